Background: an optimization exercise with open tools, aiming at small area and a short achievable clock period. Do not read the settings as production practice.
Function was checked by simulation only, so behaviour that the tests miss may differ from the original.
The runs stand in the order in which they began. Some may have run side by side, so a run need not build on the results above it, and the first need not be the original design.
Some runs may be left out. An edit can pass the tests and still lose a function that they never use.
No activity file was given, so power comes from the tool's default toggle rates.

<file path="flow/config.mk">
export PLATFORM = sky130hd
export DESIGN_NAME = gpu
export DESIGN_NICKNAME = gpu
export VERILOG_FILES = /design/flow/design.v
export SDC_FILE = /design/flow/constraint.sdc
export NUM_CORES = 4
export LEC_CHECK = 0
export CAP_MARGIN = 20
export CORE_MARGIN = 2
export CORE_UTILIZATION = 40
export SLEW_MARGIN = 20
</file>
<file path="flow/run.sh">
#!/bin/bash
# synth_recipe.tcl (not shown) runs the flow's synth.tcl, then flattens the netlist and writes it again
# the make line also repeats each setting of config.mk as NAME=value (left out here)
make -C /OpenROAD-flow-scripts/flow DESIGN_CONFIG=/design/flow/config.mk WORK_HOME=/design/flow/orfs CLKGATE_MAP_FILE= SYNTH_SCRIPT=/design/flow/synth_recipe.tcl finish
</file>
<file path="flow/design.v">
module gpu (
    input clk,
    input rst,
    input [1:0] shape,
    input [23:0] color,
    input signed [11:0] x0,
    input signed [11:0] y0,
    input signed [11:0] x1,
    input signed [11:0] y1,
    input signed [11:0] x2,
    input signed [11:0] y2,
    input signed [11:0] cx,
    input signed [11:0] cy,
    input [11:0] radius,
    output reg [23:0] pixel,
    output reg [9:0] counterX,
    output reg [9:0] counterY,
    output terminated,
    output reg write_done
);
    reg [19:0] term_counter;
    always @(posedge clk) begin
        if (rst)
            term_counter <= 20'd10000;
        else if (write_done && term_counter > 0)
            term_counter <= term_counter - 1;
    end
    assign terminated = write_done && term_counter == 0;
    reg [9:0] writeX;
    reg [9:0] writeY;
    reg write_state;
    always @(posedge clk) begin
        if (rst) begin
            writeX <= 0;
            writeY <= 0;
            write_state <= 0;
            write_done <= 0;
        end else if (!write_done) begin
            if (write_state) begin
                if (writeX < 99) begin
                    writeX <= writeX + 1;
                end else begin
                    writeX <= 0;
                    if (writeY < 99) begin
                        writeY <= writeY + 1;
                    end else begin
                        writeY <= 0;
                        write_state <= 0;
                        write_done <= 1;
                    end
                end
            end else begin
                write_state <= 1;
            end
        end
    end
    always @(posedge clk) begin
        if (rst) begin
            counterX <= 0;
            counterY <= 0;
        end else if (write_done) begin
            if (counterX == 639) begin
                counterX <= 0;
                if (counterY == 479)
                    counterY <= 0;
                else
                    counterY <= counterY + 1;
            end else begin
                counterX <= counterX + 1;
            end
        end
    end
    wire sample = write_done ? (counterY == 479 && counterX == 540)
                             : (write_state && writeY == 99 && writeX == 0);
    wire swap   = write_done ? (counterY == 479 && counterX == 639)
                             : (write_state && writeY == 99 && writeX == 99);
    reg [1:0] s_shape, a_shape;
    reg [23:0] s_color, a_color;
    reg signed [11:0] s_x0, s_y0, s_x1, s_y1, s_x2, s_y2, s_cx, s_cy;
    reg signed [11:0] a_x0, a_y0, a_x1, a_y1, a_x2, a_y2, a_cx, a_cy;
    reg [11:0] s_radius, a_radius;
    always @(posedge clk) begin
        if (sample) begin
            s_shape <= shape;
            s_color <= color;
            s_x0 <= x0;
            s_y0 <= y0;
            s_x1 <= x1;
            s_y1 <= y1;
            s_x2 <= x2;
            s_y2 <= y2;
            s_cx <= cx;
            s_cy <= cy;
            s_radius <= radius;
        end
        if (swap) begin
            a_shape <= s_shape;
            a_color <= s_color;
            a_x0 <= s_x0;
            a_y0 <= s_y0;
            a_x1 <= s_x1;
            a_y1 <= s_y1;
            a_x2 <= s_x2;
            a_y2 <= s_y2;
            a_cx <= s_cx;
            a_cy <= s_cy;
            a_radius <= s_radius;
        end
    end
    wire signed [13:0] px = {4'b0, counterX};
    wire signed [13:0] py = {4'b0, counterY};
    wire signed [13:0] ex0 = a_x0;
    wire signed [13:0] ey0 = a_y0;
    wire signed [13:0] ex1 = a_x1;
    wire signed [13:0] ey1 = a_y1;
    wire signed [13:0] ex2 = a_x2;
    wire signed [13:0] ey2 = a_y2;
    wire signed [13:0] ecx = a_cx;
    wire signed [13:0] ecy = a_cy;
    wire inside_rect = (px >= ex0) && (px < ex1) && (py >= ey0) && (py < ey1);
    wire signed [13:0] d1x = px - ex0;
    wire signed [13:0] d1y = py - ey0;
    wire signed [13:0] d2x = px - ex1;
    wire signed [13:0] d2y = py - ey1;
    wire signed [13:0] d3x = px - ex2;
    wire signed [13:0] d3y = py - ey2;
    wire signed [13:0] k1x = ex1 - ex0;
    wire signed [13:0] k1y = ey1 - ey0;
    wire signed [13:0] k2x = ex2 - ex1;
    wire signed [13:0] k2y = ey2 - ey1;
    wire signed [13:0] k3x = ex0 - ex2;
    wire signed [13:0] k3y = ey0 - ey2;
    wire signed [28:0] edge1 = -(d1x * k1y) + (d1y * k1x);
    wire signed [28:0] edge2 = -(d2x * k2y) + (d2y * k2x);
    wire signed [28:0] edge3 = -(d3x * k3y) + (d3y * k3x);
    wire inside_triangle = (edge1 >= 0) && (edge2 >= 0) && (edge3 >= 0);
    wire signed [13:0] dcx = px - ecx;
    wire signed [13:0] dcy = py - ecy;
    wire signed [28:0] dist_sq = dcx * dcx + dcy * dcy;
    wire signed [28:0] radius_sq = $signed({1'b0, a_radius}) * $signed({1'b0, a_radius});
    wire inside_circle = dist_sq <= radius_sq;
    reg hit;
    always @(*) begin
        case (a_shape)
            2'd0: hit = inside_rect;
            2'd1: hit = inside_triangle;
            2'd2: hit = inside_circle;
            default: hit = 1'b0;
        endcase
    end
    reg [23:0] pix_r;
    always @(posedge clk) begin
        if (rst) begin
            pix_r <= 0;
            pixel <= 0;
        end else begin
            pix_r <= (write_done && hit) ? a_color : 24'd0;
            pixel <= pix_r;
        end
    end
endmodule
</file>
<file path="flow/constraint.sdc">
create_clock -name core_clock -period 11.0 [get_ports {clk}]
set_input_delay 2.2000 -clock core_clock [delete_from_list [all_inputs] [get_ports {clk}]]
set_output_delay 2.2000 -clock core_clock [all_outputs]
set_load 0.01 [all_outputs]
</file>
==> results.txt, run 1 <==
reg2reg setup slack=0.49 ns; fmax=95.2 MHz; Die Area=0.190 mm^2; I/O Buffers=181; Hold Violations, Final=0; worst min-delay path class=flop to flop; clk root buf=clkbuf_16; status=finished clean; Worst Path Required=11.50 ns; fin nets=10.3k; TritonCTS clock tree=done; Initial Utilization=40.2%; Pre-antenna DRT Iters=6; Core Region=0.185 mm^2; slew margin rel.=28.7%; Placed Cells incl. Taps=10.2k; Iteration-0 DRC Markers=3055; clk_skew=0.0474 ns; r2r endpoint=pix_r[6]; GP Congestion=0.932; endpoint class of the critical path=flop; worst reg2reg path depth=33; cells after synthesis=7554; Post-synth top cells=inv_1, fa_1, ha_1; Period minus WS final=10.51 ns; H-tree Lvls=2; RSZ-0062 raised after global routing=false; share of cells above drive strength 1=4.55%; Post-Route WL=204000 um; crit path DAT=11.01 ns; Finished Layout Cells=10.3k; Slowest cell on crit path=nor4_1; num rows=158; first-pass GRT wire length=322000 um; async set-or-reset flop fraction in the synthesized netlist=0%; largest net degree at the start of global routing=61; CP Max Fanout=19; Worst Hold Launch=s_y2[7]; Yosys warning total=1; IO Count=182; WHS Endpoint=a_y2[7]; final setup violation count=0; CP max stage delay=0.79 ns; max cap viols=0; drt via density=4.96; vias in the first global route=56.1k; die height=435 um; vias=51.1k; synth top area cells=fa_1, ha_1, edfxtp_1; Die W=435 um; cts hold-fix bufs=0; post-route ant nets=0; share of the synthesized area in the top cell type=44.3%; DR WL/cell=19.8 um; WS Path Type=flop to flop; Tcrit/Tclk final=95.5%; Clock Sinks=378; most frequent cell on the critical path=fa_1; detailed-route DRC error count=0; initial antenna violation count=2; Post-Syn Nets=10.0k; buffers and inverters on the worst path=7; Worst Tran Pin Value=1.07 ns; R2R Path Start=a_y0[2]; sequential element share of the synthesized area=13.8%; type of origin of the critical path=flop; count leader, synth=inv_1; CP delay by family, top=adder cells; Cell Area, Synth=0.0744 mm^2; Total GRT Usage=22.1%; Post-synth EDFFs=268; later-pin clock latency in the skew report=0.67 ns; Mean Syn Cell Area=9.85 um^2; clk slew on worst S/H paths=0.07 ns; WHS=0.390 ns; gr ovfl total=0; deepest clock path buffer count=3; largest area contributor in the netlist=fa_1; FF+latch count, synth=378; ys flop type=edfxtp_1; library cells used by synthesis=73; P&R area growth vs syn=10.0%; hold path depth=0; cts bufs inserted=46; max-slew violation count=0; DP HPWL=179000 um; fill count=17.9k
==> timing repair <==
| action | 4_1_cts | 5_1_grt |
|---|---|---|
| pin swaps | 0 | 1 |
| gates resized for setup | 3 | 27 |
| endpoints found under the setup margin | 24 | 24 |
| cloned | 0 | 0 |
| buffers inserted | 0 | 4 |
==> cells in the final DEF, fill, tap and decap left out, types with 34 or more instances in the layout <==
cell             count
inv_1             1937
fa_1              1644
ha_1               685
nor2_1             588
nand2_1            552
edfxtp_1           268
buf_4              182
clkdlybuf4s50_1    180
xnor2_1            166
a21oi_1            151
nor2b_1            131
nand2b_1           129
dfxtp_1            110
o21ai_1             98
and2_1              95
nor3_1              87
xor2_1              82
nand3_1             77
a21boi_1            51
and3_1              46
clkbuf_16           46
a21o_1              43
o21ai_0             34
==> sequential cells by signal (all words and copies together), names as in the netlist, 20 cells and up <==
register / flops
s_color: 24
term_counter: 20
pix_r: 24
a_color: 24
pixel: 24
==> worst reg2reg max path: cells and delay by family, from the launching register on <==
kind                     cells  cell delay [ns]
AO/OA/AOI/OAI               10             2.28
XOR/XNOR                     1             0.39
adder cells (fa/ha/maj)      9             4.32
buffers and inverters        7             0.76
flip-flops                   1             0.60
AND/OR/NAND/NOR              6             2.04
==> final cells by class <==
class	instances	area, um^2	area share [%]
inverter	1966	7390	9.02
clock buffer	53	1200	1.46
antenna	3	7.51	0.00917
timing repair buffer	367	3240	3.96
tap	2480	3100	3.79
clock inverter	32	357	0.436
multi-input combinational	5028	56300	68.8
sequential	378	10200	12.5
==> worst max path at each step <==
stage | end | depth (start not counted) | start
after floorplan | pix_r[0] | 42 | counterX[0]
after global placement | pix_r[10] | 35 | counterX[0]
after detailed placement | pix_r[7] | 36 | counterX[0]
after CTS | pix_r[6] | 40 | counterX[0]
after global routing | pix_r[6] | 41 | counterY[0]
final | pix_r[6] | 33 | a_y0[2]
==> cells by family after synthesis <==
kind of cell / share of synthesized area (%)
multiplexers: 0.138
AO/OA/AOI/OAI: 4.68
AND/OR/NAND/NOR: 11.8
buffers and inverters: 10.8
adder cells (fa/ha/maj): 55.8
XOR/XNOR: 3.02
flip-flops: 13.8
==> layer usage <==
layer | up-vias | track usage (%) | wire (um) | part of all wire [%]
li1 | 23200 | - | - | -
met1 | 26300 | 27.6 | 81700 | 40
met2 | 1262 | 37.9 | 101000 | 49
met3 | 331 | 2.45 | 9450 | 4.6
met4 | 0 | 11.4 | 12500 | 6.1
met5 | - | 0 | 0 | 0
==> through the flow <==
| step | utilization, % | TNS, ns | cell area [um^2] | setup slack [ns] |
|---|---|---|---|---|
| 2_1_floorplan | - | 0 | 74400 | 0.666 |
| 3_3_place_gp | 43.2 | -11.62 | 80100 | -0.489 |
| 3_5_place_dp | 43.3 | -5.13 | 80100 | -0.279 |
| 4_1_cts | 44.1 | 0 | 81700 | 0.0646 |
| 5_1_grt | 44.2 | 0 | 81900 | 0.00422 |
| 6_report | 44.2 | 0 | 81900 | 0.494 |
Power of run 1 is not shown: the default activity estimate is doubtful for this run.
==> inputs of run 2 (changes only) <==
==> flow/design.v (replaced) <==
module gpu_span (
    input clk,
    input sample,
    input start,
    input [9:0] Yn,
    input [1:0] shape,
    input signed [11:0] x0,
    input signed [11:0] y0,
    input signed [11:0] x1,
    input signed [11:0] y1,
    input signed [11:0] x2,
    input signed [11:0] y2,
    input signed [11:0] cx,
    input signed [11:0] cy,
    input [11:0] radius,
    output reg [9:0] lo,
    output reg [9:0] hi
);
    reg [1:0] shp;
    reg [11:0] px0, py0, px1, py1, px2, py2;
    reg [1:0] edg;           
    reg [4:0] stp;           
    reg [24:0] P;            
    reg [13:0] B;            
    reg [12:0] A;            
    reg sb, sa, sd;          
    wire act  = (edg != 2'd3);
    wire e0   = (edg == 2'd0);
    wire s_rect = (shp == 2'd0);
    wire s_tri  = (shp == 2'd1);
    wire s_cir  = (shp == 2'd2);
    wire s_none = (shp == 2'd3);
    wire st_mul  = (stp >= 5'd4) && (stp <= 5'd15);
    wire st_hi   = (stp >= 5'd16) && (stp <= 5'd28);    
    wire t_lb  = act & s_tri & (stp == 5'd0);
    wire t_la  = act & s_tri & (stp == 5'd1);
    wire t_ld  = act & s_tri & (stp == 5'd2);
    wire t_neg = act & s_tri & (stp == 5'd3);
    wire t_mul = act & s_tri & st_mul;
    wire t_div = act & s_tri & st_hi;
    wire t_fin = act & s_tri & (stp == 5'd29);
    wire c_ld  = act & s_cir & e0 & (stp == 5'd0);
    wire c_neg = act & s_cir & e0 & (stp == 5'd1);
    wire c_lbr = act & s_cir & e0 & (stp == 5'd2);
    wire c_lpr = act & s_cir & e0 & (stp == 5'd3);
    wire c_mul = act & s_cir & e0 & st_mul;
    wire c_sq  = act & s_cir & e0 & st_hi & (stp != 5'd28);
    wire c_sq0 = (stp == 5'd16);
    wire c_fl  = act & s_cir & e0 & (stp == 5'd28);
    wire c_fu  = act & s_cir & e0 & (stp == 5'd29);
    wire r_chk = act & s_rect & e0 & (stp == 5'd0);
    wire r_fl  = act & s_rect & e0 & (stp == 5'd1);
    wire r_fu  = act & s_rect & e0 & (stp == 5'd2);
    wire r_chk2= act & s_rect & e0 & (stp == 5'd3);
    wire r_rot = act & s_rect & e0 & ((stp == 5'd2) | (stp == 5'd4) | (stp == 5'd5));
    wire n_emp = act & s_none & e0 & (stp == 5'd0);
    wire rot = t_fin | r_rot;
    wire ld_d = t_ld | c_ld | r_chk | r_chk2;
    wire neg  = t_neg | c_neg;
    wire mul  = t_mul | c_mul;
    reg [14:0] X, Y;
    reg inv, cin;
    wire sat = P[12];                        
    wire tneg = sd ^ sa;                     
    wire tc = sd & (P[24:13] != 12'd0);      
    always @(*) begin
        X = 15'd0; Y = 15'd0; inv = 1'b0; cin = 1'b0;
        if (t_lb) begin
            X = {{3{px1[11]}}, px1}; Y = {{3{px0[11]}}, px0}; inv = 1'b1; cin = 1'b1;
        end else if (t_la) begin
            X = {{3{py1[11]}}, py1}; Y = {{3{py0[11]}}, py0}; inv = 1'b1; cin = 1'b1;
        end else if (ld_d) begin
            X = {5'd0, Yn}; Y = {{3{py0[11]}}, py0}; inv = 1'b1; cin = 1'b1;
        end else if (neg) begin
            Y = {{2{P[12]}}, P[12:0]}; inv = sd; cin = sd;
        end else if (c_lbr | c_lpr) begin
            X = {3'd0, px1}; Y = {{2{P[12]}}, P[12:0]}; inv = c_lpr; cin = c_lpr;
        end else if (mul) begin
            X = {2'd0, P[24:12]}; Y = P[0] ? {B[13], B} : 15'd0; inv = sb; cin = sb;
        end else if (t_div) begin
            X = {2'd0, P[24:12]}; Y = {{2{A[12]}}, A}; inv = ~sa; cin = ~sa;
        end else if (c_sq) begin
            X = {c_sq0 ? 13'd0 : B[12:0], P[23:22]};
            Y = {1'b0, c_sq0 ? 12'd0 : A[11:0], 2'b01}; inv = 1'b1; cin = 1'b1;
        end else if (t_fin) begin
            X = {{3{px0[11]}}, px0}; Y = {{2{P[12]}}, P[12:0]}; inv = tneg; cin = tneg ^ tc;
        end else if (c_fl | c_fu) begin
            X = {{3{px0[11]}}, px0}; Y = {{2{A[12]}}, A}; inv = c_fl; cin = c_fl;
        end else if (r_fl) begin
            X = {{3{px0[11]}}, px0};
        end else if (r_fu) begin
            X = {{3{px1[11]}}, px1}; inv = 1'b1;
        end
    end
    wire [14:0] D = X + (inv ? ~Y : Y) + {14'd0, cin};
    wire Dn = D[14];
    wire az = (A == 13'd0);
    wire is_up = (t_fin & ~sa) | c_fu | r_fu;
    wire is_lo = (t_fin & sa) | c_fl | r_fl;
    wire tri_special = t_fin & (az | sat);
    wire force_emp =
        n_emp |
        (r_chk & Dn) | (r_chk2 & ~Dn) |
        (c_lpr & Dn) |
        (t_fin & az & sd) |
        (t_fin & ~az & sat & (sa ? ~tneg : tneg)) |
        (is_up & ~tri_special & Dn) |
        (is_lo & ~tri_special & ~Dn & (D[13:10] != 4'd0));
    wire fits = ~Dn & (D[13:10] == 4'd0);
    wire upd_hi = is_up & ~tri_special & fits & (D[9:0] < hi);
    wire upd_lo = is_lo & ~tri_special & fits & (D[9:0] > lo);
    always @(posedge clk) begin
        if (sample) begin
            shp <= shape;
            px0 <= (shape == 2'd2) ? cx : x0;
            py0 <= (shape == 2'd2) ? cy : y0;
            px1 <= (shape == 2'd2) ? radius : x1;
            py1 <= y1;
            px2 <= x2;
            py2 <= y2;
        end else if (rot) begin
            px0 <= px1; py0 <= py1;
            px1 <= px2; py1 <= py2;
            px2 <= px0; py2 <= py0;
        end
        if (start) begin
            edg <= 2'd0;
            stp <= 5'd0;
        end else if (act) begin
            if (stp == 5'd29) begin
                stp <= 5'd0;
                edg <= edg + 2'd1;
            end else
                stp <= stp + 5'd1;
        end
        if (t_lb) begin B <= D[13:0]; sb <= Dn; end
        if (c_lbr) begin B <= D[13:0]; sb <= 1'b0; end
        if (t_la) begin A <= D[12:0]; sa <= Dn; end
        if (t_ld | c_ld) begin P <= {12'd0, D[12:0]}; sd <= Dn; end
        if (neg) P <= {12'd0, D[12:0]};
        if (c_lpr) P <= {13'd0, D[11:0]};
        if (mul) P <= {D[13:0], P[11:1]};
        if (t_div) begin
            if (stp == 5'd16) sd <= sd ^ sb && (P != 25'd0);
            P <= {(Dn ? P[23:12] : D[11:0]), P[11:0], ~Dn};
        end
        if (c_sq) begin
            P <= {P[22:0], 2'b00};
            B <= Dn ? {1'b0, X[12:0]} : D[13:0];
            A <= {c_sq0 ? 12'd0 : A[11:0], ~Dn};
        end
        if (start) begin
            lo <= 10'd0;
            hi <= 10'd1023;
        end else begin
            if (force_emp) lo <= 10'd1023;
            else if (upd_lo) lo <= D[9:0];
            if (upd_hi) hi <= D[9:0];
        end
    end
endmodule
module gpu (
    input clk,
    input rst,
    input [1:0] shape,
    input [23:0] color,
    input signed [11:0] x0,
    input signed [11:0] y0,
    input signed [11:0] x1,
    input signed [11:0] y1,
    input signed [11:0] x2,
    input signed [11:0] y2,
    input signed [11:0] cx,
    input signed [11:0] cy,
    input [11:0] radius,
    output [23:0] pixel,
    output reg [9:0] counterX,
    output reg [9:0] counterY,
    output reg terminated,
    output reg write_done
);
    reg [13:0] sc;
    wire sc_end = (sc == 14'd10000);
    always @(posedge clk) begin
        if (rst) begin
            sc <= 14'd0;
            write_done <= 1'b0;
            terminated <= 1'b0;
        end else begin
            sc <= sc_end ? 14'd1 : sc + 14'd1;
            if (sc_end) begin
                write_done <= 1'b1;
                if (write_done) terminated <= 1'b1;
            end
        end
    end
    wire x_last = (counterX == 10'd639);
    wire y_last = (counterY == 10'd479);
    wire [9:0] y_inc = counterY + 10'd1;
    always @(posedge clk) begin
        if (rst) begin
            counterX <= 10'd0;
            counterY <= 10'd0;
        end else if (write_done) begin
            if (x_last) begin
                counterX <= 10'd0;
                counterY <= y_last ? 10'd0 : y_inc;
            end else
                counterX <= counterX + 10'd1;
        end
    end
    wire start  = write_done ? (counterX == 10'd540) : (sc == 14'd9901);
    wire sample = start & (y_last | ~write_done);
    wire swap   = write_done ? x_last : sc_end;
    wire [9:0] Yn = (write_done & ~y_last) ? y_inc : 10'd0;
    wire [9:0] lo, hi;
    gpu_span span (
        .clk(clk), .sample(sample), .start(start), .Yn(Yn),
        .shape(shape), .x0(x0), .y0(y0), .x1(x1), .y1(y1), .x2(x2), .y2(y2),
        .cx(cx), .cy(cy), .radius(radius), .lo(lo), .hi(hi)
    );
    reg [9:0] Lc, Hc;
    always @(posedge clk)
        if (swap) begin
            Lc <= lo;
            Hc <= hi;
        end
    wire hit = (counterX >= Lc) & (counterX <= Hc);
    reg [23:0] colS, colA;
    always @(posedge clk) begin
        if (sample) colS <= color;
        if (write_done & (counterX == 10'd1) & (counterY == 10'd0)) colA <= colS;
    end
    reg h1, h2;
    always @(posedge clk) begin
        if (rst) begin
            h1 <= 1'b0;
            h2 <= 1'b0;
        end else begin
            h1 <= write_done & hit;
            h2 <= h1;
        end
    end
    assign pixel = h2 ? colA : 24'd0;
endmodule
==> run 2 against run 1 <==
Compared with the run above:
- worst hold slack improved by 0.023 ns
- first-iteration DRC count decreased by 59%
- synthesized cell count is 80% lower
- non-clock buffer count down 154
- final cell count down 79%
- core utilization is 5.5 points higher
- maximum frequency rose by 41%
- die area decreased by 79%
- worst setup slack improved by 3.0 ns
- critical path depth down 8
- critical endpoint is now span.lo[2]
==> results.txt, run 2 <==
H-tree Lvls=1; endpoint class of the critical path=flop; cells after synthesis=1483; postcts setup bufs=0; TritonCTS clock tree=done; CP max stage delay=0.77 ns; gr ovfl total=0; sequential element share of the synthesized area=47.9%; CP Max Fanout=18; most frequent cell on the critical path=o21ai_0; status=finished clean; mux cell area share after synthesis=7.35%; library cells used by synthesis=80; Pre-antenna DRT Iters=8; FF+latch count, synth=262; share of the synthesized area in the top cell type=38.7%; cts hold-fix bufs=0; Top Registers=span.P x25, colA x24, colS x24; worst min-delay path class=flop to flop; largest net degree at the start of global routing=99; Worst Path Required=11.45 ns; Mean Syn Cell Area=10.1 um^2; final setup violation count=0; clk_skew=0.0201 ns; RSZ-0062 raised after global routing=false; GP Congestion=0.940; detailed-route DRC error count=0; Post-Synth XOR/XNOR Area=3.26%; I/O Buffers=181; WS Path Type=flop to flop; Die Area=0.0390 mm^2; Total GRT Usage=22.8%; compound-gate portion of the synthesized area=17.5%; clk root buf=clkbuf_16; vias=12.5k; Initial Utilization=40.7%; drt via density=5.87; deepest clock path buffer count=3; slew margin rel.=30.2%; IO Count=182; initial antenna violation count=0; Post-synth EDFFs=193; vias in the first global route=11.8k; Yosys warning total=2; share of cells above drive strength 1=8.69%; most frequent cells in the layout=edfxtp_1, clkdlybuf4s50_1, nor2_1; Post-Route WL=45200 um; Slowest cell on crit path=xnor3_2; die height=198 um; DR WL/cell=21.2 um; later-pin clock latency in the skew report=0.59 ns; Core Region=0.0368 mm^2; Biggest register=span.P; fill count=3413; largest family of logic cells by synthesized area=compound AO/OA/AOI/OAI gates; crit path DAT=7.92 ns; Post-Syn Nets=1689; synth top area cells=edfxtp_1, dfxtp_1, ha_1; Period minus WS final=7.47 ns; fmax=134 MHz; post-CTS resize count=0; largest area contributor in the netlist=edfxtp_1; fin nets=1853; max-slew violation count=0; num rows=70; max reg flops=25; count leader, synth=edfxtp_1; Tcrit/Tclk final=67.9%; clk slew on worst S/H paths=0.06 ns; commonest non-fill, non-tap cell in the layout=edfxtp_1; Clock Sinks=262; Die W=198 um; P&R area growth vs syn=22.0%; max cap viols=0; Post-synth top cells=edfxtp_1, nor2_1, a21oi_1; Hold Violations, Final=0; first-pass GRT wire length=69000 um; number of diodes=0; async set-or-reset flop fraction in the synthesized netlist=0%; Worst Tran Pin Value=1.04 ns; cts bufs inserted=31; Cell Area, Synth=0.0150 mm^2; adder-cell share of the synthesized area=5.94%; DP HPWL=33200 um; Setup TNS=0 ns; Iteration-0 DRC Markers=1241; post-route ant nets=0; ys flop type=edfxtp_1; Synth Area in Simple Gates=14.1%; type of origin of the critical path=flop
run 2: cell types whose count changed in the layout (fill, tap and decap cells not counted), moves of 136 or more:
cell	before	now
buf_4	182	32
fa_1	1644	2
ha_1	685	68
inv_1	1937	65
nand2_1	552	110
nor2_1	588	146
xnor2_1	166	30
run 2: per-layer routing:
layer  wire [um]  part of all wire [%]  track usage, %  up-vias
met3        3820                   8.5            3.47      117
met5           0                     0               0        -
met2       20300                    45            35.5      599
met1       19400                    43            31.9     5961
met4        1750                   3.9            8.83        0
li1            -                     -               -     5858
run 2: logic make-up (layout without fill, tap and decap cells):
kind of cell / count (synthesis) / after routing
fa+ha+maj: 70 / 70
compound gates: 405 / 405
buf+inv: 149 / 334
mux: 104 / 104
xor+xnor: 54 / 54
flops: 262 / 262
simple gates: 439 / 439
run 2: final cells by class:
class,count,area (um^2),share of cell area (%)
Multi-Input combinational cell,1072,7280,39.8
Sequential cell,262,7180,39.3
Timing Repair Buffer,213,2050,11.2
Clock buffer,41,833,4.56
Tap cell,468,586,3.20
Inverter,67,251,1.38
Clock inverter,13,104,0.568
run 2: per-stage QoR:
stage,hold WS (ns),cell area (um^2),setup WS [ns],util [%],std cells
final,0.413,18300,3.53,49.7,2136
after global routing,0.424,18300,3.00,49.7,2136
after CTS,0.413,18300,3.56,49.7,2136
after detailed placement,0.405,17300,3.60,47.1,2082
after global placement,0.401,17300,3.80,47.1,2082
after floorplan,0.400,15000,5.01,-,1483
run 2: worst max-delay path, delay by kind of cell (launching register included):
| kind | cells | cell delay (ns) |
|---|---|---|
| fa+ha+maj | 3 | 1.04 |
| flops | 1 | 0.35 |
| compound gates | 10 | 2.09 |
| xor+xnor | 2 | 0.95 |
| simple gates | 6 | 2.06 |
| mux | 1 | 0.34 |
| buf+inv | 3 | 0.48 |
run 2: worst paths after layout:
| path | start | endpoint | slack [ns] | cells after the start |
|---|---|---|---|---|
| worst min-delay path | colS[6] | colA[6] | 0.41 | 0 |
| worst max register to register | span.edg[0] | span.lo[2] | 3.53 | 25 |
| worst min register to register | colS[6] | colA[6] | 0.41 | 0 |
| worst max-delay path | span.edg[0] | span.lo[2] | 3.53 | 25 |
Power of run 2 is not shown: the default activity estimate is doubtful for this run.
==> inputs of run 3 (changes only) <==
==> flow/design.v (replaced) <==
module gpu_span (
    input clk,
    input sample,
    input start,
    input [9:0] Yn,
    input [1:0] shape,
    input signed [11:0] x0,
    input signed [11:0] y0,
    input signed [11:0] x1,
    input signed [11:0] y1,
    input signed [11:0] x2,
    input signed [11:0] y2,
    input signed [11:0] cx,
    input signed [11:0] cy,
    input [11:0] radius,
    output reg [9:0] lo,
    output reg [9:0] hi
);
    reg [1:0] shp;
    reg [11:0] px0, py0, px1, py1, px2, py2;
    reg [1:0] edg;           
    reg [4:0] stp;           
    reg [24:0] P;            
    reg [13:0] B;            
    reg [12:0] A;            
    reg sb, sa, sd;          
    wire act  = (edg != 2'd3);
    wire e0   = (edg == 2'd0);
    wire s_rect = (shp == 2'd0);
    wire s_tri  = (shp == 2'd1);
    wire s_cir  = (shp == 2'd2);
    wire s_none = (shp == 2'd3);
    wire st_mul  = (stp >= 5'd4) && (stp <= 5'd15);
    wire st_hi   = (stp >= 5'd16) && (stp <= 5'd28);    
    wire t_    = act & s_tri;
    wire c_    = act & s_cir & e0;
    wire r_    = act & s_rect & e0;
    wire k0 = (stp == 5'd0), k1 = (stp == 5'd1), k2 = (stp == 5'd2), k3 = (stp == 5'd3);
    wire k28 = (stp == 5'd28), k29 = (stp == 5'd29), k30 = (stp == 5'd30);
    wire kmul = (stp >= 5'd4) && (stp <= 5'd15);
    wire khi  = (stp >= 5'd16) && (stp <= 5'd28);
    wire n_t_lb  = t_ & k1;               
    wire n_t_la  = t_ & k2;               
    wire n_ld    = (t_ & k0) | (c_ & k0); 
    wire n_rchk  = r_ & k0;               
    wire n_rchk2 = r_ & k3;               
    wire n_neg   = (t_ & k3) | (c_ & k1); 
    wire n_clbr  = c_ & k2;               
    wire n_clpr  = c_ & k3;               
    wire n_mul   = (t_ | c_) & kmul;
    wire n_div   = t_ & khi;
    wire n_sq    = c_ & khi & ~k28;
    wire n_tfin  = t_ & k30;
    wire n_cfl   = c_ & k28;
    wire n_cfu   = c_ & k29;
    wire n_rfl   = r_ & k1;
    wire n_rfu   = r_ & k2;
    wire n_rrot  = r_ & (k2 | (stp == 5'd4) | (stp == 5'd5));
    wire n_none  = act & s_none & e0 & k0;
    reg xs_x1s, xs_x1z, xs_y1, xs_yn, xs_ph, xs_x0;
    reg ys_x0, ys_y0, ys_p, ys_a;
    reg t_fin, c_fl, c_fu, r_fl, r_fu, r_chk, r_chk2, c_lpr, n_emp;
    reg neg, mul, t_div, c_sq, first, wB, wA, wPl, wSd, fin, rot;
    wire tc_dec = sd & (P[24:13] != 12'd0);   
    reg inv_s, cin_s;
    reg [9:0] Yr;    
    always @(posedge clk) begin
        xs_x1s <= ~start & (n_t_lb | n_rfu);
        xs_x1z <= ~start & (n_clbr | n_clpr);
        xs_y1  <= ~start & n_t_la;
        xs_yn  <= ~start & (n_ld | n_rchk | n_rchk2);
        xs_ph  <= ~start & (n_mul | n_div);
        xs_x0  <= ~start & (n_tfin | n_cfl | n_cfu | n_rfl);
        ys_x0  <= ~start & n_t_lb;
        ys_y0  <= ~start & (n_t_la | n_ld | n_rchk | n_rchk2);
        ys_p   <= ~start & (n_neg | n_clbr | n_clpr | n_tfin);
        ys_a   <= ~start & (n_div | n_cfl | n_cfu);
        t_fin  <= ~start & n_tfin;
        c_fl   <= ~start & n_cfl;
        c_fu   <= ~start & n_cfu;
        r_fl   <= ~start & n_rfl;
        r_fu   <= ~start & n_rfu;
        r_chk  <= ~start & n_rchk;
        r_chk2 <= ~start & n_rchk2;
        c_lpr  <= ~start & n_clpr;
        n_emp  <= ~start & n_none;
        neg    <= ~start & n_neg;
        mul    <= ~start & n_mul;
        t_div  <= ~start & n_div;
        c_sq   <= ~start & n_sq;
        first  <= (stp == 5'd16);
        Yr     <= Yn;
        wB     <= ~start & (n_t_lb | n_clbr);
        wA     <= ~start & n_t_la;
        wPl    <= ~start & (n_ld | n_clpr);
        wSd    <= ~start & n_ld;
        fin    <= ~start & (n_tfin | n_cfl | n_cfu | n_rfl | n_rfu);
        rot    <= ~start & (n_tfin | n_rrot);
        inv_s  <= ~start & (n_t_lb | n_t_la | n_ld | n_rchk | n_rchk2 | n_clpr | n_sq | n_neg |
                            n_cfl | n_rfu | (n_mul & sb) | (n_div & ~sa) | (n_tfin & (sd ^ sa)));
        cin_s  <= ~start & (n_t_lb | n_t_la | n_ld | n_rchk | n_rchk2 | n_clpr | n_sq | n_neg |
                            n_cfl | (n_mul & sb) | (n_div & ~sa) | (n_tfin & (sd ^ sa ^ tc_dec)));
    end
    wire sat = P[12];                        
    wire tneg = sd ^ sa;                     
    wire [14:0] X =
        ({15{xs_x1s}} & {{3{px1[11]}}, px1}) |
        ({15{xs_x1z}} & {3'd0, px1}) |
        ({15{xs_y1}}  & {{3{py1[11]}}, py1}) |
        ({15{xs_yn}}  & {5'd0, Yr}) |
        ({15{xs_ph}}  & {2'd0, P[24:12]}) |
        ({15{c_sq}}   & {first ? 13'd0 : B[12:0], P[23:22]}) |
        ({15{xs_x0}}  & {{3{px0[11]}}, px0});
    wire [14:0] Y =
        ({15{ys_x0}}      & {{3{px0[11]}}, px0}) |
        ({15{ys_y0}}      & {{3{py0[11]}}, py0}) |
        ({15{ys_p}}       & {{2{P[12]}}, P[12:0]}) |
        ({15{mul & P[0]}} & {B[13], B}) |
        ({15{ys_a}}       & {{2{A[12]}}, A}) |
        ({15{c_sq}}       & {1'b0, first ? 12'd0 : A[11:0], 2'b01});
    wire inv = inv_s;
    wire cin = cin_s;
    wire [14:0] D;
    gpu_add15 alu (.a(X), .b(inv ? ~Y : Y), .cin(cin), .s(D));
    wire Dn = D[14];
    wire az = (A == 13'd0);
    wire tri_special = az | sat;
    reg updU, updL;
    always @(posedge clk) begin
        updU <= (t_fin & ~sa & ~tri_special) | c_fu | r_fu;
        updL <= (t_fin & sa & ~tri_special) | c_fl | r_fl;
    end
    wire Vn = P[14];
    wire fits = ~P[14] & (P[13:10] == 4'd0);
    reg empR;    
    always @(posedge clk)
        empR <= n_emp | (r_chk & Dn) | (r_chk2 & ~Dn) | (c_lpr & Dn);
    wire force_emp =
        empR |
        (t_fin & az & sd) |
        (t_fin & ~az & sat & (sa ? ~tneg : tneg)) |
        (updU & Vn) |
        (updL & ~Vn & ~fits);
    wire upd_hi = updU & fits & (P[9:0] < hi);
    wire upd_lo = updL & fits & (P[9:0] > lo);
    always @(posedge clk) begin
        if (sample) begin
            shp <= shape;
            px0 <= (shape == 2'd2) ? cx : x0;
            py0 <= (shape == 2'd2) ? cy : y0;
            px1 <= (shape == 2'd2) ? radius : x1;
            py1 <= y1;
            px2 <= x2;
            py2 <= y2;
        end else if (rot) begin
            px0 <= px1; py0 <= py1;
            px1 <= px2; py1 <= py2;
            px2 <= px0; py2 <= py0;
        end
        if (start) begin
            edg <= 2'd0;
            stp <= 5'd0;
        end else if (act) begin
            if (stp == 5'd30) begin
                stp <= 5'd0;
                edg <= edg + 2'd1;
            end else
                stp <= stp + 5'd1;
        end
        if (wB) begin B <= D[13:0]; sb <= Dn; end
        if (wA) begin A <= D[12:0]; sa <= Dn; end
        if (wPl | (neg & sd)) P <= {12'd0, D[12:0]};
        if (wSd) sd <= Dn;
        if (mul) P <= {D[13:0], P[11:1]};
        if (t_div) begin
            if (first) sd <= sd ^ sb && (P != 25'd0);
            P <= {(Dn ? P[23:12] : D[11:0]), P[11:0], ~Dn};
        end
        if (fin) P <= {10'd0, D};
        if (c_sq) begin
            P <= {P[22:0], 2'b00};
            B <= Dn ? {1'b0, X[12:0]} : D[13:0];
            A <= {first ? 12'd0 : A[11:0], ~Dn};
        end
        if (start) begin
            lo <= 10'd0;
            hi <= 10'd1023;
        end else begin
            if (force_emp) lo <= 10'd1023;
            else if (upd_lo) lo <= P[9:0];
            if (upd_hi) hi <= P[9:0];
        end
    end
endmodule
module gpu_add15 (
    input [14:0] a,
    input [14:0] b,
    input cin,
    output [14:0] s
);
    reg [14:0] g, p, G, Pg;
    reg [14:0] sum;
    integer i, k, j;
    always @(*) begin
        p = a ^ b;
        g = a & b;
        G = g;
        Pg = p;
        G[0] = g[0] | (p[0] & cin);
        for (k = 0; k < 4; k = k + 1)
            for (i = 14; i >= 0; i = i - 1)
                if ((i >> k) & 1) begin
                    j = ((i >> k) << k) - 1;
                    G[i] = G[i] | (Pg[i] & G[j]);
                    Pg[i] = Pg[i] & Pg[j];
                end
        sum[0] = p[0] ^ cin;
        for (i = 1; i < 15; i = i + 1)
            sum[i] = p[i] ^ G[i - 1];
    end
    assign s = sum;
endmodule
module gpu (
    input clk,
    input rst,
    input [1:0] shape,
    input [23:0] color,
    input signed [11:0] x0,
    input signed [11:0] y0,
    input signed [11:0] x1,
    input signed [11:0] y1,
    input signed [11:0] x2,
    input signed [11:0] y2,
    input signed [11:0] cx,
    input signed [11:0] cy,
    input [11:0] radius,
    output [23:0] pixel,
    output reg [9:0] counterX,
    output reg [9:0] counterY,
    output reg terminated,
    output reg write_done
);
    reg [13:0] sc;
    wire sc_end = (sc == 14'd10000);
    always @(posedge clk) begin
        if (rst) begin
            sc <= 14'd0;
            write_done <= 1'b0;
            terminated <= 1'b0;
        end else begin
            sc <= sc_end ? 14'd1 : sc + 14'd1;
            if (sc_end) begin
                write_done <= 1'b1;
                if (write_done) terminated <= 1'b1;
            end
        end
    end
    wire x_last = (counterX == 10'd639);
    wire y_last = (counterY == 10'd479);
    wire [9:0] y_inc = counterY + 10'd1;
    always @(posedge clk) begin
        if (rst) begin
            counterX <= 10'd0;
            counterY <= 10'd0;
        end else if (write_done) begin
            if (x_last) begin
                counterX <= 10'd0;
                counterY <= y_last ? 10'd0 : y_inc;
            end else
                counterX <= counterX + 10'd1;
        end
    end
    wire start  = write_done ? (counterX == 10'd540) : (sc == 14'd9901);
    wire sample = start & (y_last | ~write_done);
    wire swap   = write_done ? x_last : sc_end;
    wire [9:0] Yn = (write_done & ~y_last) ? y_inc : 10'd0;
    wire [9:0] lo, hi;
    gpu_span span (
        .clk(clk), .sample(sample), .start(start), .Yn(Yn),
        .shape(shape), .x0(x0), .y0(y0), .x1(x1), .y1(y1), .x2(x2), .y2(y2),
        .cx(cx), .cy(cy), .radius(radius), .lo(lo), .hi(hi)
    );
    reg [9:0] Lc, Hc;
    always @(posedge clk)
        if (swap) begin
            Lc <= lo;
            Hc <= hi;
        end
    wire hit = (counterX >= Lc) & (counterX <= Hc);
    reg [23:0] colS, colA;
    always @(posedge clk) begin
        if (sample) colS <= color;
        if (write_done & (counterX == 10'd1) & (counterY == 10'd0)) colA <= colS;
    end
    reg h1, h2;
    always @(posedge clk) begin
        if (rst) begin
            h1 <= 1'b0;
            h2 <= 1'b0;
        end else begin
            h1 <= write_done & hit;
            h2 <= h1;
        end
    end
    assign pixel = h2 ? colA : 24'd0;
endmodule
==> run 3 against run 2 <==
Compared with the run above:
- worst setup slack gained 2.5 ns
- final area rose by 4.0%
- global-route usage is 0.78 points lower
- final cell count increased by 4.5%
- worst hold slack better by 0.0032 ns
- via count fell by 1.8%
- critical path depth shrank 9
- first-iteration DRC count fell by 24%
- non-clock buffer count decreased by 15
- critical endpoint is now span.B[2]
- largest cell class is now registers
==> results.txt, run 3 <==
first-pass GRT wire length=69200 um; deepest clock path buffer count=3; max-slew violation count=0; clk_skew=0.0254 ns; most frequent cells in the layout=nand2_1, edfxtp_1, clkdlybuf4s50_1; number of diodes=0; Post-synth EDFFs=194; drt via density=5.52; later-pin clock latency in the skew report=0.55 ns; post-route ant nets=0; postcts setup bufs=0; die height=201 um; status=finished clean; library cells used by synthesis=85; P&R area growth vs syn=22.6%; count leader, synth=nand2_1; clk slew on worst S/H paths=0.06 ns; fin nets=1893; crit path DAT=5.22 ns; Biggest register=span.P; TritonCTS clock tree=done; Worst VDD drop=0.123 mV; Clock Sinks=306; Mean Syn Cell Area=10.1 um^2; Pre-antenna DRT Iters=6; share of cells above drive strength 1=6.36%; vias in the first global route=11.8k; Yosys warning total=3; Die Area=0.0403 mm^2; fmax=202 MHz; vias=12.3k; num rows=72; WS Path Type=flop to flop; cells after synthesis=1529; detailed-route DRC error count=0; Total GRT Usage=22.0%; Worst Tran Pin Value=0.992 ns; share of the synthesized area in the top cell type=37.6%; Die W=201 um; Post-synth top cells=nand2_1, edfxtp_1, dfxtp_1, nor2_1, o21ai_0; FF+latch count, synth=306; IO Count=182; Placed Cells incl. Taps=2166; Iteration-0 DRC Markers=938; slew margin rel.=33.0%; post-CTS resize count=0; Finished Layout Cells=2232; initial antenna violation count=0; sequential element share of the synthesized area=52.1%; ys flop type=edfxtp_1; largest net degree at the start of global routing=95; final setup violation count=0; Cell Area, Synth=0.0155 mm^2; DP HPWL=32700 um; P_leak=7.60 nW; fill count=3620; Core Region=0.0385 mm^2; max reg flops=25; cts hold-fix bufs=0; GP Congestion=0.918; CP Max Fanout=61; DR WL/cell=20.2 um; synth top area cells=edfxtp_1, dfxtp_1, nand2_1; Period minus WS final=4.95 ns; Placed Area=0.0178 mm^2; RSZ-0062 raised after global routing=false; endpoint class of the critical path=flop; largest area contributor in the netlist=edfxtp_1; area of the multi-input gates=0.00685 mm^2; gr ovfl total=0; Setup TNS=0 ns; Tcrit/Tclk final=45.0%; clk root buf=clkbuf_16; cts bufs inserted=36; worst min-delay path class=flop to flop; Worst Path Required=11.27 ns; Seq. cell area=0.00807 mm^2; type of origin of the critical path=flop; async set-or-reset flop fraction in the synthesized netlist=0%; Hold Violations, Final=0; commonest non-fill, non-tap cell in the layout=nand2_1; Top Registers=span.P x25, colA x24, colS x24; Post-Syn Nets=1736; Post-Route WL=45100 um; I/O Buffers=181; final instance area=0.0190 mm^2; H-tree Lvls=2; P per Cell Area=147 mW/mm^2; max cap viols=0; Initial Utilization=40.3%
## run 3: changes by cell type after synthesis, sizes merged, moves of 13 or more
cell,previous run,this run
nand2,110,223
a21oi,113,50
dfxtp,69,112
mux2,48,5
nor2,150,114
nand3,29,53
xor2,22,42
a22oi,38,57
inv,66,81
mux2i,56,42
nor3,18,32
xnor2,31,18
## run 3: metrics by stage
step / worst slack [ns] / hold WS [ns] / utilization (%) / power [mW]
global placement: 6.29 / 0.400 / 46.3 / 1.61
finish: 6.05 / 0.416 / 49.4 / 2.79
global route: 5.84 / 0.421 / 49.4 / 2.89
detailed placement: 6.17 / 0.405 / 46.3 / 1.61
CTS: 6.17 / 0.418 / 49.4 / 2.81
floorplan: 6.97 / 0.393 / - / 1.48
## run 3: area by class of cell
| class | count | area share (%) |
|---|---|---|
| sequential | 306 | 42.5 |
| multi-input combinational | 1063 | 36.0 |
| timing repair buffer | 198 | 10.2 |
| clock buffer | 51 | 5.69 |
| tap | 518 | 3.41 |
| inverter | 81 | 1.61 |
| clock inverter | 15 | 0.592 |
## run 3: kinds of logic (layout without fill, tap and decap cells)
family / count (synthesis) / in the layout / synth area share, %
mux: 47 / 47 / 3.17
fa+ha+maj: 71 / 71 / 5.97
simple gates: 544 / 544 / 16.3
xor+xnor: 60 / 60 / 3.44
compound gates: 341 / 341 / 15.0
flops: 306 / 306 / 52.1
buf+inv: 160 / 345 / 4.04
## run 3: final timing paths
path              startpoint        end  slack, ns  depth (start not counted)
hold reg to reg      colS[5]    colA[5]       0.42                          0
hold / removal       colS[5]    colA[5]       0.42                          0
setup / recovery   span.c_sq  span.B[2]       6.05                         16
setup reg to reg   span.c_sq  span.B[2]       6.05                         16
## run 3: worst max-delay path, stage by stage (launching register included)
cell      delay, ns
dfxtp_2        0.31
buf_4          0.52
inv_2          0.34
nor2_1         0.17
buf_4          0.33
nand2_1        0.12
nand4_1        0.12
xor2_1         0.19
ha_1           0.29
a211oi_2       0.23
o211ai_1       0.17
a32o_1         0.33
o211a_1        0.27
nor3_4         0.40
nor2_8         0.10
nor2_2         0.60
mux2i_1        0.17
## run 3: per-layer routing
metal  track usage [%]  wire [um]
met4              8.94       1440
met5                 0          0
met1              29.0      19500
met3              3.78       2750
met2              36.0      21400
## run 3: power by group
group          leakage [nW]  switching [mW]  internal [mW]  total (mW)
clock                 0.584           0.485          0.713        1.20
combinational          4.43           0.171          0.137       0.307
sequential             2.58          0.0437           1.24        1.28
total                  7.60           0.699           2.09        2.79
==> inputs of run 4 (changes only) <==
==> flow/flow/run.sh (new file) <==
#!/bin/bash
# Standard ORFS layout, except that the port buffers are the platform's
# smallest plain buffer (buf_1) instead of the delay buffer buffer_ports
# picks by default. Each step's full output goes to a log file here.
set -euo pipefail
export BUFFER_PORTS_ARGS="-buffer_cell sky130_fd_sc_hd__buf_1"
bash standard.sh synth > synth.log 2>&1
bash standard.sh > layout.log 2>&1
==> flow/standard.sh (new file) <==
#!/bin/bash
# synth_recipe.tcl (not shown) runs the flow's synth.tcl, then flattens the netlist and writes it again
# the make line also repeats each setting of config.mk as NAME=value (left out here)
make -C /OpenROAD-flow-scripts/flow DESIGN_CONFIG=/design/flow/config.mk WORK_HOME=/design/flow/orfs CLKGATE_MAP_FILE= SYNTH_SCRIPT=/design/flow/synth_recipe.tcl "${@:-finish}"
--- a/flow/config.mk
+++ b/flow/config.mk
@@ -8,4 +8,5 @@
 export CAP_MARGIN = 20
 export CORE_MARGIN = 2
 export CORE_UTILIZATION = 40
+export CTS_BUF_LIST = sky130_fd_sc_hd__clkbuf_4
 export SLEW_MARGIN = 20
removed: flow/run.sh
==> run 4 against run 3 <==
Compared with the run above:
- synthesized cell count is the same
- via count grew 2.6%
- die area is the same
- non-clock buffer count shrank 1
- area after synthesis is the same
- worst setup slack gained 0.21 ns
- largest cell class unchanged
==> results.txt, run 4 <==
Worst VDD drop=0.124 mV; gr ovfl total=0; Comb pwr share=10.5%; TritonCTS clock tree=done; post-CTS resize count=0; IO Count=182; worst min-delay path class=flop to flop; Hold Violations, Final=0; most frequent cells in the layout=nand2_1, edfxtp_1, buf_1; max-slew violation count=0; Util after Layout=46.2%; num rows=72; max cap viols=0; CP max stage delay=0.53 ns; Top Registers=span.P x25, colA x24, colS x24; count leader, synth=nand2_1; post-route ant nets=0; H-tree Lvls=3; GP Congestion=0.936; Biggest register=span.P; Clock Sinks=306; I/O Buffers=181; P per Cell Area=145 mW/mm^2; Period minus WS final=4.74 ns; initial antenna violation count=2; DP HPWL=32200 um; Initial Utilization=40.3%; share of the synthesized area in the top cell type=37.6%; Post-synth EDFFs=194; status=finished clean; deepest clock path buffer count=3; DR WL/cell=19.1 um; synth top area cells=edfxtp_1, dfxtp_1, nand2_1; FF+latch count, synth=306; die height=201 um; drt via density=5.43; type of origin of the critical path=flop; async set-or-reset flop fraction in the synthesized netlist=0%; largest net degree at the start of global routing=73; share of cells above drive strength 1=10.2%; critical-path cell list=buf_4 > a222oi_1 > nand2_1 > fa_1 > fa_1 > a211oi_2 > o211ai_1 > a32o_1 > o211a_1 > nor3_4 > nor2_8 > nor2_2 > mux2i_1; Worst Tran Pin Value=1.04 ns; CP Max Fanout=60; Post-synth top cells=nand2_1, edfxtp_1, dfxtp_1, nor2_1, o21ai_0; largest area contributor in the netlist=edfxtp_1; cts bufs inserted=83; Slowest cell on crit path=nor2_2; clk root buf=clkbuf_4; cells after synthesis=1529; Tcrit/Tclk final=43.1%; Core Region=0.0385 mm^2; vias in the first global route=12.1k; Finished Layout Cells=2325; fmax=211 MHz; Post-Syn Nets=1736; R2R Path Start=span.c_sq; Iteration-0 DRC Markers=1056; most frequent cell on the critical path=fa_1; Mean Syn Cell Area=10.1 um^2; internal power=1.87 mW; WS Path Type=flop to flop; ys flop type=edfxtp_1; first-pass GRT wire length=68700 um; Cell Area, Synth=0.0155 mm^2; Worst Path Required=11.54 ns; RSZ-0062 raised after global routing=false; later-pin clock latency in the skew report=0.83 ns; Die Area=0.0403 mm^2; slew margin rel.=30.3%; Post-Route WL=44500 um; library cells used by synthesis=85; Worst Hold Launch=span.r_fu; Yosys warning total=3; P&R area growth vs syn=14.6%; Sw Ratio=27.4%; commonest non-fill, non-tap cell in the layout=nand2_1; clk slew on worst S/H paths=0.06 ns; crit path DAT=5.28 ns; switching pwr=0.709 mW; P_leak=7.17 nW; Die W=201 um; max reg flops=25; fin nets=1939; vias=12.6k; Worst Setup SP=span.c_sq; Setup TNS=0 ns; clk_skew=0.0523 ns; Seq pwr share=49.8%; endpoint class of the critical path=flop; detailed-route DRC error count=0; final setup violation count=0; Pre-antenna DRT Iters=6; cts hold-fix bufs=0; Total GRT Usage=21.9%; postcts setup bufs=0; sequential element share of the synthesized area=52.1%; Placed Cells incl. Taps=2165; Clock power frac=39.8%
==> run 4: changes by cell type in the layout (fill, tap and decap cells not counted), sizes merged <==
cell           delta
clkbuf           +69
buf             +180
inv               +1
diode             +5
clkinv           +19
clkdlybuf4s50   -181
==> run 4: power groups by stage <==
stage,Clock [mW],Combinational [mW],Sequential [mW]
after global placement,0,0.266,1.31
after global routing,1.12,0.299,1.29
after CTS,1.05,0.270,1.28
after floorplan,0,0.201,1.28
after detailed placement,0,0.268,1.31
final,1.03,0.270,1.29
==> run 4: final timing paths <==
kind         slack (ns)  depth (start not counted)         to
max                6.26                         13  span.B[2]
min                0.41                          2  span.updU
max reg2reg        6.26                         13  span.B[2]
min reg2reg        0.41                          2  span.updU
==> run 4: logic make-up after synthesis <==
group	synth area share [%]
simple gates	16.3
compound gates	15.0
flops	52.1
buf+inv	4.04
fa+ha+maj	5.97
xor+xnor	3.44
mux	3.17
==> run 4: layer usage <==
metal	GRT usage (%)	vias up	share of wire, %
met5	0	-	0
met4	8.86	0	3.3
met3	5.11	100	7.2
met2	34.7	516	47
met1	28.9	5992	43
li1	-	6022	-
==> run 4: worst max-delay path, delay by kind of cell, from the launching register on <==
kind	cells	cell delay (ns)
buffers and inverters	1	0.32
multiplexers	1	0.15
adder cells (fa/ha/maj)	2	0.89
AND/OR/NAND/NOR	4	1.21
flip-flops	1	0.32
AO/OA/AOI/OAI	5	1.58
==> run 4: area by class of cell <==
class	instances	area [um^2]
well taps	518	648
diodes	5	12.5
clock buffers	120	901
clock inverters	35	174
flip-flops and latches	306	8070
repair buffers	197	800
inverters	81	307
multi-input cells	1063	6850
fillers	3695	20700
==> run 4: metrics by stage <==
step                hold slack, ns  power, mW  area (um^2)  worst slack (ns)
floorplan                    0.393       1.48        15500              6.97
global placement             0.400       1.58        16700              6.32
detailed placement           0.405       1.58        16700              6.27
CTS                          0.407       2.61        17700              6.27
global route                 0.425       2.70        17800              6.02
finish                       0.406       2.58        17800              6.26
==> inputs of run 5 (changes only) <==
==> flow/run.sh (new file) <==
#!/bin/bash
# synth_recipe.tcl (not shown) runs the flow's synth.tcl, then flattens the netlist and writes it again
# the make line also repeats each setting of config.mk as NAME=value (left out here)
make -C /OpenROAD-flow-scripts/flow DESIGN_CONFIG=/design/flow/config.mk WORK_HOME=/design/flow/orfs CLKGATE_MAP_FILE= SYNTH_SCRIPT=/design/flow/synth_recipe.tcl finish
removed: flow/flow/run.sh
removed: flow/standard.sh
==> run 5 against run 4 <==
Compared with the run above:
- still clean
- sequential power about the same
- via count up 0.32%
- first-iteration DRC count up 2.2%
- critical path depth up 3
- wire length up 2.6%
- register-to-register slack worse by 0.23 ns
- sequential share of layout area down 3.0 points
- synthesized cell count unchanged
- non-clock buffer count up 1
==> results.txt, run 5 <==
status=finished clean; Hold Violations, Final=0; P per Cell Area=142 mW/mm^2; DP HPWL=32700 um; IO Count=182; Post-synth top cells=nand2_1, edfxtp_1, dfxtp_1, nor2_1, o21ai_0; initial antenna violation count=1; P_leak=7.72 nW; post-CTS resize count=0; Worst Path Required=11.47 ns; largest area contributor in the netlist=edfxtp_1; Setup WS post-layout=6.03 ns; final instance area=0.0190 mm^2; CP delay by family, top=simple AND/OR/NAND/NOR gates; Die W=201 um; vias in the first global route=12.3k; DR WL/cell=19.6 um; crit path DAT=5.44 ns; clk_skew=0.0415 ns; cells after synthesis=1529; Post-Synth XOR/XNOR Area=3.44%; max-slew violation count=0; Setup TNS=0 ns; cts hold-fix bufs=0; clk root buf=clkbuf_4; first-pass GRT wire length=70300 um; DP Worst Slack=6.17 ns; Worst Setup SP=span.c_sq; Die Area=0.0403 mm^2; type of origin of the critical path=flop; I/O Buffers=181; cts bufs inserted=86; Placed Area=0.0178 mm^2; library cells used by synthesis=85; final setup violation count=0; sequential element share of the synthesized area=52.1%; most frequent cell on the critical path=buf_4; critical-path cell list=buf_4 > inv_2 > nor2_1 > buf_4 > nand2_1 > nand4_1 > xor2_1 > ha_1 > a211oi_2 > o211ai_1 > a32o_1 > o211a_1 > nor3_4 > nor2_8 > nor2_2 > mux2i_1; count leader, synth=nand2_1; Seq. cell area=0.00807 mm^2; CP Max Fanout=61; Post-Route WL=45600 um; Worst Tran Pin Value=0.992 ns; Total GRT Usage=22.4%; largest net degree at the start of global routing=95; Post-synth EDFFs=194; fmax=201 MHz; adder-cell share of the synthesized area=5.97%; synth top area cells=edfxtp_1, dfxtp_1, nand2_1; largest family of logic cells by synthesized area=simple AND/OR/NAND/NOR gates; max cap viols=0; Cell Area, Synth=0.0155 mm^2; P&R area growth vs syn=22.6%; Initial Utilization=40.3%; Util after Layout=49.4%; Synth Area in Simple Gates=16.3%; vias=12.7k; WHS=0.407 ns; Tcrit/Tclk final=45.2%; compound-gate portion of the synthesized area=15.0%; share of cells above drive strength 1=11.0%; num rows=72; FF+latch count, synth=306; ys flop type=edfxtp_1; die height=201 um; Yosys warning total=3; Slowest cell on crit path=nor2_2; Post-Syn Nets=1736; Worst Hold Launch=colS[22]; Iteration-0 DRC Markers=1079; gr ovfl total=0; Worst VDD drop=0.123 mV; Biggest register=span.P; RSZ-0062 raised after global routing=false; slew margin rel.=33.9%; CP max stage delay=0.60 ns; drt via density=5.44; later-pin clock latency in the skew report=0.78 ns; Period minus WS final=4.97 ns; area of the multi-input gates=0.00685 mm^2; fill count=3675; endpoint class of the critical path=flop; commonest non-fill, non-tap cell in the layout=nand2_1; WS Path Type=flop to flop; detailed-route DRC error count=0; deepest clock path buffer count=3; Pre-antenna DRT Iters=6; share of the synthesized area in the top cell type=37.6%; most frequent cells in the layout=nand2_1, edfxtp_1, clkdlybuf4s50_1; post-route ant nets=0; buffers and inverters on the worst path=3; async set-or-reset flop fraction in the synthesized netlist=0%; Core Region=0.0385 mm^2; H-tree Lvls=3; Clock Sinks=306; max reg flops=25; postcts setup bufs=0; clk slew on worst S/H paths=0.07 ns; Mean Syn Cell Area=10.1 um^2; Top Registers=span.P x25, colA x24, colS x24; mux cell area share after synthesis=3.17%; GP Congestion=0.918; TritonCTS clock tree=done; R2R Path Start=span.c_sq; worst min-delay path class=flop to flop; fin nets=1943
-- run 5: cell types whose count changed in the layout (fill, tap and decap cells not counted), sizes merged, moves of 4 or more --
cell,before,now
clkdlybuf4s50,0,181
clkbuf,120,136
diode,5,1
clkinv,29,20
buf,197,17
-- run 5: path summary, 6_finish.rpt --
check,slack [ns],cells after the start,to
max,6.03,16,span.B[2]
min,0.41,0,colA[22]
max reg2reg,6.03,16,span.B[2]
min reg2reg,0.41,0,colA[22]
-- run 5: per-layer routing --
layer / GRT usage (%) / routed length (um) / part of all wire (%) / vias to the layer above
met2: 36.8 / 21800 / 48 / 510
met1: 29.0 / 19400 / 43 / 6048
li1: - / - / - / 6029
met4: 9.13 / 1290 / 2.8 / 0
met3: 4.30 / 3070 / 6.7 / 84
met5: 0 / 0 / 0 / -
-- run 5: area by class of cell --
cell class	count	area share (%)
well taps	518	3.41
flip-flops and latches	306	42.5
repair buffers	198	10.2
diodes	1	0.0132
clock buffers	136	5.37
clock inverters	26	0.895
multi-input cells	1063	36.0
inverters	81	1.61
-- run 5: report_power, final --
group | internal (mW) | switching (mW)
combinational | 0.136 | 0.170
sequential | 1.24 | 0.0434
clock | 0.612 | 0.496
total | 1.99 | 0.710
-- run 5: kinds of logic after synthesis --
logic type      count (synthesis)
compound gates                341
xor+xnor                       60
fa+ha+maj                      71
buf+inv                       160
flops                         306
mux                            47
simple gates                  544
-- run 5: through the flow --
stage	total power, mW	instances
2_1_floorplan	1.48	1529
3_3_place_gp	1.61	2166
3_5_place_dp	1.61	2166
4_1_cts	2.74	2328
5_1_grt	2.83	2329
6_report	2.70	2329
==> inputs of run 6 (changes only) <==
--- a/flow/design.v
+++ b/flow/design.v
@@ -2,7 +2,8 @@
     input clk,
     input sample,
     input start,
-    input [9:0] Yn,
+    input [9:0] cy,
+    input wrap,
     input [1:0] shape,
     input signed [11:0] x0,
     input signed [11:0] y0,
@@ -10,8 +11,8 @@
     input signed [11:0] y1,
     input signed [11:0] x2,
     input signed [11:0] y2,
-    input signed [11:0] cx,
-    input signed [11:0] cy,
+    input signed [11:0] ccx,
+    input signed [11:0] ccy,
     input [11:0] radius,
     output reg [9:0] lo,
     output reg [9:0] hi
@@ -30,51 +31,56 @@
     wire s_tri  = (shp == 2'd1);
     wire s_cir  = (shp == 2'd2);
     wire s_none = (shp == 2'd3);
-    wire st_mul  = (stp >= 5'd4) && (stp <= 5'd15);
-    wire st_hi   = (stp >= 5'd16) && (stp <= 5'd28);    
     wire t_    = act & s_tri;
     wire c_    = act & s_cir & e0;
     wire r_    = act & s_rect & e0;
     wire k0 = (stp == 5'd0), k1 = (stp == 5'd1), k2 = (stp == 5'd2), k3 = (stp == 5'd3);
-    wire k28 = (stp == 5'd28), k29 = (stp == 5'd29), k30 = (stp == 5'd30);
-    wire kmul = (stp >= 5'd4) && (stp <= 5'd15);
-    wire khi  = (stp >= 5'd16) && (stp <= 5'd28);
-    wire n_t_lb  = t_ & k1;               
-    wire n_t_la  = t_ & k2;               
-    wire n_ld    = (t_ & k0) | (c_ & k0); 
-    wire n_rchk  = r_ & k0;               
-    wire n_rchk2 = r_ & k3;               
-    wire n_neg   = (t_ & k3) | (c_ & k1); 
-    wire n_clbr  = c_ & k2;               
-    wire n_clpr  = c_ & k3;               
-    wire n_mul   = (t_ | c_) & kmul;
-    wire n_div   = t_ & khi;
-    wire n_sq    = c_ & khi & ~k28;
+    wire k4 = (stp == 5'd4), k15 = (stp == 5'd15), k28 = (stp == 5'd28);
+    wire k29 = (stp == 5'd29), k30 = (stp == 5'd30);
+    wire cmul = (stp >= 5'd4) && (stp <= 5'd15);     
+    wire csq  = (stp >= 5'd16) && (stp <= 5'd27);    
+    wire tmul = (stp >= 5'd5) && (stp <= 5'd16);     
+    wire tdiv = (stp >= 5'd17) && (stp <= 5'd29);    
+    wire n_ld    = (t_ & k0) | (c_ & k0);            
+    wire n_t_lb  = t_ & k1;                          
+    wire n_t_la  = t_ & k2;                          
+    wire n_neg   = (t_ & k3) | (c_ & k1);            
+    wire n_lh    = t_ & k4;                          
+    wire n_rchk  = r_ & k0;                          
+    wire n_rchk2 = r_ & k3;                          
+    wire n_clbr  = c_ & k2;                          
+    wire n_clpr  = c_ & k3;                          
+    wire n_mul   = (t_ & tmul) | (c_ & cmul);
+    wire n_div   = t_ & tdiv;
+    wire n_sq    = c_ & csq;
     wire n_tfin  = t_ & k30;
     wire n_cfl   = c_ & k28;
     wire n_cfu   = c_ & k29;
     wire n_rfl   = r_ & k1;
     wire n_rfu   = r_ & k2;
-    wire n_rrot  = r_ & (k2 | (stp == 5'd4) | (stp == 5'd5));
+    wire n_rrot  = r_ & (k2 | k4 | (stp == 5'd5));
     wire n_none  = act & s_none & e0 & k0;
-    reg xs_x1s, xs_x1z, xs_y1, xs_yn, xs_ph, xs_x0;
-    reg ys_x0, ys_y0, ys_p, ys_a;
+    wire n_rowsel = n_ld | n_rchk | n_rchk2;
+    wire ru = sd ^ sb;                               
+    wire n_first = ((stp == 5'd16) & s_cir) | ((stp == 5'd17) & s_tri);
+    reg xs_x1s, xs_x1z, xs_y1, xs_y0, xs_ph, xs_x0, xs_m1;
+    reg ys_x0, ys_y0, ys_p, ys_a, ys_cy;
     reg t_fin, c_fl, c_fu, r_fl, r_fu, r_chk, r_chk2, c_lpr, n_emp;
-    reg neg, mul, t_div, c_sq, first, wB, wA, wPl, wSd, fin, rot;
-    wire tc_dec = sd & (P[24:13] != 12'd0);   
+    reg neg, mul, t_div, c_sq, first, wB, wA, wPl, wPh, wSd, clrB, clrA, fin, rot;
     reg inv_s, cin_s;
-    reg [9:0] Yr;    
     always @(posedge clk) begin
         xs_x1s <= ~start & (n_t_lb | n_rfu);
         xs_x1z <= ~start & (n_clbr | n_clpr);
         xs_y1  <= ~start & n_t_la;
-        xs_yn  <= ~start & (n_ld | n_rchk | n_rchk2);
+        xs_y0  <= ~start & n_rowsel;
         xs_ph  <= ~start & (n_mul | n_div);
         xs_x0  <= ~start & (n_tfin | n_cfl | n_cfu | n_rfl);
+        xs_m1  <= ~start & n_lh & ru & ~sa & (A != 13'd0);
         ys_x0  <= ~start & n_t_lb;
-        ys_y0  <= ~start & (n_t_la | n_ld | n_rchk | n_rchk2);
+        ys_y0  <= ~start & n_t_la;
         ys_p   <= ~start & (n_neg | n_clbr | n_clpr | n_tfin);
-        ys_a   <= ~start & (n_div | n_cfl | n_cfu);
+        ys_a   <= ~start & (n_div | n_cfl | n_cfu | (n_lh & ru));
+        ys_cy  <= ~start & n_rowsel & ~wrap;
         t_fin  <= ~start & n_tfin;
         c_fl   <= ~start & n_cfl;
         c_fu   <= ~start & n_cfu;
@@ -88,41 +94,57 @@
         mul    <= ~start & n_mul;
         t_div  <= ~start & n_div;
         c_sq   <= ~start & n_sq;
-        first  <= (stp == 5'd16);
-        Yr     <= Yn;
+        first  <= n_first;
         wB     <= ~start & (n_t_lb | n_clbr);
         wA     <= ~start & n_t_la;
-        wPl    <= ~start & (n_ld | n_clpr);
+        wPl    <= ~start & (n_ld | n_clpr | n_rchk | n_rchk2);
+        wPh    <= ~start & n_lh;
         wSd    <= ~start & n_ld;
+        clrB   <= ~start & c_ & k15;
+        clrA   <= ~start & n_clbr;
         fin    <= ~start & (n_tfin | n_cfl | n_cfu | n_rfl | n_rfu);
         rot    <= ~start & (n_tfin | n_rrot);
-        inv_s  <= ~start & (n_t_lb | n_t_la | n_ld | n_rchk | n_rchk2 | n_clpr | n_sq | n_neg |
-                            n_cfl | n_rfu | (n_mul & sb) | (n_div & ~sa) | (n_tfin & (sd ^ sa)));
-        cin_s  <= ~start & (n_t_lb | n_t_la | n_ld | n_rchk | n_rchk2 | n_clpr | n_sq | n_neg |
-                            n_cfl | (n_mul & sb) | (n_div & ~sa) | (n_tfin & (sd ^ sa ^ tc_dec)));
+        inv_s  <= ~start & ((n_div & ~n_first & (~Dn ^ sa)) | (n_sq & ~n_first & ~Dn) |
+                            (n_div & n_first & ~sa) | (n_sq & n_first) |
+                            n_t_lb | n_t_la | n_rowsel | n_clpr | n_neg |
+                            n_cfl | n_rfu | (n_mul & sb) | (n_lh & ru & sa) |
+                            (n_tfin & (sd ^ sa)));
+        cin_s  <= ~start & ((n_div & ~n_first & (~Dn ^ sa)) | (n_sq & ~n_first & ~Dn) |
+                            (n_div & n_first & ~sa) | (n_sq & n_first) |
+                            n_t_lb | n_t_la | (n_rowsel & wrap) | n_clpr | n_neg |
+                            n_cfl | (n_mul & sb) | (n_tfin & (sd ^ sa)));
     end
     wire sat = P[12];                        
     wire tneg = sd ^ sa;                     
+    wire dsign = ~first & ~P[0];             
     wire [14:0] X =
         ({15{xs_x1s}} & {{3{px1[11]}}, px1}) |
         ({15{xs_x1z}} & {3'd0, px1}) |
         ({15{xs_y1}}  & {{3{py1[11]}}, py1}) |
-        ({15{xs_yn}}  & {5'd0, Yr}) |
-        ({15{xs_ph}}  & {2'd0, P[24:12]}) |
-        ({15{c_sq}}   & {first ? 13'd0 : B[12:0], P[23:22]}) |
-        ({15{xs_x0}}  & {{3{px0[11]}}, px0});
+        ({15{xs_y0}}  & {{3{py0[11]}}, py0}) |
+        ({15{xs_ph}}  & {{2{t_div & dsign}}, P[24:12]}) |
+        ({15{c_sq}}   & {B[12:0], P[23:22]}) |
+        ({15{xs_x0}}  & {{3{px0[11]}}, px0}) |
+        {15{xs_m1}};
     wire [14:0] Y =
         ({15{ys_x0}}      & {{3{px0[11]}}, px0}) |
         ({15{ys_y0}}      & {{3{py0[11]}}, py0}) |
         ({15{ys_p}}       & {{2{P[12]}}, P[12:0]}) |
         ({15{mul & P[0]}} & {B[13], B}) |
         ({15{ys_a}}       & {{2{A[12]}}, A}) |
-        ({15{c_sq}}       & {1'b0, first ? 12'd0 : A[11:0], 2'b01});
+        ({15{c_sq}}       & {1'b0, A[11:0], ~inv_s, 1'b1}) |
+        ({15{ys_cy}}      & {5'd0, cy});
     wire inv = inv_s;
     wire cin = cin_s;
     wire [14:0] D;
     gpu_add15 alu (.a(X), .b(inv ? ~Y : Y), .cin(cin), .s(D));
     wire Dn = D[14];
+    wire Pz = (P[12:0] == 13'd0);
+    reg ck1, ck2;    
+    always @(posedge clk) begin
+        ck1 <= r_chk;
+        ck2 <= r_chk2;
+    end
     wire az = (A == 13'd0);
     wire tri_special = az | sat;
     reg updU, updL;
@@ -134,7 +156,7 @@
     wire fits = ~P[14] & (P[13:10] == 4'd0);
     reg empR;    
     always @(posedge clk)
-        empR <= n_emp | (r_chk & Dn) | (r_chk2 & ~Dn) | (c_lpr & Dn);
+        empR <= n_emp | (ck1 & ~P[12] & ~Pz) | (ck2 & (P[12] | Pz)) | (c_lpr & Dn);
     wire force_emp =
         empR |
         (t_fin & az & sd) |
@@ -146,8 +168,8 @@
     always @(posedge clk) begin
         if (sample) begin
             shp <= shape;
-            px0 <= (shape == 2'd2) ? cx : x0;
-            py0 <= (shape == 2'd2) ? cy : y0;
+            px0 <= (shape == 2'd2) ? ccx : x0;
+            py0 <= (shape == 2'd2) ? ccy : y0;
             px1 <= (shape == 2'd2) ? radius : x1;
             py1 <= y1;
             px2 <= x2;
@@ -168,19 +190,22 @@
                 stp <= stp + 5'd1;
         end
         if (wB) begin B <= D[13:0]; sb <= Dn; end
+        if (clrB) B <= 14'd0;
         if (wA) begin A <= D[12:0]; sa <= Dn; end
-        if (wPl | (neg & sd)) P <= {12'd0, D[12:0]};
-        if (wSd) sd <= Dn;
+        if (clrA) A <= 13'd0;
+        if (wPl | (neg & P[12])) P <= {12'd0, D[12:0]};
+        if (wPh) P[24:12] <= D[12:0];
+        if (wSd) sd <= ~Dn;
         if (mul) P <= {D[13:0], P[11:1]};
         if (t_div) begin
             if (first) sd <= sd ^ sb && (P != 25'd0);
-            P <= {(Dn ? P[23:12] : D[11:0]), P[11:0], ~Dn};
+            P <= {D[11:0], P[11:0], ~Dn};
         end
         if (fin) P <= {10'd0, D};
         if (c_sq) begin
             P <= {P[22:0], 2'b00};
-            B <= Dn ? {1'b0, X[12:0]} : D[13:0];
-            A <= {first ? 12'd0 : A[11:0], ~Dn};
+            B <= D[13:0];
+            A <= {A[11:0], ~Dn};
         end
         if (start) begin
             lo <= 10'd0;
@@ -273,12 +298,12 @@
     wire start  = write_done ? (counterX == 10'd540) : (sc == 14'd9901);
     wire sample = start & (y_last | ~write_done);
     wire swap   = write_done ? x_last : sc_end;
-    wire [9:0] Yn = (write_done & ~y_last) ? y_inc : 10'd0;
     wire [9:0] lo, hi;
     gpu_span span (
-        .clk(clk), .sample(sample), .start(start), .Yn(Yn),
+        .clk(clk), .sample(sample), .start(start),
+        .cy(counterY), .wrap(~write_done | y_last),
         .shape(shape), .x0(x0), .y0(y0), .x1(x1), .y1(y1), .x2(x2), .y2(y2),
-        .cx(cx), .cy(cy), .radius(radius), .lo(lo), .hi(hi)
+        .ccx(cx), .ccy(cy), .radius(radius), .lo(lo), .hi(hi)
     );
     reg [9:0] Lc, Hc;
     always @(posedge clk)
==> flow/flow/run.sh (new file) <==
#!/bin/bash
set -euo pipefail
export BUFFER_PORTS_ARGS="-buffer_cell sky130_fd_sc_hd__buf_1"
export SETUP_SLACK_MARGIN=7.5
bash standard.sh synth > synth.log 2>&1
bash standard.sh > layout.log 2>&1
==> flow/standard.sh (new file) <==
#!/bin/bash
# synth_recipe.tcl (not shown) runs the flow's synth.tcl, then flattens the netlist and writes it again
# the make line also repeats each setting of config.mk as NAME=value (left out here)
make -C /OpenROAD-flow-scripts/flow DESIGN_CONFIG=/design/flow/config.mk WORK_HOME=/design/flow/orfs CLKGATE_MAP_FILE= SYNTH_SCRIPT=/design/flow/synth_recipe.tcl "${@:-finish}"
==> flow/config.mk (replaced) <==
export PLATFORM = sky130hd
export DESIGN_NAME = gpu
export DESIGN_NICKNAME = gpu
export VERILOG_FILES = /design/flow/design.v
export SDC_FILE = /design/flow/constraint.sdc
export NUM_CORES = 4
export LEC_CHECK = 0
export ABC_AREA = 1
export CAP_MARGIN = 20
export CORE_MARGIN = 2
export CORE_UTILIZATION = 65
export CTS_BUF_LIST = sky130_fd_sc_hd__clkbuf_8
export CTS_CLUSTER_DIAMETER = 60
export CTS_CLUSTER_SIZE = 14
export SLEW_MARGIN = 20
removed: flow/run.sh
==> run 6 against run 5 <==
Compared with the run above:
- maximum frequency grew 38%
- sequential share of layout area up 1.4 points
- die area fell by 36%
- worst hold slack worse by 0.080 ns
- critical endpoint is now pixel[1]
- still clean
- via count up 10%
- critical path depth decreased by 12
- register-to-register slack better by 1.4 ns
- critical path type is now flop to primary output
- sequential cell count decreased by 4
- non-clock buffer count grew 22
- clock skew fell by 0.015 ns
==> results.txt, run 6 <==
later-pin clock latency in the skew report=0.61 ns; clk_skew=0.0265 ns; Post-synth top cells=nand2_1, inv_1, edfxtp_1; number of diodes=0; crit path DAT=1.41 ns; Post-Syn Nets=2015; Die Area=0.0259 mm^2; endpoint class of the critical path=primary output; max cap viols=0; Biggest register=span.P; first-pass GRT wire length=66800 um; worst min-delay path class=flop to flop; num rows=57; Clock Sinks=302; share of cells above drive strength 1=14.3%; Worst Tran Pin Value=1.18 ns; cells after synthesis=1808; type of origin of the critical path=flop; DP HPWL=31400 um; sequential element share of the synthesized area=50.0%; final setup violation count=0; initial antenna violation count=0; library cells used by synthesis=68; share of the synthesized area in the top cell type=36.5%; WS Path Type=flop to primary output; ys flop type=edfxtp_1; synth top area cells=edfxtp_1, dfxtp_1, nand2_1; Yosys warning total=3; FF+latch count, synth=302; largest area contributor in the netlist=edfxtp_1; Worst Path Required=8.80 ns; max reg flops=25; critical-path cell list=clkbuf_16 > nand2_2 > inv_1 > buf_2; CP max stage delay=0.41 ns; Post-synth EDFFs=194; TritonCTS clock tree=done; detailed-route DRC error count=0; Cell Area, Synth=0.0160 mm^2; Tcrit/Tclk final=32.8%; buffers and inverters on the worst path=3; drt via density=5.95; IO Count=182; Slowest cell on crit path=dfxtp_4; post-route ant nets=0; RSZ-0062 raised after global routing=true; Iteration-0 DRC Markers=1837; clk root buf=clkbuf_8; I/O Buffers=181; most frequent cells in the layout=nand2_1, inv_1, edfxtp_1; CP Max Fanout=6; Hold Violations, Final=0; GP Congestion=1.03; status=finished clean; clk slew on worst S/H paths=0.09 ns; Pre-antenna DRT Iters=9; cts hold-fix bufs=0; Core Region=0.0242 mm^2; CP delay by family, top=flip-flops; vias=14.0k; commonest non-fill, non-tap cell in the layout=nand2_1; cts bufs inserted=29; Initial Utilization=65.9%; H-tree Lvls=1; Period minus WS final=3.61 ns; Mean Syn Cell Area=8.84 um^2; Post-Route WL=44300 um; fill count=1816; Setup TNS=0 ns; Total GRT Usage=32.6%; die height=161 um; fin nets=2209; count leader, synth=nand2_1; vias in the first global route=13.0k; gr ovfl total=0; deepest clock path buffer count=3; DR WL/cell=18.8 um; Die W=161 um; Top Registers=span.P x25, colA x24, colS x24; slew margin rel.=20.8%; fmax=277 MHz; P&R area growth vs syn=14.8%; largest net degree at the start of global routing=73; max-slew violation count=0; async set-or-reset flop fraction in the synthesized netlist=0%
-- run 6: changes by cell type after synthesis, moves of 12 or more --
cell / previous run / this run
nand2_1: 222 / 437
inv_1: 78 / 238
a22oi_1: 57 / 3
a21oi_1: 49 / 82
clkbuf_1: 64 / 33
and2_1: 30 / 0
o21ai_0: 89 / 116
xor2_1: 42 / 23
o2111ai_1: 0 / 13
xnor2_1: 17 / 4
nand2_2: 0 / 12
-- run 6: cells by family after synthesis --
| group | synth area share (%) |
|---|---|
| xor gates and xnor gates | 1.58 |
| AOI/OAI and AO/OA | 12.3 |
| buffers and inverters | 7.84 |
| muxes | 2.25 |
| DFF | 50.0 |
| and+or+nand+nor | 20.3 |
| adders and majority gates | 5.79 |
-- run 6: metal layers --
layer	vias up	global-route usage, %	part of all wire, %
met5	-	0	0
met4	0	13.3	5.2
met3	219	5.29	9.4
met2	821	55.5	48
met1	6454	42.0	38
li1	6487	-	-
-- run 6: stage by stage --
| step | instance area [um^2] | util (%) | std cells | hold slack (ns) | setup WS, ns |
|---|---|---|---|---|---|
| 3_3_place_gp | 16800 | 69.5 | 2260 | 0.315 | 6.85 |
| 5_1_grt | 18300 | 75.7 | 2349 | 0.336 | 7.29 |
| 4_1_cts | 17800 | 73.5 | 2331 | 0.327 | 7.43 |
| 6_report | 18300 | 75.7 | 2349 | 0.327 | 7.39 |
| 2_1_floorplan | 16000 | - | 1808 | 0.310 | 7.51 |
| 3_5_place_dp | 16800 | 69.5 | 2260 | 0.315 | 6.77 |
-- run 6: area by class of cell --
type,count,area (um^2),area share [%]
Multi-Input combinational cell,1190,7100,38.7
Timing Repair Buffer,220,1190,6.49
Sequential cell,302,8040,43.8
Timing Repair inverter,1,5.00,0.0273
Tap cell,324,405,2.21
Inverter,258,990,5.39
Clock inverter,25,213,1.16
Clock buffer,29,399,2.18
-- run 6: path summary, 6_finish.rpt --
check | startpoint | end | slack (ns) | cells past startpoint
hold / removal | span.r_chk | span.ck1 | 0.33 | 0
setup reg to reg | span.px0[0] | span.P[20] | 7.47 | 17
hold reg to reg | span.r_chk | span.ck1 | 0.33 | 0
setup / recovery | h2 | pixel[1] | 7.39 | 4
-- run 6: what timing repair did --
action                     CTS  global route
pin swaps                    7             8
cloned                       2             2
resized for setup           90           111
setup buffers               15            16
setup endpoints to repair  151           192
Power of run 6 is not shown: the default activity estimate is doubtful for this run.
==> inputs of run 7 (changes only) <==
--- a/flow/config.mk
+++ b/flow/config.mk
@@ -8,8 +8,8 @@
 export ABC_AREA = 1
 export CAP_MARGIN = 20
 export CORE_MARGIN = 2
-export CORE_UTILIZATION = 65
+export CORE_UTILIZATION = 40
 export CTS_BUF_LIST = sky130_fd_sc_hd__clkbuf_8
 export CTS_CLUSTER_DIAMETER = 60
-export CTS_CLUSTER_SIZE = 14
+export CTS_CLUSTER_SIZE = 20
 export SLEW_MARGIN = 20
==> run 7 against run 6 <==
Compared with the run above:
- still clean on timing, DRC and antenna
- synthesized cell count did not move
- global-route usage is 11 points lower
- wire length increased by 5.6%
- sequential share of layout area is 0.56 points lower
- largest cell class unchanged
==> results.txt, run 7 <==
status=finished clean; Core Region=0.0395 mm^2; Placed Area=0.0171 mm^2; slew margin rel.=27.1%; fin nets=2221; WS Path Type=flop to flop; clk root buf=clkbuf_8; Total GRT Usage=21.6%; vias=13.5k; vias in the first global route=12.6k; Post-synth top cells=nand2_1, inv_1, edfxtp_1; Cell Area, Synth=0.0160 mm^2; reg2reg setup slack=7.42 ns; first-pass GRT wire length=70600 um; I/O Buffers=181; Worst Tran Pin Value=1.09 ns; CP max stage delay=0.59 ns; final setup violation count=0; Post-synth EDFFs=194; Slowest cell on crit path=fa_2; number of diodes=0; most frequent cells in the layout=nand2_1, inv_1, edfxtp_1; GP Congestion=0.954; initial antenna violation count=0; Setup WS post-layout=7.42 ns; max cap viols=0; DP Worst Slack=6.62 ns; DP HPWL=33600 um; Worst Path Required=11.40 ns; library cells used by synthesis=68; crit path DAT=3.98 ns; Mean Syn Cell Area=8.84 um^2; clk slew on worst S/H paths=0.12 ns; Pre-antenna DRT Iters=8; drt via density=5.29; IO Count=182; cells after synthesis=1808; deepest clock path buffer count=3; Yosys warning total=3; worst min-delay path class=flop to flop; largest area contributor in the netlist=edfxtp_1; sequential element share of the synthesized area=50.0%; endpoint class of the critical path=flop; TritonCTS clock tree=done; Initial Utilization=40.4%; P&R area growth vs syn=16.7%; gr ovfl total=0; WHS=0.334 ns; share of cells above drive strength 1=15.5%; buffers and inverters on the worst path=3; Post-Route WL=46700 um; count leader, synth=nand2_1; Post-Syn Nets=2015; fmax=279 MHz; Biggest register=span.P; num rows=73; die height=204 um; FF+latch count, synth=302; synth top area cells=edfxtp_1, dfxtp_1, nand2_1; cts hold-fix bufs=0; post-route ant nets=0; Setup TNS=0 ns; Period minus WS final=3.58 ns; critical-path cell list=a221oi_2 > nand2_1 > xor2_1 > fa_2 > fa_2 > inv_2 > nand2_2 > nand2_2 > nand3_2 > nand2_2 > inv_2 > fa_2 > inv_2 > nand2_2 > o21ai_1 > nor2_1 > o221ai_1; Clock Sinks=302; ys flop type=edfxtp_1; largest net degree at the start of global routing=110; CP Max Fanout=4; DR WL/cell=18.3 um; async set-or-reset flop fraction in the synthesized netlist=0%; final instance area=0.0186 mm^2; RSZ-0062 raised after global routing=true; H-tree Lvls=1; max reg flops=25; max-slew violation count=0; Die Area=0.0416 mm^2; clk_skew=0.0635 ns; later-pin clock latency in the skew report=0.67 ns; CP delay by family, top=adder cells; detailed-route DRC error count=0; Die W=204 um; Tcrit/Tclk final=32.6%; Iteration-0 DRC Markers=1179; Hold Violations, Final=0; commonest non-fill, non-tap cell in the layout=nand2_1; cts bufs inserted=29; most frequent cell on the critical path=nand2_2; type of origin of the critical path=flop; Top Registers=span.P x25, colA x24, colS x24; share of the synthesized area in the top cell type=36.5%
run 7: cell counts after synthesis:
No cell type changed its count.
run 7: metal layers:
metal  GRT usage [%]  share of wire, %
met1            30.5                44
met2            34.8                45
met3            3.38               8.9
met4            5.58               2.4
met5               0                 0
run 7: final cells by class:
cell class	instances	area [um^2]
clock buffer	29	399
tap	525	657
multi-input combinational	1193	7140
fill	3874	20900
inverter	258	990
timing repair buffer	229	1140
sequential	302	8070
clock inverter	24	243
timing repair inverter	1	5.00
run 7: what timing repair did:
action                                  4_1_cts  5_1_grt
gates resized for setup                     108       84
pin swaps                                     4       29
cloned                                        4        1
setup buffers                                18       23
endpoints found under the setup margin      167      132
run 7: final timing paths:
path	depth (start not counted)	to	startpoint
min	0	span.ck2	span.r_chk2
max reg2reg	17	span.P[8]	span.px0[0]
min reg2reg	0	span.ck2	span.r_chk2
max	17	span.P[8]	span.px0[0]
run 7: metrics by stage:
stage,std cells,utilization [%]
finish,2561,47.1
global route,2561,47.1
CTS,2537,45.9
detailed placement,2462,43.2
global placement,2462,43.2
floorplan,1808,-
run 7: cells by family after synthesis:
| family | count (synthesis) | synth area share, % |
|---|---|---|
| muxes | 36 | 2.25 |
| xor gates and xnor gates | 28 | 1.58 |
| adders and majority gates | 71 | 5.79 |
| DFF | 302 | 50.0 |
| and+or+nand+nor | 737 | 20.3 |
| AOI/OAI and AO/OA | 317 | 12.3 |
| buffers and inverters | 317 | 7.84 |
run 7: worst register-to-register path, cell delays in order (launching register included):
cell and delay, ns:
edfxtp_1 0.50, a221oi_2 0.29, nand2_1 0.10, xor2_1 0.18, fa_2 0.38, fa_2 0.42
inv_2 0.07, nand2_2 0.05, nand2_2 0.07, nand3_2 0.06, nand2_2 0.08, inv_2 0.04
fa_2 0.59, inv_2 0.06, nand2_2 0.07, o21ai_1 0.08, nor2_1 0.14, o221ai_1 0.13
Power of run 7 is not shown: the default activity estimate is doubtful for this run.
==> inputs of run 8 (changes only) <==
--- a/flow/design.v
+++ b/flow/design.v
@@ -223,15 +223,13 @@
     input cin,
     output [14:0] s
 );
-    reg [14:0] g, p, G, Pg;
-    reg [14:0] sum;
+    reg [14:0] p, G, Pg;
+    reg [15:0] c;
     integer i, k, j;
     always @(*) begin
         p = a ^ b;
-        g = a & b;
-        G = g;
+        G = a & b;
         Pg = p;
-        G[0] = g[0] | (p[0] & cin);
         for (k = 0; k < 4; k = k + 1)
             for (i = 14; i >= 0; i = i - 1)
                 if ((i >> k) & 1) begin
@@ -239,11 +237,11 @@
                     G[i] = G[i] | (Pg[i] & G[j]);
                     Pg[i] = Pg[i] & Pg[j];
                 end
-        sum[0] = p[0] ^ cin;
-        for (i = 1; i < 15; i = i + 1)
-            sum[i] = p[i] ^ G[i - 1];
+        c[0] = cin;
+        for (i = 1; i < 16; i = i + 1)
+            c[i] = G[i - 1] | (Pg[i - 1] & cin);
     end
-    assign s = sum;
+    assign s = p ^ c[14:0];
 endmodule
 module gpu (
     input clk,
@@ -259,21 +257,22 @@
     input signed [11:0] cx,
     input signed [11:0] cy,
     input [11:0] radius,
-    output [23:0] pixel,
+    output reg [23:0] pixel,
     output reg [9:0] counterX,
     output reg [9:0] counterY,
     output reg terminated,
     output reg write_done
 );
     reg [13:0] sc;
-    wire sc_end = (sc == 14'd10000);
+    wire sc_end = (sc == 14'd1470);
+    wire [13:0] sc_step = {sc[12:0], sc[13] ^ sc[12] ^ sc[11] ^ sc[1]};
     always @(posedge clk) begin
         if (rst) begin
-            sc <= 14'd0;
+            sc <= 14'd1;
             write_done <= 1'b0;
             terminated <= 1'b0;
         end else begin
-            sc <= sc_end ? 14'd1 : sc + 14'd1;
+            sc <= sc_end ? 14'd2 : sc_step;
             if (sc_end) begin
                 write_done <= 1'b1;
                 if (write_done) terminated <= 1'b1;
@@ -282,7 +281,16 @@
     end
     wire x_last = (counterX == 10'd639);
     wire y_last = (counterY == 10'd479);
-    wire [9:0] y_inc = counterY + 10'd1;
+    wire [9:0] x_inc, y_inc;
+    assign x_inc[0] = ~counterX[0];
+    assign y_inc[0] = ~counterY[0];
+    genvar gi;
+    generate
+        for (gi = 1; gi < 10; gi = gi + 1) begin : inc
+            assign x_inc[gi] = counterX[gi] ^ (&counterX[gi - 1:0]);
+            assign y_inc[gi] = counterY[gi] ^ (&counterY[gi - 1:0]);
+        end
+    endgenerate
     always @(posedge clk) begin
         if (rst) begin
             counterX <= 10'd0;
@@ -292,10 +300,10 @@
                 counterX <= 10'd0;
                 counterY <= y_last ? 10'd0 : y_inc;
             end else
-                counterX <= counterX + 10'd1;
+                counterX <= x_inc;
         end
     end
-    wire start  = write_done ? (counterX == 10'd540) : (sc == 14'd9901);
+    wire start  = write_done ? (counterX == 10'd540) : (sc == 14'd13895);
     wire sample = start & (y_last | ~write_done);
     wire swap   = write_done ? x_last : sc_end;
     wire [9:0] lo, hi;
@@ -315,17 +323,16 @@
     reg [23:0] colS, colA;
     always @(posedge clk) begin
         if (sample) colS <= color;
-        if (write_done & (counterX == 10'd1) & (counterY == 10'd0)) colA <= colS;
+        if (write_done & (counterX == 10'd0) & (counterY == 10'd0)) colA <= colS;
     end
-    reg h1, h2;
+    reg h1;
     always @(posedge clk) begin
         if (rst) begin
             h1 <= 1'b0;
-            h2 <= 1'b0;
+            pixel <= 24'd0;
         end else begin
             h1 <= write_done & hit;
-            h2 <= h1;
+            pixel <= h1 ? colA : 24'd0;
         end
     end
-    assign pixel = h2 ? colA : 24'd0;
 endmodule
==> flow/flow/run.sh (replaced) <==
#!/bin/bash
set -euo pipefail
export BUFFER_PORTS_ARGS="-buffer_cell sky130_fd_sc_hd__buf_1"
export SETUP_SLACK_MARGIN=8
bash standard.sh synth > synth.log 2>&1
bash standard.sh > layout.log 2>&1
--- a/flow/config.mk
+++ b/flow/config.mk
@@ -8,8 +8,9 @@
 export ABC_AREA = 1
 export CAP_MARGIN = 20
 export CORE_MARGIN = 2
-export CORE_UTILIZATION = 40
+export CORE_UTILIZATION = 65
 export CTS_BUF_LIST = sky130_fd_sc_hd__clkbuf_8
 export CTS_CLUSTER_DIAMETER = 60
-export CTS_CLUSTER_SIZE = 20
+export CTS_CLUSTER_SIZE = 14
 export SLEW_MARGIN = 20
+export TNS_END_PERCENT = 0
==> run 8 against run 7 <==
Compared with the run above:
- via count rose by 6.0%
- wire length fell by 2.8%
- first-iteration DRC count rose by 61%
- global-route usage rose by 11 points
- maximum frequency rose by 6.6%
- synthesized cell count rose by 3.3%
- non-clock buffer count rose by 20
- sequential cell count rose by 23
- final cell count fell by 5.1%
- final area rose by 2.1%
==> results.txt, run 8 <==
deepest clock path buffer count=3; Core Region=0.0250 mm^2; number of diodes=0; Mean Syn Cell Area=8.81 um^2; fmax=297 MHz; detailed-route DRC error count=0; clk slew on worst S/H paths=0.08 ns; WHS=0.336 ns; Post-Route WL=45400 um; max-slew violation count=0; Period minus WS final=3.36 ns; Pre-antenna DRT Iters=6; cts bufs inserted=30; die height=163 um; Biggest register=span.P; worst min-delay path class=flop to flop; cells after synthesis=1868; Die W=163 um; CP Max Fanout=8; clk root buf=clkbuf_8; RSZ-0062 raised after global routing=true; crit path DAT=3.72 ns; share of the synthesized area in the top cell type=35.4%; Post-synth top cells=nand2_1, inv_1, edfxtp_1; Yosys warning total=3; IO Count=182; final setup violation count=0; slew margin rel.=22.2%; post-route ant nets=0; synth top area cells=edfxtp_1, dfxtp_1, nand2_1; count leader, synth=nand2_1; I/O Buffers=181; num rows=58; Hold Violations, Final=0; Initial Utilization=65.8%; async set-or-reset flop fraction in the synthesized netlist=0%; share of cells above drive strength 1=13.4%; sequential element share of the synthesized area=51.3%; clk_skew=0.0361 ns; Setup TNS=0 ns; Clock Sinks=325; vias=14.4k; H-tree Lvls=1; DP HPWL=31400 um; Worst Tran Pin Value=1.15 ns; first-pass GRT wire length=68500 um; initial antenna violation count=0; Post-Syn Nets=2077; TritonCTS clock tree=done; vias in the first global route=13.2k; DR WL/cell=18.7 um; max reg flops=25; P&R area growth vs syn=15.6%; max cap viols=0; endpoint class of the critical path=flop; later-pin clock latency in the skew report=0.62 ns; most frequent cells in the layout=nand2_1, inv_1, edfxtp_1; status=finished clean; fin nets=2287; ys flop type=edfxtp_1; drt via density=5.90; WS Path Type=flop to flop; type of origin of the critical path=flop; GP Congestion=0.983; Total GRT Usage=32.8%; Tcrit/Tclk final=30.6%; library cells used by synthesis=57; gr ovfl total=0; Worst Path Required=11.36 ns; Post-synth EDFFs=194; Iteration-0 DRC Markers=1894; Die Area=0.0266 mm^2; largest area contributor in the netlist=edfxtp_1; largest net degree at the start of global routing=73; commonest non-fill, non-tap cell in the layout=nand2_1; Cell Area, Synth=0.0165 mm^2; FF+latch count, synth=325
run 8: layout make-up:
type	instances	area, um^2
repair buffers	249	1390
multi-input cells	1233	7140
fillers	1826	6010
clock inverters	22	183
clock buffers	33	454
flip-flops and latches	325	8530
inverters	239	920
well taps	330	413
run 8: path summary, 6_finish.rpt:
kind,endpoint,slack [ns],startpoint,cells past startpoint
worst min register to register,span.ck2,0.34,span.r_chk2,0
worst min-delay path,span.ck2,0.34,span.r_chk2,0
worst max-delay path,span.P[20],7.64,span.ys_p,19
worst max register to register,span.P[20],7.64,span.ys_p,19
run 8: through the flow:
stage	instance area, um^2	cells	utilization [%]	setup slack [ns]
after floorplan	16500	1868	-	7.57
after global placement	17300	2319	69.0	6.82
after detailed placement	17300	2319	69.0	6.75
after CTS	18500	2403	73.9	7.71
after global routing	19000	2431	76.0	7.56
final	19000	2431	76.0	7.64
run 8: logic make-up (layout without fill, tap and decap cells):
kind of cell	after synthesis	after routing	synth area share (%)
simple gates	773	773	20.2
compound gates	329	329	11.8
flops	325	325	51.3
buf+inv	310	543	7.68
fa+ha+maj	73	73	5.59
mux	36	36	2.19
xor+xnor	22	22	1.22
run 8: layer usage:
layer	track usage, %	vias up	part of all wire [%]
li1	-	6734	-
met1	43.6	6576	39
met2	52.1	876	46
met3	6.86	162	10
met4	14.0	2	4.3
met5	1.89	-	0.14
run 8: worst max-delay path: stages (launching register included):
cell and delay [ns]:
dfxtp_1 0.55, inv_4 0.16, o21ai_1 0.25, a221oi_2 0.06, o2111ai_1 0.13, xor2_1 0.23, ha_2 0.33, nand2_1 0.08
inv_2 0.06, nand2_1 0.11, inv_2 0.07, nand2_2 0.09, nand3_4 0.14, buf_6 0.16, xnor2_4 0.26, nor2_2 0.08
a21oi_1 0.12, o21ai_0 0.09, nand3_1 0.09, nand2_1 0.05
run 8: repair_timing:
| action | CTS | global route |
|---|---|---|
| pin swaps | 7 | 31 |
| endpoints found under the hold margin | 0 | 0 |
| gates resized for setup | 115 | 70 |
| endpoints found under the setup margin | 296 | 220 |
| gates cloned | 1 | 1 |
| hold buffers | 0 | 0 |
| buffers inserted | 28 | 27 |
Power of run 8 is not shown: the default activity estimate is doubtful for this run.
==> inputs of run 9 (changes only) <==
==> flow/flow/run.sh (replaced) <==
#!/bin/bash
set -euo pipefail
export BUFFER_PORTS_ARGS="-buffer_cell sky130_fd_sc_hd__buf_1"
export SETUP_SLACK_MARGIN=8.3
bash standard.sh synth > synth.log 2>&1
bash standard.sh > layout.log 2>&1
==> run 9 against run 8 <==
Compared with the run above:
- still clean on timing, DRC and antenna
- final cell count hardly changed
- synthesized cell count stayed put
- die area did not move
- final area decreased by 0.68%
- clock skew fell by 0.0061 ns
- non-clock buffer count decreased by 3
- area after synthesis is the same
- sequential cell count did not move
- core utilization is 0.51 points lower
- first-iteration DRC count increased by 4.8%
==> results.txt, run 9 <==
clk slew on worst S/H paths=0.10 ns; later-pin clock latency in the skew report=0.62 ns; Slowest cell on crit path=dfxtp_4; DR WL/cell=18.7 um; Tcrit/Tclk final=30.1%; Worst Path Required=8.80 ns; RSZ-0062 raised after global routing=true; most frequent cells in the layout=nand2_1, inv_1, edfxtp_1; R2R Path Start=span.c_sq; GP Congestion=0.993; Placed Cells incl. Taps=2316; I/O Buffers=181; Clock Sinks=325; P&R area growth vs syn=14.8%; Yosys warning total=3; commonest non-fill, non-tap cell in the layout=nand2_1; num rows=58; buffers and inverters on the worst path=1; fin nets=2287; Hold Violations, Final=0; area of the multi-input gates=0.00708 mm^2; drt via density=5.87; count leader, synth=nand2_1; Mean Syn Cell Area=8.81 um^2; deepest clock path buffer count=3; Iteration-0 DRC Markers=1985; CP Max Fanout=2; IO Count=182; slew margin rel.=30.0%; Setup TNS=0 ns; clk_skew=0.0300 ns; Worst Tran Pin Value=1.04 ns; library cells used by synthesis=57; final setup violation count=0; share of cells above drive strength 1=13.6%; post-route ant nets=0; gr ovfl total=0; Seq. cell area=0.00853 mm^2; critical-path cell list=buf_2; max reg flops=25; vias=14.3k; cts bufs inserted=31; vias in the first global route=13.0k; Period minus WS final=3.31 ns; worst min-delay path class=flop to flop; first-pass GRT wire length=68300 um; Post-synth top cells=nand2_1, inv_1, edfxtp_1; fmax=302 MHz; number of diodes=0; Worst Hold Launch=span.r_chk; Die W=163 um; H-tree Lvls=1; WS Path Type=flop to primary output; crit path DAT=1.11 ns; cells after synthesis=1868; die height=163 um; Post-Route WL=45400 um; largest net degree at the start of global routing=90; cts hold-fix bufs=0; fill count=1920; DP HPWL=31800 um; Finished Layout Cells=2433; largest area contributor in the netlist=edfxtp_1; Core Region=0.0250 mm^2; Post-Syn Nets=2077; TritonCTS clock tree=done; Biggest register=span.P; CP max stage delay=0.36 ns; Total GRT Usage=32.9%; sequential element share of the synthesized area=51.3%; Die Area=0.0266 mm^2; Pre-antenna DRT Iters=6; reg2reg setup slack=7.71 ns; WHS Endpoint=span.ck1; WHS=0.346 ns; Cell Area, Synth=0.0165 mm^2; max cap viols=0; detailed-route DRC error count=0; ys flop type=edfxtp_1; share of the synthesized area in the top cell type=35.4%; Post-synth EDFFs=194; clk root buf=clkbuf_8; endpoint class of the critical path=primary output; r2r endpoint=span.P[24]; FF+latch count, synth=325; max-slew violation count=0; CP delay by family, top=flip-flops; worst reg2reg path depth=23; initial antenna violation count=0; status=finished clean; async set-or-reset flop fraction in the synthesized netlist=0%; synth top area cells=edfxtp_1, dfxtp_1, nand2_1; type of origin of the critical path=flop; Initial Utilization=65.8%; hold path depth=0
## run 9: how the worst max path moves through the flow
stage / startpoint / endpoint / depth (start not counted)
detailed placement: span.c_sq / span.P[2] / 17
finish: counterY[1] / counterY[1] / 1
floorplan: shape[0] / span.px1[10] / 5
global route: counterY[4] / span.P[22] / 23
global placement: span.c_sq / span.P[17] / 17
CTS: counterX[9] / counterX[9] / 1
## run 9: logic make-up after synthesis
logic type | Yosys count | share of synthesized area (%)
mux | 36 | 2.19
simple gates | 773 | 20.2
flops | 325 | 51.3
fa+ha+maj | 73 | 5.59
compound gates | 329 | 11.8
buf+inv | 310 | 7.68
xor+xnor | 22 | 1.22
## run 9: worst register-to-register path, stage by stage (launching register included)
cell and delay (ns):
dfxtp_4 0.37, buf_12 0.15, nand2_1 0.10, o2111ai_1 0.17, a221oi_1 0.35, o21ai_1 0.16
xor2_1 0.16, inv_1 0.06, ha_1 0.31, nand2_1 0.08, inv_2 0.06, nand2_2 0.07
inv_2 0.09, nand2_2 0.07, nand3_4 0.15, nand2_4 0.09, nand2_4 0.07, nand2_4 0.08
nand2_2 0.10, nand2_4 0.07, nand2_2 0.09, nand2_1 0.06, nand3_1 0.10, nand2_1 0.05
## run 9: cell type report
cell class              count  share of cell area (%)
clock buffers              34                    2.48
clock inverters            24                   0.735
inverters                 239                    4.87
multi-input cells        1235                    37.4
flip-flops and latches    325                    45.1
well taps                 330                    2.18
repair buffers            246                    7.18
## run 9: routing by layer
metal	track usage [%]	routed length, um	vias to the layer above
li1	-	-	6762
met1	44.9	17700	6521
met2	53.5	20900	808
met3	5.18	4620	185
met4	11.8	2230	0
met5	0	0	-
## run 9: stage by stage
step | cell area [um^2] | util, % | setup slack, ns
CTS | 18300 | 72.9 | 7.68
finish | 18900 | 75.5 | 7.69
global route | 18900 | 75.5 | 7.61
global placement | 17300 | 69.0 | 7.02
floorplan | 16500 | - | 7.94
detailed placement | 17300 | 69.0 | 6.98
## run 9: what timing repair did
| item | in CTS | in global routing |
|---|---|---|
| gates cloned | 1 | 4 |
| resized for setup | 85 | 94 |
| endpoints found under the setup margin | 332 | 353 |
| pin swaps | 2 | 29 |
| buffers inserted | 22 | 32 |
Power of run 9 is not shown: the default activity estimate is doubtful for this run.
==> inputs of run 10 (changes only) <==
==> flow/flow/run.sh (replaced) <==
#!/bin/bash
set -euo pipefail
export BUFFER_PORTS_ARGS="-buffer_cell sky130_fd_sc_hd__buf_1"
export SETUP_SLACK_MARGIN=7.5
bash standard.sh synth > synth.log 2>&1
bash standard.sh > layout.log 2>&1
--- a/flow/config.mk
+++ b/flow/config.mk
@@ -13,4 +13,3 @@
 export CTS_CLUSTER_DIAMETER = 60
 export CTS_CLUSTER_SIZE = 14
 export SLEW_MARGIN = 20
-export TNS_END_PERCENT = 0
==> run 10 against run 9 <==
Compared with the run above:
- still clean
- final area shrank 2.3%
- clock skew rose by 0.0057 ns
- maximum frequency decreased by 4.1%
- first-iteration DRC count fell by 5.6%
- global-route usage fell by 1.1 points
- worst hold slack got worse by 0.0090 ns
==> results.txt, run 10 <==
cells after synthesis=1868; share of the synthesized area in the top cell type=35.4%; max reg flops=25; post-route ant nets=0; deepest clock path buffer count=3; commonest non-fill, non-tap cell in the layout=nand2_1; Core Region=0.0250 mm^2; final setup violation count=0; Mean Syn Cell Area=8.81 um^2; Total GRT Usage=31.8%; share of cells above drive strength 1=9.00%; CP delay by family, top=flip-flops; Worst Path Required=8.80 ns; final instance area=0.0185 mm^2; RSZ-0062 raised after global routing=true; endpoint class of the critical path=primary output; num rows=58; synth top area cells=edfxtp_1, dfxtp_1, nand2_1; gr ovfl total=0; Setup TNS=0 ns; clk root buf=clkbuf_8; P&R area growth vs syn=12.2%; H-tree Lvls=1; Iteration-0 DRC Markers=1874; Initial Utilization=65.8%; Placed Area=0.0173 mm^2; max-slew violation count=0; Pre-antenna DRT Iters=9; async set-or-reset flop fraction in the synthesized netlist=0%; Hold Violations, Final=0; cts bufs inserted=30; Worst Tran Pin Value=1.13 ns; slew margin rel.=24.0%; Post-synth top cells=nand2_1, inv_1, edfxtp_1; Biggest register=span.P; clk_skew=0.0356 ns; Die Area=0.0266 mm^2; type of origin of the critical path=flop; grt peak-use layer=met2; IO Count=182; Die W=163 um; Slowest cell on crit path=dfxtp_1; vias in the first global route=12.9k; drt via density=5.90; library cells used by synthesis=57; status=finished clean; fin nets=2253; fill count=1923; buffers and inverters on the worst path=1; largest area contributor in the netlist=edfxtp_1; largest net degree at the start of global routing=73; GP Congestion=0.983; CP Max Fanout=5; Clock Sinks=325; WS Path Type=flop to primary output; Post-synth EDFFs=194; M1 GR Usage=43.4%; worst min-delay path class=flop to flop; TritonCTS clock tree=done; DP HPWL=31400 um; most frequent cells in the layout=nand2_1, inv_1, edfxtp_1; initial antenna violation count=0; Tcrit/Tclk final=31.3%; sequential element share of the synthesized area=51.3%; met2 usage=50.0%; met3 usage=6.73%; max cap viols=0; CP max stage delay=0.48 ns; ys flop type=edfxtp_1; number of diodes=0; die height=163 um; crit path DAT=1.25 ns; vias=14.1k; FF+latch count, synth=325; Util after Layout=73.8%; Period minus WS final=3.45 ns; detailed-route DRC error count=0; critical-path cell list=buf_1; DR WL/cell=18.3 um; later-pin clock latency in the skew report=0.62 ns; Post-Syn Nets=2077; first-pass GRT wire length=66500 um; Yosys warning total=3; I/O Buffers=181; Cell Area, Synth=0.0165 mm^2; Post-Route WL=43800 um; clk slew on worst S/H paths=0.08 ns; count leader, synth=nand2_1; fmax=290 MHz
==> run 10: cell counts after synthesis <==
No cell type changed its count.
==> run 10: final cells by class <==
class | count | area [um^2] | area share (%)
Clock buffer | 33 | 454 | 2.46
Tap cell | 330 | 413 | 2.24
Inverter | 239 | 907 | 4.91
Clock inverter | 22 | 183 | 0.989
Multi-Input combinational cell | 1233 | 7020 | 38.0
Sequential cell | 325 | 8470 | 45.9
Timing Repair Buffer | 215 | 1020 | 5.54
==> run 10: per-stage QoR <==
step | setup WS, ns | hold WS, ns | cells
floorplan | 7.57 | 0.310 | 1868
global placement | 6.82 | 0.313 | 2319
detailed placement | 6.75 | 0.316 | 2319
CTS | 7.50 | 0.339 | 2375
global route | 7.48 | 0.344 | 2397
finish | 7.55 | 0.337 | 2397
==> run 10: final timing paths <==
| check | start | to | slack, ns | cells past startpoint |
|---|---|---|---|---|
| worst max-delay path | counterY[9] | counterY[9] | 7.55 | 1 |
| worst min-delay path | span.r_chk2 | span.ck2 | 0.34 | 0 |
| worst max register to register | span.xs_ph | span.P[6] | 7.57 | 19 |
| worst min register to register | span.r_chk2 | span.ck2 | 0.34 | 0 |
==> run 10: timing repair <==
item	in CTS	in global routing
endpoints found under the hold margin	0	0
pin swaps	1	21
endpoints found under the setup margin	114	115
buffers inserted	1	21
hold buffers	0	0
cloned	0	1
resized for setup	24	57
==> run 10: kinds of logic after synthesis <==
group	synth area share, %
flip-flops	51.3
AND/OR/NAND/NOR	20.2
multiplexers	2.19
adder cells (fa/ha/maj)	5.59
buffers and inverters	7.68
XOR/XNOR	1.22
AO/OA/AOI/OAI	11.8
==> run 10: per-layer routing <==
layer  vias to the layer above  routed length [um]  part of all wire, %
li1                       6670                   -                    -
met1                      6502               17700                   40
met2                       828               20000                   46
met3                       143                4360                  9.9
met4                         0                1790                  4.1
met5                         -                   0                    0
Power of run 10 is not shown: the default activity estimate is doubtful for this run.
==> inputs of run 11 (changes only) <==
--- a/flow/design.v
+++ b/flow/design.v
@@ -65,8 +65,7 @@
     wire n_first = ((stp == 5'd16) & s_cir) | ((stp == 5'd17) & s_tri);
     reg xs_x1s, xs_x1z, xs_y1, xs_y0, xs_ph, xs_x0, xs_m1;
     reg ys_x0, ys_y0, ys_p, ys_a, ys_cy;
-    reg t_fin, c_fl, c_fu, r_fl, r_fu, r_chk, r_chk2, c_lpr, n_emp;
-    reg neg, mul, t_div, c_sq, first, wB, wA, wPl, wPh, wSd, clrB, clrA, fin, rot;
+    reg mul, t_div, c_sq, first;
     reg inv_s, cin_s;
     always @(posedge clk) begin
         xs_x1s <= ~start & (n_t_lb | n_rfu);
@@ -81,29 +80,10 @@
         ys_p   <= ~start & (n_neg | n_clbr | n_clpr | n_tfin);
         ys_a   <= ~start & (n_div | n_cfl | n_cfu | (n_lh & ru));
         ys_cy  <= ~start & n_rowsel & ~wrap;
-        t_fin  <= ~start & n_tfin;
-        c_fl   <= ~start & n_cfl;
-        c_fu   <= ~start & n_cfu;
-        r_fl   <= ~start & n_rfl;
-        r_fu   <= ~start & n_rfu;
-        r_chk  <= ~start & n_rchk;
-        r_chk2 <= ~start & n_rchk2;
-        c_lpr  <= ~start & n_clpr;
-        n_emp  <= ~start & n_none;
-        neg    <= ~start & n_neg;
         mul    <= ~start & n_mul;
         t_div  <= ~start & n_div;
         c_sq   <= ~start & n_sq;
         first  <= n_first;
-        wB     <= ~start & (n_t_lb | n_clbr);
-        wA     <= ~start & n_t_la;
-        wPl    <= ~start & (n_ld | n_clpr | n_rchk | n_rchk2);
-        wPh    <= ~start & n_lh;
-        wSd    <= ~start & n_ld;
-        clrB   <= ~start & c_ & k15;
-        clrA   <= ~start & n_clbr;
-        fin    <= ~start & (n_tfin | n_cfl | n_cfu | n_rfl | n_rfu);
-        rot    <= ~start & (n_tfin | n_rrot);
         inv_s  <= ~start & ((n_div & ~n_first & (~Dn ^ sa)) | (n_sq & ~n_first & ~Dn) |
                             (n_div & n_first & ~sa) | (n_sq & n_first) |
                             n_t_lb | n_t_la | n_rowsel | n_clpr | n_neg |
@@ -114,6 +94,38 @@
                             n_t_lb | n_t_la | (n_rowsel & wrap) | n_clpr | n_neg |
                             n_cfl | (n_mul & sb) | (n_tfin & (sd ^ sa)));
     end
+    reg [1:0] edq;
+    reg [4:0] stq;
+    always @(posedge clk) begin
+        edq <= start ? 2'd3 : edg;
+        stq <= stp;
+    end
+    wire aq  = (edq != 2'd3);
+    wire tq  = aq & s_tri;
+    wire cq  = aq & s_cir & (edq == 2'd0);
+    wire rq  = aq & s_rect & (edq == 2'd0);
+    wire q0 = (stq == 5'd0), q1 = (stq == 5'd1), q2 = (stq == 5'd2), q3 = (stq == 5'd3);
+    wire q4 = (stq == 5'd4), q5 = (stq == 5'd5), q15 = (stq == 5'd15), q28 = (stq == 5'd28);
+    wire q29 = (stq == 5'd29), q30 = (stq == 5'd30);
+    wire t_fin  = tq & q30;
+    wire c_fl   = cq & q28;
+    wire c_fu   = cq & q29;
+    wire r_fl   = rq & q1;
+    wire r_fu   = rq & q2;
+    wire r_chk  = rq & q0;
+    wire r_chk2 = rq & q3;
+    wire c_lpr  = cq & q3;
+    wire n_emp  = aq & s_none & (edq == 2'd0) & q0;
+    wire neg    = (tq & q3) | (cq & q1);
+    wire wB     = (tq & q1) | (cq & q2);
+    wire wA     = tq & q2;
+    wire wPl    = (tq & q0) | (cq & q0) | c_lpr | r_chk | r_chk2;
+    wire wPh    = tq & q4;
+    wire wSd    = (tq & q0) | (cq & q0);
+    wire clrB   = cq & q15;
+    wire clrA   = cq & q2;
+    wire fin    = t_fin | c_fl | c_fu | r_fl | r_fu;
+    wire rot    = t_fin | (rq & (q2 | q4 | q5));
     wire sat = P[12];                        
     wire tneg = sd ^ sa;                     
     wire dsign = ~first & ~P[0];             
==> flow/flow/run.sh (replaced) <==
#!/bin/bash
set -euo pipefail
export BUFFER_PORTS_ARGS="-buffer_cell sky130_fd_sc_hd__buf_1"
export SETUP_SLACK_MARGIN=8.3
bash standard.sh synth > synth.log 2>&1
bash standard.sh > layout.log 2>&1
--- a/flow/config.mk
+++ b/flow/config.mk
@@ -13,3 +13,4 @@
 export CTS_CLUSTER_DIAMETER = 60
 export CTS_CLUSTER_SIZE = 14
 export SLEW_MARGIN = 20
+export TNS_END_PERCENT = 0
==> run 11 against run 10 <==
Compared with the run above:
- die area fell by 0.98%
- critical endpoint is now counterY[7]
- worst hold slack improved by 0.082 ns
- via count rose by 4.9%
==> results.txt, run 11 <==
DR WL/cell=19.3 um; WS Path Type=flop to primary output; deepest clock path buffer count=3; Period minus WS final=3.32 ns; vias in the first global route=14.1k; TritonCTS clock tree=done; cells after synthesis=1912; Biggest register=span.P; Pre-antenna DRT Iters=6; Post-synth top cells=nand2_1, inv_1, nor2_1; fmax=301 MHz; num rows=57; Iteration-0 DRC Markers=1914; Yosys warning total=3; ys flop type=edfxtp_1; CP max stage delay=0.39 ns; Die W=162 um; Slowest cell on crit path=dfxtp_4; worst reg2reg path depth=16; clk slew on worst S/H paths=0.09 ns; Clock Sinks=314; Worst Path Required=8.80 ns; CP delay by family, top=flip-flops; Die Area=0.0264 mm^2; Worst Tran Pin Value=1.05 ns; crit path DAT=1.12 ns; clk_skew=0.0382 ns; Mean Syn Cell Area=8.52 um^2; RSZ-0062 raised after global routing=true; Total GRT Usage=35.2%; largest area contributor in the netlist=edfxtp_1; Hold Violations, Final=0; Worst Hold Launch=colS[14]; cts bufs inserted=31; number of diodes=0; Worst Setup SP=counterY[7]; buffers and inverters on the worst path=1; reg2reg setup slack=7.69 ns; Post-synth EDFFs=194; P&R area growth vs syn=13.9%; H-tree Lvls=1; DP HPWL=34000 um; IO Count=182; Setup TNS=0 ns; max-slew violation count=0; drt via density=6.05; vias=14.8k; share of the synthesized area in the top cell type=35.7%; status=finished clean; synth top area cells=edfxtp_1, dfxtp_1, nand2_1; max cap viols=0; later-pin clock latency in the skew report=0.63 ns; post-route ant nets=0; r2r endpoint=span.P[22]; WHS Endpoint=colA[14]; count leader, synth=nand2_1; first-pass GRT wire length=72800 um; initial antenna violation count=0; worst min-delay path class=flop to flop; slew margin rel.=30.0%; Core Region=0.0245 mm^2; detailed-route DRC error count=0; Post-Route WL=47400 um; R2R Path Start=span.xs_ph; I/O Buffers=181; largest net degree at the start of global routing=88; Post-Syn Nets=2121; die height=162 um; FF+latch count, synth=314; type of origin of the critical path=flop; max reg flops=25; Cell Area, Synth=0.0163 mm^2; async set-or-reset flop fraction in the synthesized netlist=0%; library cells used by synthesis=58; final setup violation count=0; share of cells above drive strength 1=12.0%; Initial Utilization=66.6%; sequential element share of the synthesized area=50.5%; gr ovfl total=0; GP Congestion=0.999; Tcrit/Tclk final=30.2%; hold path depth=0; fin nets=2314; CP Max Fanout=5; most frequent cells in the layout=nand2_1, inv_1, nor2_1; clk root buf=clkbuf_8; endpoint class of the critical path=primary output; critical-path cell list=buf_2; commonest non-fill, non-tap cell in the layout=nand2_1
## run 11: cell count changes after synthesis, sizes merged, moves of 11 or more
cell / delta
nand2: +15
dfxtp: -11
nand4: +12
a31oi: +37
o21ai: -42
mux2i: -36
a21oi: +14
nor2: +40
nand3: +14
## run 11: worst max-delay path by stage
stage,endpoint,slack [ns],cells after the start
after CTS,counterX[1],7.67,1
after global routing,span.P[24],7.61,21
after floorplan,span.px1[10],8.08,5
after detailed placement,span.P[17],7.04,17
final,counterY[7],7.68,1
after global placement,span.P[3],6.98,14
## run 11: cell families after synthesis
logic type,after synthesis,share of synthesized area [%]
XOR/XNOR,22,1.18
adder cells (fa/ha/maj),73,5.65
AND/OR/NAND/NOR,854,22.2
AO/OA/AOI/OAI,336,12.9
flip-flops,314,50.5
buffers and inverters,313,7.58
## run 11: stage by stage
step                worst slack, ns  utilization, %  hold WS, ns  cell area, um^2  std cells
global placement               6.98            70.2        0.401            17200       2355
CTS                            7.67            74.4        0.422            18200       2439
finish                         7.68            75.9        0.419            18600       2453
global route                   7.61            75.9        0.422            18600       2453
floorplan                      8.08               -        0.329            16400       1912
detailed placement             7.04            70.2        0.405            17200       2355
## run 11: repair_timing
item                                   CTS  global route
buffers inserted                        27            14
endpoints found under the hold margin    0             0
hold buffers                             0             0
pin swaps                                4            16
setup endpoints to repair              335           365
resized for setup                       83            61
## run 11: metal layers
layer,vias up,global-route usage [%],share of wire [%]
met5,-,0,0.093
met4,2,14.9,4.4
met3,165,5.22,9.1
met2,861,59.6,48
met1,6934,45.6,38
li1,6869,-,-
## run 11: cell type report
type                       instances  area [um^2]
clock buffer                      33          454
inverter                         242          933
tap                              324          405
sequential                       314         8320
fill                            1797         5900
clock inverter                    24          194
timing repair buffer             231         1130
multi-input combinational       1285         7130
Power of run 11 is not shown: the default activity estimate is doubtful for this run.
==> inputs of run 12 (changes only) <==
--- a/flow/config.mk
+++ b/flow/config.mk
@@ -8,9 +8,9 @@
 export ABC_AREA = 1
 export CAP_MARGIN = 20
 export CORE_MARGIN = 2
-export CORE_UTILIZATION = 65
+export CORE_UTILIZATION = 70
 export CTS_BUF_LIST = sky130_fd_sc_hd__clkbuf_8
 export CTS_CLUSTER_DIAMETER = 60
-export CTS_CLUSTER_SIZE = 14
+export CTS_CLUSTER_SIZE = 16
 export SLEW_MARGIN = 20
 export TNS_END_PERCENT = 0
==> run 12 against run 11 <==
Compared with the run above:
- highest routed layer is now met4
- final area shrank 0.22%
- via count grew 2.8%
- critical endpoint is now span.P[10]
- still clean
- count of clock-buffer cells in the layout down 6
- core utilization up 5.4 points
- wire length up 4.9%
==> results.txt, run 12 <==
fill count=1459; number of diodes=0; Hold Violations, Final=0; commonest non-fill, non-tap cell in the layout=nand2_1; status=finished clean; cts hold-fix bufs=0; Die Area=0.0245 mm^2; r2r endpoint=span.P[10]; clk_skew=0.0381 ns; Pre-antenna DRT Iters=8; final setup violation count=0; cells after synthesis=1912; Die W=157 um; critical-path cell list=a22o_1 > a221oi_1 > nand3_1 > xor2_1 > inv_1 > ha_1 > nand2_2 > nor2_4 > nand2_2 > o211ai_4 > nand2_1 > nand2_1 > nand2_1 > nand2_2 > o21ai_0 > nand2_1 > o211ai_2; die height=157 um; buffers and inverters on the worst path=1; Core Region=0.0228 mm^2; Cell Area, Synth=0.0163 mm^2; vias in the first global route=14.3k; fmax=299 MHz; Slowest cell on crit path=dfxtp_1; largest net degree at the start of global routing=96; Worst Setup SP=span.ys_a; later-pin clock latency in the skew report=0.62 ns; slew margin rel.=27.6%; sequential element share of the synthesized area=50.5%; Clock Sinks=314; WS Path Type=flop to flop; num rows=55; vias=15.2k; Post-Route WL=49800 um; crit path DAT=3.72 ns; Mean Syn Cell Area=8.52 um^2; Iteration-0 DRC Markers=2546; max reg flops=25; Setup TNS=0 ns; critical path depth=17; Worst Path Required=11.37 ns; cts bufs inserted=27; fin nets=2319; DR WL/cell=20.4 um; deepest clock path buffer count=3; RSZ-0062 raised after global routing=true; ys flop type=edfxtp_1; CP delay by family, top=simple AND/OR/NAND/NOR gates; DP HPWL=33800 um; drt via density=6.24; worst min-delay path class=flop to flop; count leader, synth=nand2_1; synth top area cells=edfxtp_1, dfxtp_1, nand2_1; Biggest register=span.P; clk slew on worst S/H paths=0.11 ns; Initial Utilization=71.5%; end point of the critical path=span.P[10]; TritonCTS clock tree=done; detailed-route DRC error count=0; CP Max Fanout=13; reg2reg setup slack=7.65 ns; clk root buf=clkbuf_8; Post-Syn Nets=2121; share of the synthesized area in the top cell type=35.7%; library cells used by synthesis=58; Total GRT Usage=39.3%; Yosys warning total=3; max-slew violation count=0; share of cells above drive strength 1=11.8%; gr ovfl total=0; largest area contributor in the netlist=edfxtp_1; P&R area growth vs syn=13.6%; async set-or-reset flop fraction in the synthesized netlist=0%; GP Congestion=1.02; endpoint class of the critical path=flop; max cap viols=0; initial antenna violation count=0; post-route ant nets=0; Period minus WS final=3.35 ns; FF+latch count, synth=314; most frequent cells in the layout=nand2_1, inv_1, nor2_1; R2R Path Start=span.ys_a; worst reg2reg path depth=17; first-pass GRT wire length=74800 um; Post-synth top cells=nand2_1, inv_1, nor2_1; Worst Tran Pin Value=1.08 ns; H-tree Lvls=1; IO Count=182; Post-synth EDFFs=194; I/O Buffers=181; type of origin of the critical path=flop; Tcrit/Tclk final=30.4%; CP max stage delay=0.57 ns; most frequent cell on the critical path=nand2_1
[run 12: how the worst min path moves through the flow]
stage / slack [ns] / end / depth (start not counted) / start
2_1_floorplan: 0.33 / span.stq[2] / 0 / span.stp[2]
3_3_place_gp: 0.40 / colA[5] / 0 / colS[5]
3_5_place_dp: 0.40 / colA[16] / 0 / colS[16]
4_1_cts: 0.43 / colA[0] / 0 / colS[0]
5_1_grt: 0.44 / colA[16] / 0 / colS[16]
6_report: 0.43 / colA[16] / 0 / colS[16]
[run 12: cell families (layout without fill, tap and decap cells)]
family                     after synthesis  in the layout  synth area share [%]
DFF                                    314            314                  50.5
and+or+nand+nor                        854            854                  22.2
AOI/OAI and AO/OA                      336            336                  12.9
buffers and inverters                  313            531                  7.58
adders and majority gates               73             73                  5.65
xor gates and xnor gates                22             22                  1.18
[run 12: what timing repair did]
item	CTS	global route
cloned	1	2
setup buffers	26	20
pin swaps	4	23
setup endpoints to repair	338	372
resized for setup	92	51
[run 12: layout make-up]
class	count	area, um^2	area share, %
timing repair inverter	1	5.00	0.0270
clock buffer	27	372	2.01
multi-input combinational	1285	7080	38.2
tap	313	392	2.11
clock inverter	22	169	0.912
inverter	242	935	5.05
timing repair buffer	239	1250	6.76
sequential	314	8320	44.9
[run 12: metrics by stage]
stage	instances	instance area, um^2	hold WS [ns]	setup WS (ns)	util, %
floorplan	1912	16400	0.329	8.08	-
global placement	2345	17200	0.401	7.11	75.4
detailed placement	2345	17200	0.405	7.00	75.4
CTS	2421	18100	0.427	7.70	79.5
global route	2443	18500	0.439	7.56	81.3
finish	2443	18500	0.429	7.65	81.3
[run 12: routing by layer]
layer  track usage, %  vias to the layer above  part of all wire (%)
met1             50.5                     7032                    36
met4             17.1                        0                   5.2
met3             7.28                      229                    11
met2             65.4                     1112                    48
met5                0                        -                     0
li1                 -                     6871                     -
Power of run 12 is not shown: the default activity estimate is doubtful for this run.

## separate check: timing with driven ports
Ports are ideal in the flow. The routed layouts listed here were re-timed in OpenROAD. Step 1 sets driving cells, clkbuf_16 on the clock port and buf_2 on the other inputs (assumed; they add their load-dependent delay and slew). Step 2 also shifts input and output timing later by t, the mid clock arrival at the registers, as if the neighbouring blocks saw the same clock. a / b / c = no drivers / after step 1 / after step 2; a / b = the first two.
run	t (ns)	slack for setup (ns)	worst setup path after step 2
run 1	0.716	0.494 / 0.494 / 0.494	register to register
run 2	0.639	3.532 / 3.532 / 3.532	register to register
run 3	0.594	6.053 / 6.053 / 6.053	register to register
run 4	0.857	6.259 / 6.259 / 6.259	register to register
run 5	0.812	6.031 / 6.031 / 6.031	register to register
run 6	0.643	7.393 / 7.343 / 7.078	input to register
run 7	0.683	7.416 / 7.399 / 7.107	input to register
run 8	0.649	7.636 / 7.636 / 7.289	input to register
run 9	0.647	7.694 / 7.647 / 7.202	input to register
run 10	0.648	7.554 / 7.506 / 7.256	input to register
run 11	0.657	7.676 / 7.627 / 7.289	input to register
run 12	0.644	7.652 / 7.611 / 7.207	input to register
After both steps every run listed still meets setup and hold. For run 9, which loses most, drivers alone change the setup slack by -0.047 ns; drivers and shift together by -0.492 ns.
